What follows belongs to an exercise in optimizing a design on an open flow for small area and a short achievable clock period; a production flow would make more cautious choices.
Where RTL was checked, it was by simulation tests only, not by an equivalence proof against the original.
Runs are listed by start time; runs that overlapped did not see each other's results, and the first one shown may already differ from the original design.
Not every run is shown, and edits may drop behaviour that the tests do not exercise.
For runs 1 and 2, only the layout was checked, not whether the RTL still works.
No activity file was given, so power comes from the tool's default toggle rates.

### design.v
module comparer2 #(
    parameter DATA_WIDTH = 8
)(clk,arstn,dinA,dinB,max,min);
input clk;
input arstn;
input [DATA_WIDTH-1:0]dinA;
input [DATA_WIDTH-1:0]dinB;
output [DATA_WIDTH-1:0]max;
output [DATA_WIDTH-1:0]min;
reg [DATA_WIDTH-1:0]max_reg;
reg [DATA_WIDTH-1:0]min_reg;
assign max = max_reg;
assign min = min_reg;
always@(posedge clk or negedge arstn)
    begin
        if(~arstn)
            begin
                max_reg <= 0;
                min_reg <= 0;
            end
        else
            begin
                if(dinA > dinB)
                    begin
                        max_reg <= dinA;
                        min_reg <= dinB;
                    end
                else
                    begin
                        max_reg <= dinB;
                        min_reg <= dinA;
                    end
            end
    end
endmodule
module comparer3 #(
    parameter DATA_WIDTH = 8
)(clk,arstn,dinA,dinB,dinC,max,mid,min);
input clk;
input arstn;
input [DATA_WIDTH-1:0]dinA;
input [DATA_WIDTH-1:0]dinB;
input [DATA_WIDTH-1:0]dinC;
output [DATA_WIDTH-1:0]max;
output [DATA_WIDTH-1:0]mid;
output [DATA_WIDTH-1:0]min;
reg [DATA_WIDTH-1:0]dinc_delay;
always@(posedge clk or negedge arstn)
    begin
        if(~arstn)
            dinc_delay <= 0;
        else
            dinc_delay <= dinC;
    end
wire [DATA_WIDTH-1:0]first_max;
wire [DATA_WIDTH-1:0]first_min;
reg [DATA_WIDTH-1:0]first_min_delay;
always@(posedge clk or negedge arstn)
    begin
        if(~arstn)
            first_min_delay <= 0;
        else
            first_min_delay <= first_min;
    end
comparer2 #(
    .DATA_WIDTH(DATA_WIDTH)
)Inst_compare2_first(
    .clk(clk),
    .arstn(arstn),
    .dinA(dinA),
    .dinB(dinB),
    .max(first_max),
    .min(first_min)
);
wire [DATA_WIDTH-1:0]second_max;
wire [DATA_WIDTH-1:0]second_min;
reg [DATA_WIDTH-1:0]max_reg;
always@(posedge clk or negedge arstn)
    begin
        if(~arstn)
            max_reg <= 0;
        else
            max_reg <= second_max;
    end
assign max = max_reg;
comparer2 #(
    .DATA_WIDTH(DATA_WIDTH)
)Inst_compare2_second(
    .clk(clk),
    .arstn(arstn),
    .dinA(dinc_delay),
    .dinB(first_max),
    .max(second_max),
    .min(second_min)
);
comparer2 #(
    .DATA_WIDTH(DATA_WIDTH)
)Inst_compare2_third(
    .clk(clk),
    .arstn(arstn),
    .dinA(second_min),
    .dinB(first_min_delay),
    .max(mid),
    .min(min)
);
endmodule
module MidSort3x3 #(
    parameter DATA_WIDTH = 8
)(clk,arstn,din00,din01,din02,din10,din11,din12,
    din20,din21,din22,din_valid,dout_data,dout_valid,out0,out1,out2,
    out3,out4,out5,out6,out7,out8);
input clk;
input arstn;
input din_valid;
input [DATA_WIDTH-1:0]din00;
input [DATA_WIDTH-1:0]din01;
input [DATA_WIDTH-1:0]din02;
input [DATA_WIDTH-1:0]din10;
input [DATA_WIDTH-1:0]din11;
input [DATA_WIDTH-1:0]din12;
input [DATA_WIDTH-1:0]din20;
input [DATA_WIDTH-1:0]din21;
input [DATA_WIDTH-1:0]din22;
output [DATA_WIDTH-1:0]dout_data;
output dout_valid;
output [DATA_WIDTH-1:0]out0;
output [DATA_WIDTH-1:0]out1;
output [DATA_WIDTH-1:0]out2;
output [DATA_WIDTH-1:0]out3;
output [DATA_WIDTH-1:0]out4;
output [DATA_WIDTH-1:0]out5;
output [DATA_WIDTH-1:0]out6;
output [DATA_WIDTH-1:0]out7;
output [DATA_WIDTH-1:0]out8;
localparam W = DATA_WIDTH;
function ge;
    input [W-1:0] a;
    input [W-1:0] b;
    integer n;
    reg c;
    begin
        c = 1'b1;
        for (n = 0; n < W; n = n + 1)
            c = (a[n] & ~b[n]) | ((a[n] | ~b[n]) & c);
        ge = c;
    end
endfunction
function [7:0] bsort;
    input [7:0] v;
    reg [7:0] t;
    reg h;
    begin
        t = v;
        begin h = t[0] | t[1]; t[1] = t[0] & t[1]; t[0] = h; end begin h = t[2] | t[3]; t[3] = t[2] & t[3]; t[2] = h; end begin h = t[4] | t[5]; t[5] = t[4] & t[5]; t[4] = h; end begin h = t[6] | t[7]; t[7] = t[6] & t[7]; t[6] = h; end
        begin h = t[0] | t[2]; t[2] = t[0] & t[2]; t[0] = h; end begin h = t[1] | t[3]; t[3] = t[1] & t[3]; t[1] = h; end begin h = t[4] | t[6]; t[6] = t[4] & t[6]; t[4] = h; end begin h = t[5] | t[7]; t[7] = t[5] & t[7]; t[5] = h; end
        begin h = t[1] | t[2]; t[2] = t[1] & t[2]; t[1] = h; end begin h = t[5] | t[6]; t[6] = t[5] & t[6]; t[5] = h; end
        begin h = t[0] | t[4]; t[4] = t[0] & t[4]; t[0] = h; end begin h = t[1] | t[5]; t[5] = t[1] & t[5]; t[1] = h; end begin h = t[2] | t[6]; t[6] = t[2] & t[6]; t[2] = h; end begin h = t[3] | t[7]; t[7] = t[3] & t[7]; t[3] = h; end
        begin h = t[2] | t[4]; t[4] = t[2] & t[4]; t[2] = h; end begin h = t[3] | t[5]; t[5] = t[3] & t[5]; t[3] = h; end
        begin h = t[1] | t[2]; t[2] = t[1] & t[2]; t[1] = h; end begin h = t[3] | t[4]; t[4] = t[3] & t[4]; t[3] = h; end begin h = t[5] | t[6]; t[6] = t[5] & t[6]; t[5] = h; end
        bsort = t;
    end
endfunction
function [8:0] count1h;
    input [7:0] x;
    reg [7:0] t;
    begin
        t = bsort(x);
        count1h = {t[7], t[6:0] & ~t[7:1], ~t[0]};
    end
endfunction
wire [W-1:0] d [0:8];
assign d[0] = din00; assign d[1] = din01; assign d[2] = din02;
assign d[3] = din10; assign d[4] = din11; assign d[5] = din12;
assign d[6] = din20; assign d[7] = din21; assign d[8] = din22;
reg valid1, valid2;
always @(posedge clk or negedge arstn)
    if (~arstn) begin
        valid1 <= 1'b0;
        valid2 <= 1'b0;
    end else begin
        valid1 <= din_valid;
        valid2 <= valid1;
    end
assign dout_valid = valid2;
reg [W-1:0] s1_d [0:8];
reg [8:0] s1_ge [0:8];
integer i, j, k;
always @(posedge clk) begin
    for (i = 0; i < 9; i = i + 1) begin
        s1_d[i] <= d[i];
        for (j = 0; j < 9; j = j + 1)
            if (i < j) s1_ge[i][j] <= ge(d[i], d[j]);
    end
end
reg [7:0] beat [0:8];
reg [8:0] pos [0:8];
reg [W-1:0] res [0:8];
always @(*) begin
    for (i = 0; i < 9; i = i + 1) begin
        beat[i] = 8'd0;
        for (j = 0; j < 9; j = j + 1) begin
            if (j < i) beat[i][j] = s1_ge[j][i];
            if (j > i) beat[i][j-1] = ~s1_ge[i][j];
        end
        pos[i] = count1h(beat[i]);
    end
    for (k = 0; k < 9; k = k + 1) begin
        res[k] = {W{1'b0}};
        for (i = 0; i < 9; i = i + 1)
            res[k] = res[k] | (s1_d[i] & {W{pos[i][k]}});
    end
end
reg [W-1:0] s2_out [0:8];
always @(posedge clk) begin
    for (k = 0; k < 9; k = k + 1)
        s2_out[k] <= res[k];
end
assign out0 = s2_out[0];
assign out1 = s2_out[1];
assign out2 = s2_out[2];
assign out3 = s2_out[3];
assign out4 = s2_out[4];
assign out5 = s2_out[5];
assign out6 = s2_out[6];
assign out7 = s2_out[7];
assign out8 = s2_out[8];
assign dout_data = s2_out[4];
endmodule
### constraint.sdc
create_clock -name core_clock -period 3.0 [get_ports {clk}]
set_input_delay 0.6000 -clock core_clock [delete_from_list [all_inputs] [get_ports {clk}]]
set_output_delay 0.6000 -clock core_clock [all_outputs]
set_load 0.01 [all_outputs]
### run.sh
#!/bin/bash
# synth_recipe.tcl (not shown) runs the flow's synth.tcl, then flattens the netlist and writes it again
# the make line also repeats each setting of config.mk as NAME=value (left out here)
make -C /OpenROAD-flow-scripts/flow DESIGN_CONFIG=/design/flow/config.mk WORK_HOME=/design/flow/orfs CLKGATE_MAP_FILE= SYNTH_SCRIPT=/design/flow/synth_recipe.tcl finish
### config.mk
export PLATFORM = sky130hd
export DESIGN_NAME = MidSort3x3
export DESIGN_NICKNAME = MidSort3x3
export VERILOG_FILES = /design/flow/design.v
export SDC_FILE = /design/flow/constraint.sdc
export NUM_CORES = 4
export LEC_CHECK = 0
export CAP_MARGIN = 20
export CORE_MARGIN = 2
export CORE_UTILIZATION = 40
export SETUP_SLACK_MARGIN = 1.2
export SLEW_MARGIN = 20
==> results of run 1 <==
[routing by layer]
layer / up-vias / GRT usage / wire [um]
met5: - / 0 / 0
met4: 0 / 0.186 / 3780
met3: 268 / 0.0643 / 6650
met2: 1228 / 0.542 / 30200
met1: 8011 / 0.463 / 26700
li1: 7320 / - / -
[cells by family (layout without fill, tap and decap cells)]
| group | count (synthesis) | in the layout |
|---|---|---|
| buf+inv | 359 | 589 |
| simple gates | 453 | 453 |
| other cells | 0 | 1 |
| compound gates | 675 | 675 |
| fa+ha+maj | 156 | 156 |
| flops | 182 | 182 |
[repair_timing]
| action | in CTS | in global routing |
|---|---|---|
| cloned | 2 | 0 |
| endpoints found under the setup margin | 189 | 107 |
| pin swaps | 210 | 161 |
| gates resized for setup | 662 | 164 |
| hold buffers | 0 | 0 |
| buffers inserted | 81 | 36 |
| hold endpoints to repair | 0 | 0 |
[area by class of cell]
| class | instances | area, um^2 |
|---|---|---|
| Clock buffer | 17 | 425 |
| Tap cell | 461 | 577 |
| Sequential cell | 182 | 3770 |
| Antenna cell | 1 | 2.50 |
| Multi-Input combinational cell | 1284 | 11500 |
| Fill cell | 3082 | 14300 |
| Inverter | 119 | 542 |
| Clock inverter | 15 | 204 |
| Timing Repair Buffer | 438 | 4070 |
[worst max path at each step]
stage,start,endpoint,slack (ps),depth (start not counted)
after floorplan,s1_ge[2][8],s2_out[5][6],250,15
after global placement,din10[0],s1_ge[3][4],-10,8
after detailed placement,din01[1],s1_ge[0][1],-40,7
after CTS,s1_ge[2][8],s2_out[5][6],350,11
after global routing,s1_ge[2][8],s2_out[3][0],150,11
final,s1_ge[2][8],s2_out[3][5],260,11
[through the flow]
step           instances  area, um^2
2_1_floorplan       1825       15800
3_3_place_gp        2365       17400
3_5_place_dp        2365       17400
4_1_cts             2480       20100
5_1_grt             2516       21100
6_report            2517       21100
[sequential cells by signal, indices dropped and copies added, names as in the netlist]
register,count
valid1,1
s2_out,72
s1_d,72
valid2,1
s1_ge,36
[cell usage in the layout, fill, tap and decap left out, types with 32 or more instances in the layout]
cell type                         n
sky130_fd_sc_hd__buf_4          204
sky130_fd_sc_hd__dfxtp_1        144
sky130_fd_sc_hd__nand2_1        124
sky130_fd_sc_hd__maj3_2          94
sky130_fd_sc_hd__dlygate4sd2_1   90
sky130_fd_sc_hd__inv_1           80
sky130_fd_sc_hd__a22oi_1         80
sky130_fd_sc_hd__a222oi_1        73
sky130_fd_sc_hd__a21oi_1         69
sky130_fd_sc_hd__nor2_1          68
sky130_fd_sc_hd__buf_6           68
sky130_fd_sc_hd__a22o_1          62
sky130_fd_sc_hd__nand3_1         61
sky130_fd_sc_hd__a221oi_2        46
sky130_fd_sc_hd__o21ai_0         39
sky130_fd_sc_hd__a221o_1         33
sky130_fd_sc_hd__o22ai_1         33
sky130_fd_sc_hd__a21oi_2         32
[power groups by stage]
stage	Clock (uW)	Sequential, uW	Combinational (uW)
after floorplan	0	3150	3180
after global placement	0	3310	4830
after detailed placement	0	3330	4850
final	2340	3290	5620
after global routing	2460	3320	5940
after CTS	2370	3270	5220
==> tab_implementation.tex, run 1 <==
\begin{tabular}{lr}
\hline
Metric & Value \\
\hline
\multicolumn{2}{l}{\textbf{STA}} \\
Least-Margin Pin Slew & 695 ps \\
Fin crit share & 0.914 \\
Headroom to the max-slew limit & 0.535 \\
Worst hold slack across all endpoints & 311 ps \\
Setup Skew & 13.9 ps \\
Fmax & 365 MHz \\
Setup-violating endpoint count in the final report & 0 \\
Final Hold Fails & 0 \\
Shortest period the worst path allows & 2740 ps \\
Least setup slack across all paths after layout & 257 ps \\
Total count of max-transition violations in the final report & 0 \\
Unrepaired setup endpoints after global routing & yes \\
Setup TNS & 0 ps \\
\multicolumn{2}{l}{\textbf{Yosys}} \\
Portion of the post-synthesis area used by sequential elements & 0.256 \\
Simple-Gate Fraction of Synth Area & 0.160 \\
Largest cells by area after synthesis & sky130\_fd\_sc\_hd\_\_dfxtp\_1 (25\%), sky130\_fd\_sc\_hd\_\_maj3\_1 (6.9\%), sky130\_fd\_sc\_hd\_\_a22oi\_1 (5.3\%), sky130\_fd\_sc\_hd\_\_a222oi\_1 (5.1\%), sky130\_fd\_sc\_hd\_\_ha\_1 (4.7\%) \\
Cell taking the most area after synthesis & sky130\_fd\_sc\_hd\_\_dfxtp\_1 \\
Ys flop type & sky130\_fd\_sc\_hd\_\_dfxtp\_1 \\
Dominant combinational cell family by area after synthesis & compound AO/OA/AOI/OAI gates \\
Share of the synthesized netlist area taken by xor and xnor gates & 0 \\
EDFF count, synth & 0 \\
Post-synthesis sequential element count & 182 \\
Compound-gate portion of the synthesized area & 0.353 \\
Synthesis Warnings & 7 \\
Syn nets & 1,954 \\
List of most frequent post-synthesis cells & sky130\_fd\_sc\_hd\_\_dfxtp\_1 (180), sky130\_fd\_sc\_hd\_\_nand2\_1 (149), sky130\_fd\_sc\_hd\_\_clkbuf\_1 (147) \\
Summed instance area of the synthesized netlist & 0.0143 mm\^{}2 \\
Fraction of synthesized area in multiplexers & 0 \\
Fraction of synthesized cell area taken by the top area cell type & 0.252 \\
Gate Count Post-Synth & 1,825 \\
Count leader, synth & sky130\_fd\_sc\_hd\_\_dfxtp\_1 \\
Async S/R FF share, synth & 0.0110 \\
Adder-Cell Fraction of Synth Area & 0.119 \\
Avg Inst Size Synth & 7.83 um\^{}2 \\
Synth unique cells & 79 \\
\multicolumn{2}{l}{\textbf{Placement}} \\
Last weighted congestion value of the routability-driven placer & 0.956 \\
\# port buffers & 155 \\
Detailed placer's ending HPWL & 49,800 um \\
Worst setup slack before clock tree synthesis & -35.5 ps \\
\multicolumn{2}{l}{\textbf{Floorplan}} \\
Die Span Y & 193 um \\
Die Outline Area & 0.0373 mm\^{}2 \\
Initial cell density of the core & 0.404 \\
Total I/O pin count & 156 \\
Placeable Area & 0.0354 mm\^{}2 \\
Die extent in x & 193 um \\
Number of placement rows & 69 \\
\multicolumn{2}{l}{\textbf{Global route}} \\
First-pass GRT wire length & 98,700 um \\
Number of global-route vias before repair & 15,900 \\
Antenna violations before repair & 2 \\
Global-route usage over all layers & 0.350 \\
Overflow left after global routing & 0 \\
Pin count of the biggest net entering global routing & 21 \\
\multicolumn{2}{l}{\textbf{CTS}} \\
Latest clock arrival within the worst-skew pair & 460 ps \\
Worst-path clk slew & 70 ps \\
Number of clock sinks seen by CTS & 182 \\
Clock root cell & sky130\_fd\_sc\_hd\_\_clkbuf\_16 \\
H-tree depth reported by CTS & 4 \\
TritonCTS clock tree & built \\
Buffer depth of the longest clock path & 2 \\
Total clock buffers created by CTS & 17 \\
\multicolumn{2}{l}{\textbf{Setup path}} \\
Reg2reg setup slack & 260 ps \\
Critical-path maximum fanout & 8 \\
CP Capture Type & flip-flop \\
CP cell instances & or2\_4 -> nand2\_2 -> nand2\_4 -> o22ai\_1 -> o21ai\_0 -> ha\_4 -> and2\_4 -> buf\_12 -> a222oi\_1 -> nand3\_1 -> a221o\_1 \\
Family of cells with the greatest summed delay on the critical path & compound AO/OA/AOI/OAI gates \\
Worst r2r dst & s2\_out[3][5] \\
Slowest Stage Delay on Critical Path & 360 ps \\
Type of origin of the critical path & flip-flop \\
Category of the most critical setup path & flip-flop to flip-flop \\
Library cell contributing the largest single delay on the critical path & sky130\_fd\_sc\_hd\_\_dfxtp\_4 \\
WP data required & 3330 ps \\
Crit path arrival time & 3080 ps \\
Buffers and inverters on the worst path & 1 \\
Register-to-Register Path Depth & 11 \\
Reg2Reg Launch Point & s1\_ge[2][8] \\
\multicolumn{2}{l}{\textbf{Power}} \\
Internal power component & 6630 uW \\
Logic pwr share & 0.499 \\
Clk network pwr share & 0.208 \\
Net switching fraction of the power & 0.411 \\
Part of the total power dissipated in sequential elements & 0.292 \\
Peak supply drop & 0.472 mV \\
Pwr Density & 533 mW/mm\^{}2 \\
Tot Pwr & 11,300 uW \\
LEAKAGE & 0.00859 uW \\
Net Switching & 4630 uW \\
\multicolumn{2}{l}{\textbf{Flow run}} \\
Max Cap Viol & 0 \\
\multicolumn{2}{l}{\textbf{Route}} \\
Via count & 16,800 \\
Post-detailed-route via-to-cell ratio & 6.69 \\
DRC violations left & 0 \\
Number of nets with antenna violations after detailed routing & 0 \\
DRT Pass-1 Iters & 12 \\
DRC violation total after the first TritonRoute iteration & 2,678 \\
Drt total wl & 67,300 um \\
Wire length per cell & 26.7 um \\
\multicolumn{2}{l}{\textbf{Final layout}} \\
Number of nets in the layout & 2,171 \\
End-of-flow core utilization & 0.596 \\
Growth of design area from synthesis to finish & 47.6\% \\
Share of cells above drive strength 1 & 0.444 \\
\multicolumn{2}{l}{\textbf{Outcome}} \\
Run status & finished clean \\
\multicolumn{2}{l}{\textbf{Hold path}} \\
Kind of path behind the tightest hold check & input port to asynchronous set/reset pin \\
\hline
\end{tabular}
==> run 2, diff against run 1 <==
==> flow/run.sh (new file) <==
#!/bin/bash
# Standard layout, with each tool's output in its own log.
bash standard.sh > standard.log 2>&1
==> standard.sh (new file) <==
#!/bin/bash
# synth_recipe.tcl (not shown) runs the flow's synth.tcl, then flattens the netlist and writes it again
# the make line also repeats each setting of config.mk as NAME=value (left out here)
make -C /OpenROAD-flow-scripts/flow DESIGN_CONFIG=/design/flow/config.mk WORK_HOME=/design/flow/orfs CLKGATE_MAP_FILE= SYNTH_SCRIPT=/design/flow/synth_recipe.tcl "${@:-finish}"
removed: run.sh
==> tab_implementation.tex, run 2 <==
\begin{tabular}{lr}
\hline
Metric & Value \\
\hline
\multicolumn{2}{l}{\textbf{Outcome}} \\
Run status & finished clean \\
\multicolumn{2}{l}{\textbf{CTS}} \\
Number of clock sinks seen by CTS & 182 (unchanged) \\
Total clock buffers created by CTS & 17 (unchanged) \\
Buffer depth of the longest clock path & 2 (unchanged) \\
Worst-path clk slew & 70 ps (about the same) \\
Latest clock arrival within the worst-skew pair & 460 ps (about the same) \\
Clock root cell & sky130\_fd\_sc\_hd\_\_clkbuf\_16 \\
H-tree depth reported by CTS & 4 (unchanged) \\
TritonCTS clock tree & built \\
Total of hold buffers inserted after clock tree synthesis & 0 (unchanged) \\
\multicolumn{2}{l}{\textbf{Setup path}} \\
WP data required & 3330 ps (about the same) \\
Category of the most critical setup path & flip-flop to flip-flop \\
CP Capture Type & flip-flop \\
Library cell contributing the largest single delay on the critical path & sky130\_fd\_sc\_hd\_\_dfxtp\_4 \\
Type of origin of the critical path & flip-flop \\
Slowest Stage Delay on Critical Path & 360 ps (about the same) \\
CP cell instances & or2\_4 -> nand2\_2 -> nand2\_4 -> o22ai\_1 -> o21ai\_0 -> ha\_4 -> and2\_4 -> buf\_12 -> a222oi\_1 -> nand3\_1 -> a221o\_1 \\
Crit path arrival time & 3080 ps (about the same) \\
Critical-path maximum fanout & 8 (unchanged) \\
\multicolumn{2}{l}{\textbf{Yosys}} \\
List of most frequent post-synthesis cells & sky130\_fd\_sc\_hd\_\_dfxtp\_1 (180), sky130\_fd\_sc\_hd\_\_nand2\_1 (149), sky130\_fd\_sc\_hd\_\_clkbuf\_1 (147) \\
Count leader, synth & sky130\_fd\_sc\_hd\_\_dfxtp\_1 \\
Gate Count Post-Synth & 1,825 (unchanged) \\
Post-synthesis sequential element count & 182 (unchanged) \\
Summed instance area of the synthesized netlist & 0.0143 mm\^{}2 (unchanged) \\
Cell taking the most area after synthesis & sky130\_fd\_sc\_hd\_\_dfxtp\_1 \\
Avg Inst Size Synth & 7.83 um\^{}2 (unchanged) \\
Syn nets & 1,954 (unchanged) \\
Fraction of synthesized cell area taken by the top area cell type & 0.252 (unchanged) \\
Synth unique cells & 79 (unchanged) \\
EDFF count, synth & 0 (unchanged) \\
Portion of the post-synthesis area used by sequential elements & 0.256 (unchanged) \\
Largest cells by area after synthesis & sky130\_fd\_sc\_hd\_\_dfxtp\_1 (25\%), sky130\_fd\_sc\_hd\_\_maj3\_1 (6.9\%), sky130\_fd\_sc\_hd\_\_a22oi\_1 (5.3\%), sky130\_fd\_sc\_hd\_\_a222oi\_1 (5.1\%), sky130\_fd\_sc\_hd\_\_ha\_1 (4.7\%) \\
Async S/R FF share, synth & 0.0110 (unchanged) \\
Ys flop type & sky130\_fd\_sc\_hd\_\_dfxtp\_1 \\
Synthesis Warnings & 7 (unchanged) \\
\multicolumn{2}{l}{\textbf{STA}} \\
Setup TNS & 0 ps (unchanged) \\
Total count of max-transition violations in the final report & 0 (unchanged) \\
Setup Skew & 13.9 ps (unchanged) \\
Setup-violating endpoint count in the final report & 0 (unchanged) \\
Fin crit share & 0.914 (unchanged) \\
Fmax & 365 MHz (unchanged) \\
Final Hold Fails & 0 (unchanged) \\
Headroom to the max-slew limit & 0.535 (unchanged) \\
Unrepaired setup endpoints after global routing & yes \\
Shortest period the worst path allows & 2740 ps (unchanged) \\
Least-Margin Pin Slew & 695 ps (unchanged) \\
Worst hold slack across all endpoints & 311 ps (unchanged) \\
\multicolumn{2}{l}{\textbf{Final layout}} \\
Share of cells above drive strength 1 & 0.444 (unchanged) \\
Filler cell count & 3,082 (unchanged) \\
Number of nets in the layout & 2,171 (unchanged) \\
Leading cell types in the layout, fill and taps excluded & sky130\_fd\_sc\_hd\_\_buf\_4 (204), sky130\_fd\_sc\_hd\_\_dfxtp\_1 (144), sky130\_fd\_sc\_hd\_\_nand2\_1 (124) \\
Non-filler cells, final & 2,517 (unchanged) \\
Growth of design area from synthesis to finish & 47.6\% (unchanged) \\
Commonest non-fill, non-tap cell in the layout & sky130\_fd\_sc\_hd\_\_buf\_4 \\
\multicolumn{2}{l}{\textbf{Route}} \\
Drt total wl & 67,300 um (unchanged) \\
Post-detailed-route via-to-cell ratio & 6.69 (unchanged) \\
Wire length per cell & 26.7 um (unchanged) \\
DRC violations left & 0 (unchanged) \\
DRT Pass-1 Iters & 12 (unchanged) \\
Via count & 16,800 (unchanged) \\
Number of nets with antenna violations after detailed routing & 0 (unchanged) \\
DRC violation total after the first TritonRoute iteration & 2,678 (unchanged) \\
\multicolumn{2}{l}{\textbf{Placement}} \\
\# port buffers & 155 (unchanged) \\
Last weighted congestion value of the routability-driven placer & 0.956 (unchanged) \\
Cell Count Post-Placement & 2,365 (unchanged) \\
Detailed placer's ending HPWL & 49,800 um (unchanged) \\
\multicolumn{2}{l}{\textbf{Global route}} \\
Pin count of the biggest net entering global routing & 21 (unchanged) \\
First-pass GRT wire length & 98,700 um (unchanged) \\
Global-route usage over all layers & 0.350 (unchanged) \\
Number of global-route vias before repair & 15,900 (unchanged) \\
Antenna violations before repair & 2 (unchanged) \\
Overflow left after global routing & 0 (unchanged) \\
\multicolumn{2}{l}{\textbf{Flow run}} \\
Max Cap Viol & 0 (unchanged) \\
\multicolumn{2}{l}{\textbf{Floorplan}} \\
Number of placement rows & 69 (unchanged) \\
Initial cell density of the core & 0.404 (unchanged) \\
Placeable Area & 0.0354 mm\^{}2 (unchanged) \\
Total I/O pin count & 156 (unchanged) \\
Die Outline Area & 0.0373 mm\^{}2 (unchanged) \\
Die extent in x & 193 um (unchanged) \\
Die Span Y & 193 um (unchanged) \\
\multicolumn{2}{l}{\textbf{Power}} \\
Peak supply drop & 0.472 mV (unchanged) \\
Pwr Density & 533 mW/mm\^{}2 (unchanged) \\
Tot Pwr & 11,300 uW (unchanged) \\
LEAKAGE & 0.00859 uW (unchanged) \\
\multicolumn{2}{l}{\textbf{Hold path}} \\
Kind of path behind the tightest hold check & input port to asynchronous set/reset pin \\
\hline
\end{tabular}
-- run 2: cell counts after synthesis --
No cell type changed its count.
-- run 2: cell families (layout without fill, tap and decap cells) --
group / Yosys count / count (layout) / synth area share
flip-flops: 182 / 182 / 0.256
other: 0 / 1 / 0
AO/OA/AOI/OAI: 675 / 675 / 0.353
buffers and inverters: 359 / 589 / 0.112
AND/OR/NAND/NOR: 453 / 453 / 0.160
adder cells (fa/ha/maj): 156 / 156 / 0.119
-- run 2: worst paths after layout --
path,start,endpoint,slack [ps],depth (start not counted)
hold / removal,arstn,valid1,310,1
max in group asynchronous,arstn,valid2,2560,1
min in group core_clock,din01[1],s1_d[1][1],310,1
hold reg to reg,valid1,valid2,350,0
setup / recovery,s1_ge[2][8],s2_out[3][5],260,11
setup reg to reg,s1_ge[2][8],s2_out[3][5],260,11
-- run 2: area by class of cell --
type,instances,area (um^2),area share
Antenna cell,1,2.50,0.000119
Clock buffer,17,425,0.0202
Clock inverter,15,204,0.00966
Inverter,119,542,0.0257
Multi-Input combinational cell,1284,11500,0.546
Sequential cell,182,3770,0.179
Tap cell,461,577,0.0273
Timing Repair Buffer,438,4070,0.193
-- run 2: routing by layer --
| metal | share of wire | track usage |
|---|---|---|
| met5 | 0 | 0 |
| met4 | 0.056 | 0.186 |
| met3 | 0.099 | 0.0643 |
| met2 | 0.45 | 0.542 |
| met1 | 0.40 | 0.463 |
-- run 2: worst max-delay path: cells and delay by family, from the launching register on --
family,cells,cell delay [ps]
and+or+nand+nor,5,680
DFF,1,360
buffers and inverters,1,140
adders and majority gates,1,230
AOI/OAI and AO/OA,4,1210
-- run 2: report_power, final --
group	switching (uW)	internal, uW	leakage, uW
Sequential	461	2830	0.00154
Clock	1130	1210	0.000301
Combinational	3030	2590	0.00675
Total	4630	6630	0.00859
-- run 2: metrics by stage --
| step | util | worst slack [ps] | cell area, um^2 |
|---|---|---|---|
| after global routing | 0.596 | 146 | 21100 |
| after detailed placement | 0.493 | -35.5 | 17400 |
| after CTS | 0.569 | 351 | 20100 |
| after floorplan | - | 249 | 15800 |
| final | 0.596 | 257 | 21100 |
| after global placement | 0.493 | -9.86 | 17400 |
-- run 2: timing repair --
action,4_1_cts,5_1_grt
pin swaps,210,161
endpoints found under the setup margin,189,107
gates cloned,2,0
buffers inserted,81,36
gates resized for setup,662,164
==> run 3, diff against run 2 <==
--- a/design.v
+++ b/design.v
@@ -135,35 +135,18 @@
 localparam W = DATA_WIDTH;
-function ge;
+function [3*W-1:0] sort3;
     input [W-1:0] a;
     input [W-1:0] b;
-    integer n;
-    reg c;
-    begin
-        c = 1'b1;
-        for (n = 0; n < W; n = n + 1)
-            c = (a[n] & ~b[n]) | ((a[n] | ~b[n]) & c);
-        ge = c;
-    end
-endfunction
-function [7:0] bsort;
-    input [7:0] v;
-    reg [7:0] t;
-    reg h;
-    begin
-        t = v;
-        begin h = t[0] | t[1]; t[1] = t[0] & t[1]; t[0] = h; end begin h = t[2] | t[3]; t[3] = t[2] & t[3]; t[2] = h; end begin h = t[4] | t[5]; t[5] = t[4] & t[5]; t[4] = h; end begin h = t[6] | t[7]; t[7] = t[6] & t[7]; t[6] = h; end
-        begin h = t[0] | t[2]; t[2] = t[0] & t[2]; t[0] = h; end begin h = t[1] | t[3]; t[3] = t[1] & t[3]; t[1] = h; end begin h = t[4] | t[6]; t[6] = t[4] & t[6]; t[4] = h; end begin h = t[5] | t[7]; t[7] = t[5] & t[7]; t[5] = h; end
-        begin h = t[1] | t[2]; t[2] = t[1] & t[2]; t[1] = h; end begin h = t[5] | t[6]; t[6] = t[5] & t[6]; t[5] = h; end
-        begin h = t[0] | t[4]; t[4] = t[0] & t[4]; t[0] = h; end begin h = t[1] | t[5]; t[5] = t[1] & t[5]; t[1] = h; end begin h = t[2] | t[6]; t[6] = t[2] & t[6]; t[2] = h; end begin h = t[3] | t[7]; t[7] = t[3] & t[7]; t[3] = h; end
-        begin h = t[2] | t[4]; t[4] = t[2] & t[4]; t[2] = h; end begin h = t[3] | t[5]; t[5] = t[3] & t[5]; t[3] = h; end
-        begin h = t[1] | t[2]; t[2] = t[1] & t[2]; t[1] = h; end begin h = t[3] | t[4]; t[4] = t[3] & t[4]; t[3] = h; end begin h = t[5] | t[6]; t[6] = t[5] & t[6]; t[5] = h; end
-        bsort = t;
-    end
-endfunction
-function [8:0] count1h;
-    input [7:0] x;
-    reg [7:0] t;
-    begin
-        t = bsort(x);
-        count1h = {t[7], t[6:0] & ~t[7:1], ~t[0]};
+    input [W-1:0] c;
+    reg ab, ac, bc;
+    reg [2:0] ra, rb, rc;   
+    begin
+        ab = a >= b;
+        ac = a >= c;
+        bc = b >= c;
+        ra = {~ab & ~ac, ab ^ ac, ab & ac};
+        rb = {ab & ~bc, ~(ab ^ bc), ~ab & bc};
+        rc = {ac & bc, ac ^ bc, ~ac & ~bc};
+        sort3 = {(a & {W{ra[0]}}) | (b & {W{rb[0]}}) | (c & {W{rc[0]}}),
+                 (a & {W{ra[1]}}) | (b & {W{rb[1]}}) | (c & {W{rc[1]}}),
+                 (a & {W{ra[2]}}) | (b & {W{rb[2]}}) | (c & {W{rc[2]}})};
     end
@@ -174,3 +157,3 @@
 assign d[6] = din20; assign d[7] = din21; assign d[8] = din22;
-reg valid1, valid2;
+reg valid1, valid2, valid3;
 always @(posedge clk or negedge arstn)
@@ -179,2 +162,3 @@
         valid2 <= 1'b0;
+        valid3 <= 1'b0;
     end else begin
@@ -182,25 +166,23 @@
         valid2 <= valid1;
-    end
-assign dout_valid = valid2;
-reg [W-1:0] s1_d [0:8];
-reg [8:0] s1_ge [0:8];
-integer i, j, k;
-always @(posedge clk) begin
-    for (i = 0; i < 9; i = i + 1) begin
-        s1_d[i] <= d[i];
-        for (j = 0; j < 9; j = j + 1)
-            if (i < j) s1_ge[i][j] <= ge(d[i], d[j]);
-    end
-end
-reg [7:0] beat [0:8];
-reg [8:0] pos [0:8];
+        valid3 <= valid2;
+    end
+assign dout_valid = valid3;
+integer r, c, u, v, k;
+reg [W-1:0] s1 [0:8];    
+always @(posedge clk)
+    for (r = 0; r < 3; r = r + 1)
+        {s1[3*r], s1[3*r+1], s1[3*r+2]} <= sort3(d[3*r], d[3*r+1], d[3*r+2]);
+reg [W-1:0] s2 [0:8];    
+always @(posedge clk)
+    for (c = 0; c < 3; c = c + 1)
+        {s2[c], s2[3+c], s2[6+c]} <= sort3(s1[c], s1[3+c], s1[6+c]);
+reg [8:0] pos [0:8];     
 reg [W-1:0] res [0:8];
 always @(*) begin
-    for (i = 0; i < 9; i = i + 1) begin
-        beat[i] = 8'd0;
-        for (j = 0; j < 9; j = j + 1) begin
-            if (j < i) beat[i][j] = s1_ge[j][i];
-            if (j > i) beat[i][j-1] = ~s1_ge[i][j];
-        end
-        pos[i] = count1h(beat[i]);
+    for (u = 0; u < 9; u = u + 1) begin
+        pos[u] = 9'b1 << ((u/3 + 1) * (u%3 + 1) - 1);
+        for (v = 0; v < 9; v = v + 1)
+            if ((u/3 < v/3 && u%3 > v%3) || (u/3 > v/3 && u%3 < v%3))
+                if (v < u ? (s2[v] >= s2[u]) : (s2[v] > s2[u]))
+                    pos[u] = {pos[u][7:0], 1'b0};
     end
@@ -208,21 +190,20 @@
         res[k] = {W{1'b0}};
-        for (i = 0; i < 9; i = i + 1)
-            res[k] = res[k] | (s1_d[i] & {W{pos[i][k]}});
+        for (u = 0; u < 9; u = u + 1)
+            res[k] = res[k] | (s2[u] & {W{pos[u][k]}});
     end
 end
-reg [W-1:0] s2_out [0:8];
-always @(posedge clk) begin
+reg [W-1:0] s3 [0:8];
+always @(posedge clk)
     for (k = 0; k < 9; k = k + 1)
-        s2_out[k] <= res[k];
-end
-assign out0 = s2_out[0];
-assign out1 = s2_out[1];
-assign out2 = s2_out[2];
-assign out3 = s2_out[3];
-assign out4 = s2_out[4];
-assign out5 = s2_out[5];
-assign out6 = s2_out[6];
-assign out7 = s2_out[7];
-assign out8 = s2_out[8];
-assign dout_data = s2_out[4];
+        s3[k] <= res[k];
+assign out0 = s3[0];
+assign out1 = s3[1];
+assign out2 = s3[2];
+assign out3 = s3[3];
+assign out4 = s3[4];
+assign out5 = s3[5];
+assign out6 = s3[6];
+assign out7 = s3[7];
+assign out8 = s3[8];
+assign dout_data = s3[4];
 endmodule
==> flow/run.sh (replaced) <==
#!/bin/bash
# Layout: the standard flow (standard.sh) with our own synthesis script
# (flow/my_synth.tcl) and buf_2 cells as the port buffers.
set -euo pipefail
HERE=$(pwd)
export MY_NO_FA=1
export MY_ABC='log_cmd abc {*}$lib_args {*}$lib_dont_use_args'
export BUFFER_PORTS_ARGS="-buffer_cell sky130_fd_sc_hd__buf_2"
bash standard.sh SYNTH_SCRIPT=$HERE/flow/my_synth.tcl finish > standard.log 2>&1
==> flow/my_synth.tcl (new file) <==
# The standard synthesis (synth_recipe.tcl) with two changes to ORFS's synth.tcl:
# the combinational logic is mapped by Yosys's default ABC script (better area
# than ORFS's) and, if MY_NO_FA is 1, no half/full adder cells are extracted.
# Registers, their names and cell types are as in the standard synthesis.
proc synth {args} { yosys synth -nofsm -noshare {*}$args }
set here [file dirname [file normalize [info script]]]
set f [open $::env(SCRIPTS_DIR)/synth.tcl r]; set src [read $f]; close $f
if {[info exists ::env(MY_NO_FA)] && $::env(MY_NO_FA)} {
  set src [string map {"extract_fa \{*\}\[dont_use_extract_fa_args\]" "# no extract_fa"} $src]
}
set src [string map [list {log_cmd abc {*}$abc_args} $::env(MY_ABC)] $src]
set f [open $here/synth_patched.tcl w]; puts $f $src; close $f
source $here/synth_patched.tcl
# left out here: clear keep_hierarchy, flatten, clean up, hide names made inside functions, write 1_2_yosys.v
--- a/config.mk
+++ b/config.mk
@@ -10,3 +10,3 @@
 export CORE_UTILIZATION = 40
-export SETUP_SLACK_MARGIN = 1.2
+export SETUP_SLACK_MARGIN = 1.0
 export SLEW_MARGIN = 20
==> tab_implementation.tex, run 3 <==
\begin{tabular}{lr}
\hline
Metric & Value \\
\hline
\multicolumn{2}{l}{\textbf{Outcome}} \\
Run status & finished clean \\
\multicolumn{2}{l}{\textbf{Global route}} \\
Global-route usage over all layers & 0.278 (-0.0722) \\
Number of global-route vias before repair & 11,300 (-29\%) \\
Overflow left after global routing & 0 (unchanged) \\
Pin count of the biggest net entering global routing & 16 (-24\%) \\
Antenna violations before repair & 0 (-2) \\
First-pass GRT wire length & 62,800 um (-36\%) \\
\multicolumn{2}{l}{\textbf{Yosys}} \\
Async S/R FF share, synth & 0.0137 (+0.00271) \\
Avg Inst Size Synth & 8.74 um\^{}2 (+12\%) \\
Summed instance area of the synthesized netlist & 0.0108 mm\^{}2 (-25\%) \\
Portion of the post-synthesis area used by sequential elements & 0.408 (+0.152) \\
Synth unique cells & 45 (-43\%) \\
Gate Count Post-Synth & 1,235 (-32\%) \\
List of most frequent post-synthesis cells & sky130\_fd\_sc\_hd\_\_dfxtp\_1 (216), sky130\_fd\_sc\_hd\_\_clkinv\_1 (195), sky130\_fd\_sc\_hd\_\_nand2\_1 (107) \\
Ys flop type & sky130\_fd\_sc\_hd\_\_dfxtp\_1 \\
Fraction of synthesized cell area taken by the top area cell type & 0.401 (+0.149) \\
Count leader, synth & sky130\_fd\_sc\_hd\_\_dfxtp\_1 \\
Syn nets & 1,310 (-33\%) \\
Largest cells by area after synthesis & sky130\_fd\_sc\_hd\_\_dfxtp\_1 (40\%), sky130\_fd\_sc\_hd\_\_a222oi\_1 (9.4\%), sky130\_fd\_sc\_hd\_\_clkinv\_1 (6.8\%), sky130\_fd\_sc\_hd\_\_a221o\_1 (5.6\%), sky130\_fd\_sc\_hd\_\_o22ai\_1 (4.3\%) \\
EDFF count, synth & 0 (unchanged) \\
Synthesis Warnings & 6 (-1) \\
Post-synthesis sequential element count & 219 (+20\%) \\
Cell taking the most area after synthesis & sky130\_fd\_sc\_hd\_\_dfxtp\_1 \\
\multicolumn{2}{l}{\textbf{Power}} \\
Logic pwr share & 0.592 (+0.093) \\
Clk network pwr share & 0.136 (-0.072) \\
Pwr Density & 1250 mW/mm\^{}2 (+130\%) \\
Net switching fraction of the power & 0.440 (+0.0289) \\
Part of the total power dissipated in sequential elements & 0.271 (-0.021) \\
LEAKAGE & 0.00636 uW (-26\%) \\
Peak supply drop & 0.542 mV (+15\%) \\
Internal power component & 11,200 uW (+69\%) \\
Net Switching & 8790 uW (+90\%) \\
\multicolumn{2}{l}{\textbf{Setup path}} \\
WP data required & 3410 ps (+80 ps) \\
CP Capture Type & flip-flop \\
Critical-path maximum fanout & 6 (-2) \\
Type of origin of the critical path & flip-flop \\
Category of the most critical setup path & flip-flop to flip-flop \\
Crit path arrival time & 3100 ps (+20 ps) \\
\multicolumn{2}{l}{\textbf{CTS}} \\
Number of clock sinks seen by CTS & 219 (+20\%) \\
Latest clock arrival within the worst-skew pair & 520 ps (+60 ps) \\
TritonCTS clock tree & built \\
Worst-path clk slew & 60 ps (about the same) \\
H-tree depth reported by CTS & 1 (-3) \\
Buffer depth of the longest clock path & 3 (+1) \\
Clock root cell & sky130\_fd\_sc\_hd\_\_clkbuf\_16 \\
Total clock buffers created by CTS & 23 (+6) \\
\multicolumn{2}{l}{\textbf{Floorplan}} \\
Number of placement rows & 60 (-13\%) \\
Die Span Y & 168 um (-13\%) \\
Placeable Area & 0.0267 mm\^{}2 (-24\%) \\
Die Outline Area & 0.0283 mm\^{}2 (-24\%) \\
Die extent in x & 168 um (-13\%) \\
Initial cell density of the core & 0.404 (about the same) \\
Total I/O pin count & 156 (unchanged) \\
\multicolumn{2}{l}{\textbf{STA}} \\
Least-Margin Pin Slew & 628 ps (-66.9 ps) \\
Setup-violating endpoint count in the final report & 0 (unchanged) \\
Headroom to the max-slew limit & 0.580 (+0.0452) \\
Total count of max-transition violations in the final report & 0 (unchanged) \\
Final Hold Fails & 0 (unchanged) \\
Shortest period the worst path allows & 2690 ps (-50.9 ps) \\
Fmax & 371 MHz (+1.9\%) \\
Setup TNS & 0 ps (unchanged) \\
Setup Skew & 19.6 ps (+5.74 ps) \\
Unrepaired setup endpoints after global routing & yes \\
Fin crit share & 0.897 (-0.0170) \\
\multicolumn{2}{l}{\textbf{Final layout}} \\
End-of-flow core utilization & 0.599 (+0.00224) \\
Share of cells above drive strength 1 & 0.429 (-0.0153) \\
Commonest non-fill, non-tap cell in the layout & sky130\_fd\_sc\_hd\_\_clkinv\_1 \\
Leading cell types in the layout, fill and taps excluded & sky130\_fd\_sc\_hd\_\_clkinv\_1 (171), sky130\_fd\_sc\_hd\_\_dfxtp\_1 (167), sky130\_fd\_sc\_hd\_\_buf\_2 (146) \\
Number of nets in the layout & 1,673 (-23\%) \\
Antenna diode count & 0 (-1) \\
Growth of design area from synthesis to finish & 48.2\% \\
\multicolumn{2}{l}{\textbf{Route}} \\
DRC violation total after the first TritonRoute iteration & 1,464 (-45\%) \\
Post-detailed-route via-to-cell ratio & 6.17 (-7.7\%) \\
Drt total wl & 41,200 um (-39\%) \\
DRC violations left & 0 (unchanged) \\
DRT Pass-1 Iters & 10 (-2) \\
Number of nets with antenna violations after detailed routing & 0 (unchanged) \\
Via count & 12,100 (-28\%) \\
Wire length per cell & 21.1 um (-21\%) \\
\multicolumn{2}{l}{\textbf{Placement}} \\
Detailed placer's ending HPWL & 29,200 um (-41\%) \\
\# port buffers & 155 (unchanged) \\
Last weighted congestion value of the routability-driven placer & 0.974 (+1.8\%) \\
\multicolumn{2}{l}{\textbf{Flow run}} \\
Max Cap Viol & 0 (unchanged) \\
\multicolumn{2}{l}{\textbf{Hold path}} \\
Kind of path behind the tightest hold check & input port to flip-flop \\
\hline
\end{tabular}
## run 3: changes by cell type in the layout (fill, tap and decap cells not counted), moves of 60 or more
| cell | previous run | this run |
|---|---|---|
| sky130_fd_sc_hd__buf_4 | 204 | 144 |
| sky130_fd_sc_hd__nand3_1 | 61 | 1 |
| sky130_fd_sc_hd__buf_2 | 6 | 146 |
| sky130_fd_sc_hd__a21oi_1 | 69 | 6 |
| sky130_fd_sc_hd__clkinv_1 | 1 | 171 |
| sky130_fd_sc_hd__maj3_2 | 94 | 17 |
| sky130_fd_sc_hd__dlygate4sd2_1 | 90 | 0 |
| sky130_fd_sc_hd__inv_1 | 80 | 0 |
| sky130_fd_sc_hd__a22oi_1 | 80 | 14 |
## run 3: worst paths after layout
check                           from        to  slack [ps]  cells past startpoint
setup / recovery            s1[1][0]  s2[7][2]         310                     10
max in group asynchronous      arstn    valid1        2480                      2
setup reg to reg            s1[1][0]  s2[7][2]         310                     10
hold reg to reg             s2[0][6]  s3[0][6]         330                      0
min in group asynchronous      arstn    valid3         420                      2
hold / removal             din_valid    valid1         200                      1
## run 3: kinds of logic after synthesis
kind of cell / count (synthesis) / synth area share
buffers and inverters: 203 / 0.0734
DFF: 219 / 0.408
adders and majority gates: 21 / 0.0195
AOI/OAI and AO/OA: 444 / 0.339
xor gates and xnor gates: 7 / 0.00568
and+or+nand+nor: 341 / 0.155
## run 3: area by class of cell
| type | count | area, um^2 |
|---|---|---|
| fill | 2296 | 10700 |
| multi-input combinational | 823 | 7160 |
| sequential | 219 | 4520 |
| timing repair buffer | 336 | 2370 |
| inverter | 195 | 783 |
| clock buffer | 30 | 633 |
| tap | 341 | 427 |
| clock inverter | 10 | 97.6 |
## run 3: worst max-delay path: stages, from the launching register on
cell	delay (ps)
sky130_fd_sc_hd__dfxtp_4	350
sky130_fd_sc_hd__nand2b_4	130
sky130_fd_sc_hd__maj3_2	300
sky130_fd_sc_hd__maj3_2	310
sky130_fd_sc_hd__a221oi_2	260
sky130_fd_sc_hd__o221ai_2	150
sky130_fd_sc_hd__a22oi_2	210
sky130_fd_sc_hd__nor2_4	100
sky130_fd_sc_hd__a222oi_1	540
sky130_fd_sc_hd__buf_4	210
sky130_fd_sc_hd__clkinv_2	40
## run 3: power by group through the flow
stage                     logic (uW)  registers, uW  clock network (uW)
after floorplan                 6140           5190                   0
after global placement          8970           5420                   0
after detailed placement        8960           5450                   0
after CTS                      10400           5370                2770
after global routing           12600           5510                2910
final                          11800           5420                2720
## run 3: through the flow
stage / setup WS, ps / hold slack, ps / cells / power, uW / cell area, um^2
floorplan: 214 / 304 / 1235 / 11300 / 11600
global placement: 65.8 / 313 / 1771 / 14400 / 13100
detailed placement: 27.6 / 313 / 1771 / 14400 / 13100
CTS: 319 / 185 / 1901 / 18500 / 15100
global route: 228 / 183 / 1954 / 21000 / 16000
finish: 308 / 203 / 1954 / 20000 / 16000
## run 3: repair_timing
action	in CTS	in global routing
gates resized for setup	158	122
endpoints found under the setup margin	200	200
cloned	10	0
endpoints found under the hold margin	3	0
hold buffers	1	0
pin swaps	133	112
setup buffers	79	53
## run 3: metal layers
layer,track usage,wire length [um],vias to the layer above
li1,-,-,5570
met1,0.348,16300,5624
met2,0.468,19300,720
met3,0.0329,3270,140
met4,0.150,2340,0
met5,0,0,-
==> run 4, diff against run 3 <==
--- a/design.v
+++ b/design.v
@@ -173,3 +173,3 @@
     for (r = 0; r < 3; r = r + 1)
-        {s1[3*r], s1[3*r+1], s1[3*r+2]} <= sort3(d[3*r], d[3*r+1], d[3*r+2]);
+        {s1[3*r], s1[3*r+1], s1[3*r+2]} <= ~sort3(d[3*r], d[3*r+1], d[3*r+2]);
 reg [W-1:0] s2 [0:8];    
@@ -177,3 +177,3 @@
     for (c = 0; c < 3; c = c + 1)
-        {s2[c], s2[3+c], s2[6+c]} <= sort3(s1[c], s1[3+c], s1[6+c]);
+        {s2[c], s2[3+c], s2[6+c]} <= sort3(~s1[c], ~s1[3+c], ~s1[6+c]);
 reg [8:0] pos [0:8];     
==> flow/run.sh (replaced) <==
#!/bin/bash
# Layout: the standard flow (standard.sh) with our own synthesis script
# (flow/my_synth.tcl: Yosys's default ABC mapping, no adder extraction) and
# buf_1 cells as the port buffers. Each ORFS step logs to orfs/logs/; the
# make output goes to standard.log.
set -euo pipefail
HERE=$(pwd)
export MY_NO_FA=1
export MY_ABC='log_cmd abc {*}$lib_args {*}$lib_dont_use_args'
export BUFFER_PORTS_ARGS="-buffer_cell sky130_fd_sc_hd__buf_1"
bash standard.sh SYNTH_SCRIPT=$HERE/flow/my_synth.tcl finish > standard.log 2>&1
--- a/config.mk
+++ b/config.mk
@@ -9,4 +9,5 @@
 export CORE_MARGIN = 2
-export CORE_UTILIZATION = 40
-export SETUP_SLACK_MARGIN = 1.0
+export CORE_UTILIZATION = 60
+export GPL_TIMING_DRIVEN = 0
+export SETUP_SLACK_MARGIN = 0.1
 export SLEW_MARGIN = 20
==> tab_implementation.tex, run 4 <==
\begin{tabular}{lr}
\hline
Metric & Value \\
\hline
\multicolumn{2}{l}{\textbf{Final layout}} \\
Number of nets in the layout & 1,429 (-15\%) \\
Post-Layout Inst Area & 0.0127 mm\^{}2 (-21\%) \\
Commonest non-fill, non-tap cell in the layout & sky130\_fd\_sc\_hd\_\_dfxtp\_1 \\
Antenna diode count & 0 (unchanged) \\
Leading cell types in the layout, fill and taps excluded & sky130\_fd\_sc\_hd\_\_dfxtp\_1 (200), sky130\_fd\_sc\_hd\_\_buf\_1 (155), sky130\_fd\_sc\_hd\_\_clkinv\_1 (111) \\
Filler cell count & 1,315 (-43\%) \\
Share of cells above drive strength 1 & 0.110 (-0.319) \\
Growth of design area from synthesis to finish & 20.9\% \\
\multicolumn{2}{l}{\textbf{STA}} \\
Setup TNS & 0 ps (unchanged) \\
Total count of max-transition violations in the final report & 0 (unchanged) \\
Fin crit share & 0.938 (+0.0405) \\
Shortest period the worst path allows & 2810 ps (+122 ps) \\
Final Hold Fails & 0 (unchanged) \\
Headroom to the max-slew limit & 0.520 (-0.0607) \\
Least-Margin Pin Slew & 721 ps (+92.3 ps) \\
Setup-violating endpoint count in the final report & 0 (unchanged) \\
Setup Skew & 12.1 ps (-7.47 ps) \\
Fmax & 355 MHz (-4.3\%) \\
Unrepaired setup endpoints after global routing & yes \\
\multicolumn{2}{l}{\textbf{Route}} \\
Post-detailed-route via-to-cell ratio & 7.04 (+14\%) \\
DRT Pass-1 Iters & 17 (+7) \\
Via count & 11,200 (-6.8\%) \\
DRC violation total after the first TritonRoute iteration & 2,102 (+44\%) \\
Number of nets with antenna violations after detailed routing & 0 (unchanged) \\
DRC violations left & 0 (unchanged) \\
Wire length per cell & 21.8 um (+3.6\%) \\
Drt total wl & 34,800 um (-15\%) \\
\multicolumn{2}{l}{\textbf{Yosys}} \\
Gate Count Post-Synth & 1,157 (-6.3\%) \\
Cell taking the most area after synthesis & sky130\_fd\_sc\_hd\_\_dfxtp\_1 \\
Fraction of synthesized cell area taken by the top area cell type & 0.412 (+0.0117) \\
Portion of the post-synthesis area used by sequential elements & 0.420 (+0.0119) \\
Ys flop type & sky130\_fd\_sc\_hd\_\_dfxtp\_1 \\
Count leader, synth & sky130\_fd\_sc\_hd\_\_dfxtp\_1 \\
Avg Inst Size Synth & 9.06 um\^{}2 (+3.7\%) \\
List of most frequent post-synthesis cells & sky130\_fd\_sc\_hd\_\_dfxtp\_1 (216), sky130\_fd\_sc\_hd\_\_clkinv\_1 (118), sky130\_fd\_sc\_hd\_\_a222oi\_1 (96) \\
Syn nets & 1,232 (-6.0\%) \\
Async S/R FF share, synth & 0.0137 (unchanged) \\
EDFF count, synth & 0 (unchanged) \\
Synth unique cells & 48 (+6.7\%) \\
Largest cells by area after synthesis & sky130\_fd\_sc\_hd\_\_dfxtp\_1 (41\%), sky130\_fd\_sc\_hd\_\_a222oi\_1 (9.2\%), sky130\_fd\_sc\_hd\_\_o221ai\_1 (5.9\%), sky130\_fd\_sc\_hd\_\_o22ai\_1 (4.7\%), sky130\_fd\_sc\_hd\_\_clkinv\_1 (4.2\%) \\
Post-synthesis sequential element count & 219 (unchanged) \\
Summed instance area of the synthesized netlist & 0.0105 mm\^{}2 (-2.8\%) \\
Synthesis Warnings & 6 (unchanged) \\
\multicolumn{2}{l}{\textbf{CTS}} \\
Clock root cell & sky130\_fd\_sc\_hd\_\_clkbuf\_16 \\
H-tree depth reported by CTS & 1 (unchanged) \\
Buffer depth of the longest clock path & 3 (unchanged) \\
TritonCTS clock tree & built \\
Number of clock sinks seen by CTS & 219 (unchanged) \\
Total clock buffers created by CTS & 22 (-4.3\%) \\
Worst-path clk slew & 60 ps (about the same) \\
Latest clock arrival within the worst-skew pair & 510 ps (about the same) \\
\multicolumn{2}{l}{\textbf{Setup path}} \\
Critical-path maximum fanout & 10 (+4) \\
Library cell contributing the largest single delay on the critical path & sky130\_fd\_sc\_hd\_\_dfxtp\_2 \\
Register-to-Register Path Depth & 9 (-1) \\
Reg2Reg Launch Point & s2[2][2] \\
Category of the most critical setup path & flip-flop to flip-flop \\
CP Capture Type & flip-flop \\
Type of origin of the critical path & flip-flop \\
Slowest Stage Delay on Critical Path & 500 ps (-40 ps) \\
Buffers and inverters on the worst path & 1 (-1) \\
WP data required & 3380 ps (-30 ps) \\
Family of cells with the greatest summed delay on the critical path & simple AND/OR/NAND/NOR gates \\
Crit path arrival time & 3190 ps (+90 ps) \\
Reg2reg setup slack & 190 ps (-120 ps) \\
Worst r2r dst & s3[3][4] \\
CP cell instances & clkinv\_1 -> o221ai\_1 -> a21oi\_1 -> o22ai\_1 -> a21oi\_2 -> nor4\_4 -> and3\_2 -> nor4\_1 -> or3b\_1 \\
\multicolumn{2}{l}{\textbf{Power}} \\
Pwr Density & 1310 mW/mm\^{}2 (+5.2\%) \\
Peak supply drop & 0.879 mV (+62\%) \\
Tot Pwr & 16,600 uW (-17\%) \\
LEAKAGE & 0.00453 uW (-29\%) \\
\multicolumn{2}{l}{\textbf{Global route}} \\
Antenna violations before repair & 0 (unchanged) \\
Pin count of the biggest net entering global routing & 16 (unchanged) \\
Global-route usage over all layers & 0.360 (+0.0826) \\
First-pass GRT wire length & 52,800 um (-16\%) \\
Overflow left after global routing & 0 (unchanged) \\
Number of global-route vias before repair & 9,868 (-13\%) \\
\multicolumn{2}{l}{\textbf{Flow run}} \\
Max Cap Viol & 0 (unchanged) \\
\multicolumn{2}{l}{\textbf{Hold path}} \\
Kind of path behind the tightest hold check & input port to flip-flop \\
Cell depth of the worst hold path & 1 (unchanged) \\
HP Start & din\_valid \\
WHS Endpoint & valid1 \\
\multicolumn{2}{l}{\textbf{Floorplan}} \\
Number of placement rows & 48 (-20\%) \\
Total I/O pin count & 156 (unchanged) \\
Initial cell density of the core & 0.610 (+0.207) \\
Die Outline Area & 0.0185 mm\^{}2 (-34\%) \\
Die extent in x & 136 um (-19\%) \\
Placeable Area & 0.0172 mm\^{}2 (-36\%) \\
Die Span Y & 136 um (-19\%) \\
\multicolumn{2}{l}{\textbf{Placement}} \\
Last weighted congestion value of the routability-driven placer & 1.00 (+3.0\%) \\
Post-Place Cell Area & 0.0114 mm\^{}2 (-13\%) \\
\# port buffers & 155 (unchanged) \\
Detailed placer's ending HPWL & 24,200 um (-17\%) \\
\multicolumn{2}{l}{\textbf{Outcome}} \\
Run status & finished clean \\
\hline
\end{tabular}
-- run 4: timing repair --
item                                    4_1_cts  5_1_grt
buffers inserted                              7       10
pin swaps                                     3        8
hold buffers                                  1        0
gates resized for setup                      43       77
hold endpoints to repair                      3        0
gates cloned                                  0        0
endpoints found under the setup margin       65       93
-- run 4: metal layers --
layer	up-vias	GRT usage	share of wire	wire, um
met5	-	0	0	0
met1	5130	0.477	0.38	13400
li1	5079	-	-	-
met4	0	0.189	0.061	2140
met2	836	0.561	0.44	15200
met3	189	0.0656	0.12	4090
-- run 4: per-stage QoR --
stage           util  std cells  setup slack, ps  hold slack [ps]
2_1_floorplan      -       1157              157              304
3_3_place_gp   0.661       1537             -582              310
3_5_place_dp   0.661       1537             -632              314
4_1_cts        0.719       1585             79.2              185
5_1_grt        0.738       1595             72.4              205
6_report       0.738       1595              186              197
-- run 4: power by group --
group / switching, uW / internal, uW / total [uW]
Combinational: 4840 / 3300 / 8140
Sequential: 1510 / 4130 / 5640
Clock: 1110 / 1760 / 2870
Total: 7460 / 9190 / 16600
-- run 4: final cells by class --
type / instances / area (um^2) / share of cell area
plain buffers: 8 / 60.1 / 0.00474
clock buffers: 29 / 638 / 0.0503
clock inverters: 11 / 143 / 0.0113
inverters: 118 / 463 / 0.0365
multi-input cells: 812 / 5940 / 0.469
flip-flops and latches: 219 / 4430 / 0.350
well taps: 225 / 282 / 0.0222
repair buffers: 173 / 719 / 0.0568
-- run 4: how the worst max path moves through the flow --
stage / start / to / cells past startpoint
6_report: s2[2][2] / s3[3][4] / 9
3_5_place_dp: s2[6][3] / s3[3][0] / 9
3_3_place_gp: s2[6][3] / s3[4][0] / 9
5_1_grt: s2[2][2] / s3[3][4] / 9
4_1_cts: s2[6][3] / s3[4][4] / 9
2_1_floorplan: s2[6][3] / s3[3][6] / 9
-- run 4: kinds of logic (layout without fill, tap and decap cells) --
kind of cell / Yosys count / after routing / share of synthesized area
AOI/OAI and AO/OA: 473 / 473 / 0.361
xor gates and xnor gates: 4 / 4 / 0.00334
adders and majority gates: 18 / 18 / 0.0172
buffers and inverters: 126 / 339 / 0.0480
DFF: 219 / 219 / 0.420
and+or+nand+nor: 317 / 317 / 0.151
==> run 5, diff against run 4 <==
==> flow/run.sh (replaced) <==
#!/bin/bash
# Layout: the standard flow (standard.sh) with our own synthesis script
# (flow/my_synth.tcl: ABC maps with flow/abc_fast.script, a delay-oriented
# mapping with gate sizing (the {D} in it is left empty: no delay target),
# and no adder extraction) and buf_1 cells as the
# port buffers. Each ORFS step logs to orfs/logs/; make's output goes to
# standard.log.
set -euo pipefail
HERE=$(pwd)
export MY_NO_FA=1
export MY_ABC="log_cmd abc -script $HERE/flow/abc_fast.script {*}\$lib_args {*}\$lib_dont_use_args"
export BUFFER_PORTS_ARGS="-buffer_cell sky130_fd_sc_hd__buf_1"
bash standard.sh SYNTH_SCRIPT=$HERE/flow/my_synth.tcl finish > standard.log 2>&1
==> flow/abc_fast.script (new file) <==
strash; dch -f; map {D}; topo; buffer -p; upsize {D}; dnsize {D}; stime -p
--- a/flow/my_synth.tcl
+++ b/flow/my_synth.tcl
@@ -1,4 +1,4 @@
 # The standard synthesis (synth_recipe.tcl) with two changes to ORFS's synth.tcl:
-# the combinational logic is mapped by Yosys's default ABC script (better area
-# than ORFS's) and, if MY_NO_FA is 1, no half/full adder cells are extracted.
+# the combinational logic is mapped by the ABC command in MY_ABC (see run.sh)
+# and, if MY_NO_FA is 1, no half/full adder cells are extracted.
 # Registers, their names and cell types are as in the standard synthesis.
--- a/config.mk
+++ b/config.mk
@@ -10,4 +10,5 @@
 export CORE_UTILIZATION = 60
+export CTS_BUF_LIST = sky130_fd_sc_hd__clkbuf_8
 export GPL_TIMING_DRIVEN = 0
-export SETUP_SLACK_MARGIN = 0.1
+export SETUP_SLACK_MARGIN = 0.8
 export SLEW_MARGIN = 20
==> tab_implementation.tex, run 5 <==
\begin{tabular}{lr}
\hline
Metric & Value \\
\hline
\multicolumn{2}{l}{\textbf{Setup path}} \\
CP Capture Type & flip-flop \\
Register-to-Register Path Depth & 7 (-2) \\
Category of the most critical setup path & flip-flop to flip-flop \\
Reg2reg setup slack & 790 ps (+610 ps) \\
Critical-path maximum fanout & 10 (unchanged) \\
Reg2Reg Launch Point & s1[7][7] \\
Worst r2r dst & s2[7][4] \\
Crit path arrival time & 2610 ps (-580 ps) \\
WP data required & 3410 ps (+30 ps) \\
Type of origin of the critical path & flip-flop \\
\multicolumn{2}{l}{\textbf{Global route}} \\
Number of global-route vias before repair & 13,200 (+33\%) \\
Antenna violations before repair & 2 (+2) \\
Overflow left after global routing & 0 (unchanged) \\
First-pass GRT wire length & 69,300 um (+31\%) \\
Routing usage on met3 & 0.0870 (+0.0214) \\
Met1 Usage GRT & 0.484 (+0.00663) \\
Pin count of the biggest net entering global routing & 14 (-2) \\
Global-route usage over all layers & 0.386 (+0.0256) \\
GR Util met2 & 0.626 (+0.0654) \\
Most used routing layer in global routing & met2 \\
\multicolumn{2}{l}{\textbf{CTS}} \\
Buffer depth of the longest clock path & 3 (unchanged) \\
Latest clock arrival within the worst-skew pair & 530 ps (+20 ps) \\
Total clock buffers created by CTS & 36 (+64\%) \\
H-tree depth reported by CTS & 2 (+1) \\
Worst-path clk slew & 60 ps (about the same) \\
Clock root cell & sky130\_fd\_sc\_hd\_\_clkbuf\_8 \\
Number of clock sinks seen by CTS & 219 (unchanged) \\
TritonCTS clock tree & built \\
\multicolumn{2}{l}{\textbf{STA}} \\
Total count of max-transition violations in the final report & 0 (unchanged) \\
Final Hold Fails & 0 (unchanged) \\
Fmax & 453 MHz (+28\%) \\
Headroom to the max-slew limit & 0.521 (+0.00109) \\
Shortest period the worst path allows & 2210 ps (-607 ps) \\
Setup Skew & 22.2 ps (+10.0 ps) \\
Unrepaired setup endpoints after global routing & yes \\
Setup TNS & 0 ps (unchanged) \\
Least setup slack across all paths after layout & 794 ps (+607 ps) \\
Least-Margin Pin Slew & 714 ps (-6.42 ps) \\
Fin crit share & 0.735 (-0.202) \\
Setup-violating endpoint count in the final report & 0 (unchanged) \\
\multicolumn{2}{l}{\textbf{Final layout}} \\
Growth of design area from synthesis to finish & 17.8\% \\
Number of nets in the layout & 2,059 (+44\%) \\
Leading cell types in the layout, fill and taps excluded & sky130\_fd\_sc\_hd\_\_nand2\_1 (289), sky130\_fd\_sc\_hd\_\_nand3\_1 (220), sky130\_fd\_sc\_hd\_\_nor2\_1 (174) \\
Commonest non-fill, non-tap cell in the layout & sky130\_fd\_sc\_hd\_\_nand2\_1 \\
Filler cell count & 1,738 (+32\%) \\
Share of cells above drive strength 1 & 0.190 (+0.0802) \\
\multicolumn{2}{l}{\textbf{Yosys}} \\
Cell taking the most area after synthesis & sky130\_fd\_sc\_hd\_\_dfxtp\_1 \\
Post-synthesis sequential element count & 219 (unchanged) \\
Count leader, synth & sky130\_fd\_sc\_hd\_\_nand2\_1 \\
Ys flop type & sky130\_fd\_sc\_hd\_\_dfxtp\_1 \\
Async S/R FF share, synth & 0.0137 (unchanged) \\
Avg Inst Size Synth & 7.39 um\^{}2 (-18\%) \\
Synthesis Warnings & 6 (unchanged) \\
Synth unique cells & 84 (+75\%) \\
List of most frequent post-synthesis cells & sky130\_fd\_sc\_hd\_\_nand2\_1 (307), sky130\_fd\_sc\_hd\_\_nand3\_1 (223), sky130\_fd\_sc\_hd\_\_dfxtp\_1 (216) \\
Summed instance area of the synthesized netlist & 0.0130 mm\^{}2 (+24\%) \\
Syn nets & 1,839 (+49\%) \\
EDFF count, synth & 0 (unchanged) \\
Gate Count Post-Synth & 1,764 (+52\%) \\
Portion of the post-synthesis area used by sequential elements & 0.337 (-0.0821) \\
Largest cells by area after synthesis & sky130\_fd\_sc\_hd\_\_dfxtp\_1 (33\%), sky130\_fd\_sc\_hd\_\_nand2\_1 (8.8\%), sky130\_fd\_sc\_hd\_\_nand3\_1 (8.6\%), sky130\_fd\_sc\_hd\_\_nor2\_1 (5.2\%), sky130\_fd\_sc\_hd\_\_inv\_1 (4.3\%) \\
Fraction of synthesized cell area taken by the top area cell type & 0.332 (-0.0807) \\
\multicolumn{2}{l}{\textbf{Floorplan}} \\
Number of placement rows & 53 (+10\%) \\
Die Span Y & 151 um (+11\%) \\
Total I/O pin count & 156 (unchanged) \\
Placeable Area & 0.0212 mm\^{}2 (+23\%) \\
Die extent in x & 151 um (+11\%) \\
Die Outline Area & 0.0229 mm\^{}2 (+24\%) \\
Initial cell density of the core & 0.616 (+0.00588) \\
\multicolumn{2}{l}{\textbf{Hold path}} \\
WHS Endpoint & valid1 \\
Cell depth of the worst hold path & 1 (unchanged) \\
HP Start & din\_valid \\
Kind of path behind the tightest hold check & input port to flip-flop \\
\multicolumn{2}{l}{\textbf{Power}} \\
Pwr Density & 1330 mW/mm\^{}2 (+1.3\%) \\
LEAKAGE & 0.00669 uW (+48\%) \\
Peak supply drop & 0.691 mV (-21\%) \\
\multicolumn{2}{l}{\textbf{Placement}} \\
\# port buffers & 155 (unchanged) \\
Worst setup slack before clock tree synthesis & 336 ps (+968 ps) \\
Detailed placer's ending HPWL & 34,100 um (+41\%) \\
Last weighted congestion value of the routability-driven placer & 1.05 (+4.8\%) \\
\multicolumn{2}{l}{\textbf{Route}} \\
DRC violation total after the first TritonRoute iteration & 2,103 (+0.048\%) \\
DRC violations left & 0 (unchanged) \\
Number of nets with antenna violations after detailed routing & 0 (unchanged) \\
Post-detailed-route via-to-cell ratio & 6.47 (-8.1\%) \\
Drt total wl & 45,300 um (+30\%) \\
Wire length per cell & 19.8 um (-9.2\%) \\
DRT Pass-1 Iters & 7 (-10) \\
Via count & 14,800 (+31\%) \\
\multicolumn{2}{l}{\textbf{Flow run}} \\
Max Cap Viol & 0 (unchanged) \\
\multicolumn{2}{l}{\textbf{Outcome}} \\
Run status & finished clean \\
\hline
\end{tabular}
## run 5: cell count changes after synthesis, sizes merged, moves of 22 or more
| cell | change |
|---|---|
| inv | +197 |
| o211a | +24 |
| clkinv | -112 |
| a222oi | -96 |
| nand3 | +208 |
| nor2 | +136 |
| nand4 | +80 |
| nor2b | -48 |
| a22o | -22 |
| nand2b | -53 |
| nand2 | +242 |
| buf | +29 |
| a21oi | +27 |
## run 5: cell type report
type                    instances  area (um^2)  share of cell area
plain buffers                  37          258              0.0168
multi-input cells            1305         7860               0.512
inverters                     203          800              0.0520
flip-flops and latches        219         4500               0.293
diodes                          1         2.50            0.000163
well taps                     275          344              0.0224
repair buffers                182          818              0.0533
clock inverters                18          196              0.0128
clock buffers                  42          578              0.0376
## run 5: where the power goes
part	switching, uW	total (uW)	internal [uW]
combinational	7660	11800	4160
clock	1130	2760	1630
sequential	1540	5850	4310
total	10300	20400	10100
## run 5: timing repair
action,in CTS,in global routing
gates resized for setup,27,117
pin swaps,0,10
endpoints found under the setup margin,53,134
hold buffers,1,0
buffers inserted,0,26
endpoints found under the hold margin,3,0
gates cloned,0,0
## run 5: worst max-delay path by stage
| stage | to | start |
|---|---|---|
| 3_3_place_gp | s1[8][6] | din20[2] |
| 4_1_cts | s2[2][2] | s1[2][1] |
| 5_1_grt | s2[7][5] | s1[1][1] |
| 2_1_floorplan | s1[4][2] | din11[6] |
| 3_5_place_dp | s1[7][7] | din20[7] |
| 6_report | s2[7][4] | s1[7][7] |
## run 5: worst max-delay path, cell delays in order (launching register included)
cell                       delay (ps)
sky130_fd_sc_hd__dfxtp_1          450
sky130_fd_sc_hd__xor2_1           220
sky130_fd_sc_hd__nor2_1            80
sky130_fd_sc_hd__a221oi_1         320
sky130_fd_sc_hd__and2_1           250
sky130_fd_sc_hd__nand2_1          200
sky130_fd_sc_hd__buf_2            260
sky130_fd_sc_hd__o221ai_1         290
## run 5: stage by stage
stage	utilization	total power (uW)	area (um^2)	hold slack (ps)	instances
after floorplan	-	12800	13000	304	1764
after global placement	0.660	15900	14000	310	2194
after detailed placement	0.660	16000	14000	312	2194
after CTS	0.700	18900	14800	179	2255
after global routing	0.726	21700	15400	205	2281
final	0.726	20400	15400	191	2282
## run 5: logic make-up after synthesis
kind of cell             after synthesis  synth area share
buffers and inverters                240            0.0794
flip-flops                           219             0.337
AO/OA/AOI/OAI                        407             0.245
XOR/XNOR                              25            0.0179
adder cells (fa/ha/maj)                6           0.00489
AND/OR/NAND/NOR                      867             0.315
## run 5: metal layers
layer	wire, um	up-vias
li1	-	6808
met1	17000	6670
met2	20400	1062
met3	5430	222
met4	2480	2
met5	13	-
==> run 6, diff against run 5 <==
--- a/design.v
+++ b/design.v
@@ -135,2 +135,18 @@
 localparam W = DATA_WIDTH;
+function ge;
+    input [W-1:0] a;
+    input [W-1:0] b;
+    reg [W-1:0] gt, eq;
+    integer n, step;
+    begin
+        gt = a & ~b;
+        eq = ~(a ^ b);
+        for (step = 1; step < W; step = step * 2)
+            for (n = 0; n + step < W; n = n + 2 * step) begin
+                gt[n] = gt[n + step] | (eq[n + step] & gt[n]);
+                eq[n] = eq[n + step] & eq[n];
+            end
+        ge = gt[0] | eq[0];
+    end
+endfunction
 function [3*W-1:0] sort3;
@@ -142,5 +158,5 @@
     begin
-        ab = a >= b;
-        ac = a >= c;
-        bc = b >= c;
+        ab = ge(a, b);
+        ac = ge(a, c);
+        bc = ge(b, c);
         ra = {~ab & ~ac, ab ^ ac, ab & ac};
@@ -185,3 +201,3 @@
             if ((u/3 < v/3 && u%3 > v%3) || (u/3 > v/3 && u%3 < v%3))
-                if (v < u ? (s2[v] >= s2[u]) : (s2[v] > s2[u]))
+                if (v < u ? ge(s2[v], s2[u]) : ~ge(s2[u], s2[v]))
                     pos[u] = {pos[u][7:0], 1'b0};
--- a/flow/run.sh
+++ b/flow/run.sh
@@ -2,5 +2,4 @@
 # Layout: the standard flow (standard.sh) with our own synthesis script
-# (flow/my_synth.tcl: ABC maps with flow/abc_fast.script, a delay-oriented
-# mapping with gate sizing (the {D} in it is left empty: no delay target),
-# and no adder extraction) and buf_1 cells as the
+# (flow/my_synth.tcl: ABC maps with flow/abc_fast.script, a mapping for a
+# 1.2 ns delay target with gate sizing, and no adder extraction) and buf_1 cells as the
 # port buffers. Each ORFS step logs to orfs/logs/; make's output goes to
==> flow/abc_fast.script (replaced) <==
strash; dch -f; map -D 1200; topo; buffer -p; upsize -D 1200; dnsize -D 1200; stime -p
--- a/config.mk
+++ b/config.mk
@@ -12,3 +12,3 @@
 export GPL_TIMING_DRIVEN = 0
-export SETUP_SLACK_MARGIN = 0.8
+export SETUP_SLACK_MARGIN = 0.6
 export SLEW_MARGIN = 20
==> tab_implementation.tex, run 6 <==
\begin{tabular}{lr}
\hline
Metric & Value \\
\hline
\multicolumn{2}{l}{\textbf{Outcome}} \\
Run status & finished clean \\
\multicolumn{2}{l}{\textbf{Yosys}} \\
Synth unique cells & 59 (-30\%) \\
Synthesis Warnings & 6 (unchanged) \\
Cell taking the most area after synthesis & sky130\_fd\_sc\_hd\_\_dfxtp\_1 \\
Ys flop type & sky130\_fd\_sc\_hd\_\_dfxtp\_1 \\
Summed instance area of the synthesized netlist & 0.0113 mm\^{}2 (-13\%) \\
Portion of the post-synthesis area used by sequential elements & 0.390 (+0.0521) \\
Avg Inst Size Synth & 7.47 um\^{}2 (+1.1\%) \\
Async S/R FF share, synth & 0.0137 (unchanged) \\
Gate Count Post-Synth & 1,511 (-14\%) \\
List of most frequent post-synthesis cells & sky130\_fd\_sc\_hd\_\_nand2\_1 (245), sky130\_fd\_sc\_hd\_\_dfxtp\_1 (216), sky130\_fd\_sc\_hd\_\_inv\_1 (173) \\
Count leader, synth & sky130\_fd\_sc\_hd\_\_nand2\_1 \\
Post-synthesis sequential element count & 219 (unchanged) \\
Syn nets & 1,586 (-14\%) \\
Fraction of synthesized cell area taken by the top area cell type & 0.383 (+0.0512) \\
Largest cells by area after synthesis & sky130\_fd\_sc\_hd\_\_dfxtp\_1 (38\%), sky130\_fd\_sc\_hd\_\_nand2\_1 (8.1\%), sky130\_fd\_sc\_hd\_\_nand3\_1 (6.1\%), sky130\_fd\_sc\_hd\_\_o221ai\_1 (6.0\%), sky130\_fd\_sc\_hd\_\_inv\_1 (5.8\%) \\
EDFF count, synth & 0 (unchanged) \\
\multicolumn{2}{l}{\textbf{Global route}} \\
Antenna violations before repair & 0 (-2) \\
Overflow left after global routing & 0 (unchanged) \\
Number of global-route vias before repair & 11,100 (-15\%) \\
Global-route usage over all layers & 0.374 (-0.0116) \\
Pin count of the biggest net entering global routing & 12 (-2) \\
First-pass GRT wire length & 59,200 um (-15\%) \\
\multicolumn{2}{l}{\textbf{STA}} \\
Fin crit share & 0.782 (+0.0467) \\
Setup TNS & 0 ps (unchanged) \\
Setup-violating endpoint count in the final report & 0 (unchanged) \\
Shortest period the worst path allows & 2350 ps (+140 ps) \\
Fmax & 426 MHz (-6.0\%) \\
Least-Margin Pin Slew & 574 ps (-141 ps) \\
Headroom to the max-slew limit & 0.616 (+0.0956) \\
Final Hold Fails & 0 (unchanged) \\
Total count of max-transition violations in the final report & 0 (unchanged) \\
Unrepaired setup endpoints after global routing & yes \\
Setup Skew & 26.5 ps (+4.30 ps) \\
\multicolumn{2}{l}{\textbf{Route}} \\
DRC violation total after the first TritonRoute iteration & 1,802 (-14\%) \\
DRC violations left & 0 (unchanged) \\
Number of nets with antenna violations after detailed routing & 0 (unchanged) \\
Via count & 12,900 (-12\%) \\
Post-detailed-route via-to-cell ratio & 6.53 (+0.97\%) \\
Uppermost routed layer & met4 \\
Wire length per cell & 19.8 um (-0.41\%) \\
Drt total wl & 39,100 um (-14\%) \\
DRT Pass-1 Iters & 8 (+1) \\
Met3 wire length & 4200 um (-23\%) \\
M1 wire length & 15,000 um (-11\%) \\
Amount of wire on met2 after detailed routing & 17,900 um (-12\%) \\
\multicolumn{2}{l}{\textbf{Floorplan}} \\
Total I/O pin count & 156 (unchanged) \\
Number of placement rows & 50 (-5.7\%) \\
Placeable Area & 0.0186 mm\^{}2 (-12\%) \\
Die extent in x & 141 um (-6.7\%) \\
Die Span Y & 141 um (-6.7\%) \\
Die Outline Area & 0.0199 mm\^{}2 (-13\%) \\
Initial cell density of the core & 0.608 (-0.00850) \\
\multicolumn{2}{l}{\textbf{Power}} \\
Pwr Density & 1320 mW/mm\^{}2 (-0.98\%) \\
LEAKAGE & 0.00587 uW (-12\%) \\
Tot Pwr & 17,900 uW (-12\%) \\
Peak supply drop & 0.655 mV (-5.3\%) \\
\multicolumn{2}{l}{\textbf{Setup path}} \\
Critical-path maximum fanout & 10 (unchanged) \\
Reg2reg setup slack & 650 ps (-140 ps) \\
Category of the most critical setup path & flip-flop to flip-flop \\
WP data required & 3420 ps (about the same) \\
Crit path arrival time & 2770 ps (+160 ps) \\
Type of origin of the critical path & flip-flop \\
CP Capture Type & flip-flop \\
Register-to-Register Path Depth & 11 (+4) \\
\multicolumn{2}{l}{\textbf{CTS}} \\
H-tree depth reported by CTS & 2 (unchanged) \\
Clock root cell & sky130\_fd\_sc\_hd\_\_clkbuf\_8 \\
Latest clock arrival within the worst-skew pair & 530 ps (about the same) \\
Worst-path clk slew & 70 ps (about the same) \\
Total clock buffers created by CTS & 36 (unchanged) \\
Number of clock sinks seen by CTS & 219 (unchanged) \\
TritonCTS clock tree & built \\
Buffer depth of the longest clock path & 3 (unchanged) \\
\multicolumn{2}{l}{\textbf{Final layout}} \\
Growth of design area from synthesis to finish & 20.4\% \\
Share of cells above drive strength 1 & 0.165 (-0.0250) \\
Commonest non-fill, non-tap cell in the layout & sky130\_fd\_sc\_hd\_\_nand2\_1 \\
Antenna diode count & 0 (-1) \\
Sequential cell area & 0.00448 mm\^{}2 (-0.42\%) \\
Area used by multi-input combinational logic & 0.00634 mm\^{}2 (-19\%) \\
Post-Layout Inst Area & 0.0136 mm\^{}2 (-11\%) \\
Leading cell types in the layout, fill and taps excluded & sky130\_fd\_sc\_hd\_\_nand2\_1 (222), sky130\_fd\_sc\_hd\_\_dfxtp\_1 (181), sky130\_fd\_sc\_hd\_\_inv\_1 (176) \\
Number of nets in the layout & 1,797 (-13\%) \\
Filler cell count & 1,544 (-11\%) \\
\multicolumn{2}{l}{\textbf{Flow run}} \\
Max Cap Viol & 0 (unchanged) \\
\multicolumn{2}{l}{\textbf{Placement}} \\
Detailed placer's ending HPWL & 29,000 um (-15\%) \\
Post-Place Cell Area & 0.0122 mm\^{}2 (-13\%) \\
Last weighted congestion value of the routability-driven placer & 1.03 (-1.8\%) \\
\# port buffers & 155 (unchanged) \\
\multicolumn{2}{l}{\textbf{Hold path}} \\
Kind of path behind the tightest hold check & input port to flip-flop \\
Cell depth of the worst hold path & 1 (unchanged) \\
\hline
\end{tabular}
## run 6: changes by cell type after synthesis, moves of 19 or more
cell                       delta
sky130_fd_sc_hd__a31oi_1     -20
sky130_fd_sc_hd__nand3_1     -86
sky130_fd_sc_hd__nand2_1     -62
sky130_fd_sc_hd__nand2_2     -19
sky130_fd_sc_hd__a22oi_1     +64
sky130_fd_sc_hd__a21oi_1     +35
sky130_fd_sc_hd__o21ai_0     +26
sky130_fd_sc_hd__nand4_1     -51
sky130_fd_sc_hd__o22ai_1     +27
sky130_fd_sc_hd__o221ai_1    +19
sky130_fd_sc_hd__inv_1       +24
sky130_fd_sc_hd__nor2_1      -58
## run 6: critical path, stage by stage, from the launching register on
cell and delay (ps):
sky130_fd_sc_hd__dfxtp_4 410, sky130_fd_sc_hd__inv_2 140, sky130_fd_sc_hd__nor2_1 70, sky130_fd_sc_hd__nor3_1 240, sky130_fd_sc_hd__nand4_1 180, sky130_fd_sc_hd__a21oi_2 180
sky130_fd_sc_hd__or2_4 170, sky130_fd_sc_hd__nand3_1 120, sky130_fd_sc_hd__nor2_2 170, sky130_fd_sc_hd__inv_2 90, sky130_fd_sc_hd__buf_2 210, sky130_fd_sc_hd__o221ai_1 240
## run 6: logic make-up (layout without fill, tap and decap cells)
group / after synthesis / after routing / synth area share
AO/OA/AOI/OAI: 492 / 492 / 0.309
flip-flops: 219 / 219 / 0.390
AND/OR/NAND/NOR: 556 / 556 / 0.211
XOR/XNOR: 9 / 9 / 0.00698
buffers and inverters: 235 / 471 / 0.0836
## run 6: cell type report
type | instances | area share
clock buffer | 45 | 0.0455
clock inverter | 18 | 0.0113
buffer | 23 | 0.0113
sequential | 219 | 0.330
timing repair buffer | 173 | 0.0547
tap | 234 | 0.0215
multi-input combinational | 1057 | 0.466
inverter | 212 | 0.0596
## run 6: through the flow
stage	instances	hold slack (ps)	setup slack (ps)	util
floorplan	1511	304	875	-
global route	1981	156	537	0.732
finish	1981	169	653	0.732
global placement	1900	310	-121	0.655
detailed placement	1900	312	-168	0.655
CTS	1966	147	592	0.704
## run 6: path summary, 6_finish.rpt
kind / startpoint / endpoint
setup / recovery: s2[2][6] / s3[2][6]
hold / removal: din_valid / valid1
setup reg to reg: s2[2][6] / s3[2][6]
hold reg to reg: s2[0][5] / s3[0][5]
max in group asynchronous: arstn / valid2
min in group asynchronous: arstn / valid3
## run 6: layer usage
metal,track usage,vias to the layer above
met5,0,-
li1,-,5949
met4,0.169,0
met1,0.484,5853
met2,0.603,952
met3,0.0812,187
## run 6: where the power goes
part	internal [uW]	total [uW]	switching, uW	leakage (uW)
clock	1540	2740	1190	0.000415
combinational	3460	9610	6150	0.00360
sequential	4210	5560	1340	0.00185
## run 6: timing repair
item	CTS	global route
buffers inserted	2	15
endpoints found under the setup margin	72	143
endpoints found under the hold margin	3	0
resized for setup	45	118
hold buffers	1	0
pin swaps	0	9
==> run 7, diff against run 6 <==
--- a/flow/run.sh
+++ b/flow/run.sh
@@ -3,3 +3,3 @@
 # (flow/my_synth.tcl: ABC maps with flow/abc_fast.script, a mapping for a
-# 1.2 ns delay target with gate sizing, and no adder extraction) and buf_1 cells as the
+# 1.3 ns delay target with gate sizing, and no adder extraction) and buf_1 cells as the
 # port buffers. Each ORFS step logs to orfs/logs/; make's output goes to
==> flow/abc_fast.script (replaced) <==
strash; dch -f; map -D 1300; topo; buffer -p; upsize -D 1300; dnsize -D 1300; stime -p
==> tab_implementation.tex, run 7 <==
\begin{tabular}{lr}
\hline
Metric & Value \\
\hline
\multicolumn{2}{l}{\textbf{Outcome}} \\
Run status & finished clean \\
\multicolumn{2}{l}{\textbf{Setup path}} \\
Worst r2r dst & s3[2][7] \\
Family of cells with the greatest summed delay on the critical path & compound AO/OA/AOI/OAI gates \\
Reg2reg setup slack & 640 ps (-20 ps) \\
Reg2Reg Launch Point & s2[6][2] \\
Category of the most critical setup path & flip-flop to flip-flop \\
Cell type with the highest occurrence count on the critical path & sky130\_fd\_sc\_hd\_\_o221ai\_1 \\
Register-to-Register Path Depth & 11 (unchanged) \\
WP data required & 3430 ps (about the same) \\
Slowest Stage Delay on Critical Path & 440 ps (+30 ps) \\
CP Capture Type & flip-flop \\
Type of origin of the critical path & flip-flop \\
Library cell contributing the largest single delay on the critical path & sky130\_fd\_sc\_hd\_\_dfxtp\_4 \\
Critical-path maximum fanout & 10 (unchanged) \\
Buffers and inverters on the worst path & 2 (-1) \\
Crit path arrival time & 2790 ps (+20 ps) \\
CP cell instances & inv\_4 -> a22oi\_1 -> nand2\_1 -> o221ai\_1 -> o21ai\_1 -> a21boi\_2 -> nand3\_2 -> nor2\_4 -> nand2\_2 -> buf\_2 -> o221ai\_1 \\
\multicolumn{2}{l}{\textbf{Floorplan}} \\
Placeable Area & 0.0181 mm\^{}2 (-2.3\%) \\
Number of placement rows & 49 (-2.0\%) \\
Die extent in x & 141 um (-0.43\%) \\
Die Outline Area & 0.0198 mm\^{}2 (-0.86\%) \\
Total I/O pin count & 156 (unchanged) \\
Initial cell density of the core & 0.617 (+0.00905) \\
Die Span Y & 141 um (-0.43\%) \\
\multicolumn{2}{l}{\textbf{STA}} \\
Worst hold slack across all endpoints & 182 ps (+12.3 ps) \\
Setup-violating endpoint count in the final report & 0 (unchanged) \\
Headroom to the max-slew limit & 0.529 (-0.0869) \\
Final Hold Fails & 0 (unchanged) \\
Fin crit share & 0.787 (+0.00502) \\
Least-Margin Pin Slew & 706 ps (+132 ps) \\
Total count of max-transition violations in the final report & 0 (unchanged) \\
Fmax & 423 MHz (-0.64\%) \\
Shortest period the worst path allows & 2360 ps (+15.1 ps) \\
Setup Skew & 47.2 ps (+20.7 ps) \\
Unrepaired setup endpoints after global routing & yes \\
\multicolumn{2}{l}{\textbf{Yosys}} \\
Synth unique cells & 64 (+8.5\%) \\
Portion of the post-synthesis area used by sequential elements & 0.393 (+0.00344) \\
Ys flop type & sky130\_fd\_sc\_hd\_\_dfxtp\_1 \\
Count leader, synth & sky130\_fd\_sc\_hd\_\_dfxtp\_1 \\
Synthesis Warnings & 6 (unchanged) \\
Cell taking the most area after synthesis & sky130\_fd\_sc\_hd\_\_dfxtp\_1 \\
Syn nets & 1,496 (-5.7\%) \\
Summed instance area of the synthesized netlist & 0.0112 mm\^{}2 (-0.88\%) \\
Async S/R FF share, synth & 0.0137 (unchanged) \\
Post-synthesis sequential element count & 219 (unchanged) \\
Gate Count Post-Synth & 1,421 (-6.0\%) \\
EDFF count, synth & 0 (unchanged) \\
List of most frequent post-synthesis cells & sky130\_fd\_sc\_hd\_\_dfxtp\_1 (216), sky130\_fd\_sc\_hd\_\_nand2\_1 (204), sky130\_fd\_sc\_hd\_\_nor2\_1 (136) \\
Avg Inst Size Synth & 7.88 um\^{}2 (+5.4\%) \\
Fraction of synthesized cell area taken by the top area cell type & 0.386 (+0.00338) \\
Largest cells by area after synthesis & sky130\_fd\_sc\_hd\_\_dfxtp\_1 (39\%), sky130\_fd\_sc\_hd\_\_nand2\_1 (6.8\%), sky130\_fd\_sc\_hd\_\_o221ai\_1 (6.4\%), sky130\_fd\_sc\_hd\_\_a22oi\_1 (5.7\%), sky130\_fd\_sc\_hd\_\_o22ai\_1 (5.1\%) \\
\multicolumn{2}{l}{\textbf{Global route}} \\
Global-route usage over all layers & 0.356 (-0.0185) \\
Antenna violations before repair & 0 (unchanged) \\
Pin count of the biggest net entering global routing & 14 (+2) \\
Overflow left after global routing & 0 (unchanged) \\
Number of global-route vias before repair & 10,600 (-4.7\%) \\
First-pass GRT wire length & 56,800 um (-4.0\%) \\
\multicolumn{2}{l}{\textbf{Final layout}} \\
Growth of design area from synthesis to finish & 20.3\% \\
Filler cell count & 1,444 (-6.5\%) \\
Share of cells above drive strength 1 & 0.203 (+0.0376) \\
Antenna diode count & 0 (unchanged) \\
Commonest non-fill, non-tap cell in the layout & sky130\_fd\_sc\_hd\_\_nand2\_1 \\
Number of nets in the layout & 1,712 (-4.7\%) \\
Non-filler cells, final & 1,889 (-4.6\%) \\
Leading cell types in the layout, fill and taps excluded & sky130\_fd\_sc\_hd\_\_nand2\_1 (194), sky130\_fd\_sc\_hd\_\_dfxtp\_1 (192), sky130\_fd\_sc\_hd\_\_buf\_1 (136) \\
\multicolumn{2}{l}{\textbf{CTS}} \\
TritonCTS clock tree & built \\
Latest clock arrival within the worst-skew pair & 550 ps (+20 ps) \\
Total clock buffers created by CTS & 36 (unchanged) \\
Worst-path clk slew & 60 ps (about the same) \\
Number of clock sinks seen by CTS & 219 (unchanged) \\
Buffer depth of the longest clock path & 3 (unchanged) \\
Clock root cell & sky130\_fd\_sc\_hd\_\_clkbuf\_8 \\
H-tree depth reported by CTS & 2 (unchanged) \\
\multicolumn{2}{l}{\textbf{Hold path}} \\
WHS Endpoint & valid1 \\
HP Start & din\_valid \\
Cell depth of the worst hold path & 1 (unchanged) \\
Kind of path behind the tightest hold check & input port to flip-flop \\
\multicolumn{2}{l}{\textbf{Placement}} \\
Last weighted congestion value of the routability-driven placer & 1.01 (-2.1\%) \\
\# port buffers & 155 (unchanged) \\
Detailed placer's ending HPWL & 27,500 um (-5.3\%) \\
Cell Count Post-Placement & 1,805 (-5.0\%) \\
\multicolumn{2}{l}{\textbf{Power}} \\
Pwr Density & 1320 mW/mm\^{}2 (+0.62\%) \\
LEAKAGE & 0.00570 uW (-2.9\%) \\
Peak supply drop & 0.750 mV (+15\%) \\
\multicolumn{2}{l}{\textbf{Route}} \\
Number of nets with antenna violations after detailed routing & 0 (unchanged) \\
DRT Pass-1 Iters & 9 (+1) \\
Drt total wl & 36,800 um (-5.9\%) \\
Post-detailed-route via-to-cell ratio & 6.50 (-0.57\%) \\
DRC violations left & 0 (unchanged) \\
Wire length per cell & 19.5 um (-1.3\%) \\
Via count & 12,300 (-5.2\%) \\
DRC violation total after the first TritonRoute iteration & 1,525 (-15\%) \\
\multicolumn{2}{l}{\textbf{Flow run}} \\
Max Cap Viol & 0 (unchanged) \\
\hline
\end{tabular}
[run 7: cell count changes in the layout (fill, tap and decap cells not counted), sizes merged, moves of 21 or more]
| cell | previous run | this run |
|---|---|---|
| a21oi | 78 | 54 |
| a221oi | 19 | 58 |
| nand2 | 246 | 214 |
| nand3 | 137 | 71 |
| nor2 | 132 | 153 |
| o21ai | 64 | 42 |
[run 7: worst max path at each step]
stage / startpoint / endpoint / cells after the start
final: s2[6][2] / s3[2][7] / 11
after detailed placement: din02[3] / s1[1][7] / 13
after global routing: s1[3][1] / s2[6][5] / 11
after floorplan: s2[6][7] / s3[2][1] / 9
after global placement: din02[3] / s1[1][7] / 13
after CTS: din01[1] / s1[2][7] / 11
[run 7: cells by family (layout without fill, tap and decap cells)]
family / count (synthesis) / count (layout) / synth area share
AO/OA/AOI/OAI: 484 / 484 / 0.325
flip-flops: 219 / 219 / 0.393
buffers and inverters: 234 / 473 / 0.0880
AND/OR/NAND/NOR: 470 / 470 / 0.183
XOR/XNOR: 14 / 14 / 0.0116
[run 7: final cells by class]
| cell class | instances | area (um^2) | share of cell area |
|---|---|---|---|
| well taps | 229 | 287 | 0.0213 |
| inverters | 210 | 838 | 0.0623 |
| clock inverters | 18 | 179 | 0.0133 |
| repair buffers | 178 | 782 | 0.0581 |
| multi-input cells | 968 | 6170 | 0.458 |
| plain buffers | 24 | 155 | 0.0115 |
| clock buffers | 43 | 592 | 0.0440 |
| flip-flops and latches | 219 | 4460 | 0.332 |
[run 7: what timing repair did]
action                                  4_1_cts  5_1_grt
hold endpoints to repair                      3        0
hold buffers                                  1        0
buffers inserted                              0       22
resized for setup                            23      108
pin swaps                                     0        7
endpoints found under the setup margin       42      103
[run 7: where the power goes]
group | switching, uW | internal [uW] | total (uW) | leakage [uW]
registers | 1280 | 4200 | 5480 | 0.00185
clock network | 1170 | 1570 | 2740 | 0.000410
logic | 6100 | 3520 | 9620 | 0.00343
total | 8540 | 9300 | 17800 | 0.00570
[run 7: per-stage QoR]
stage / worst slack, ps / util / setup TNS [ps] / area, um^2 / power (uW)
after floorplan: 861 / - / 0 / 11200 / 11300
after global placement: -31.0 / 0.665 / -31.0 / 12100 / 13800
after detailed placement: -116 / 0.665 / -116 / 12100 / 13900
after CTS: 610 / 0.710 / 0 / 12900 / 16700
after global routing: 554 / 0.742 / 0 / 13500 / 18900
final: 638 / 0.742 / 0 / 13500 / 17800
[run 7: metal layers]
metal / GRT usage / part of all wire / vias up
li1: - / - / 5674
met1: 0.478 / 0.39 / 5525
met2: 0.575 / 0.46 / 919
met3: 0.0625 / 0.11 / 152
met4: 0.141 / 0.045 / 0
met5: 0 / 0 / -
[run 7: worst register-to-register path: stages (launching register included)]
cell and delay [ps]:
sky130_fd_sc_hd__dfxtp_4 440, sky130_fd_sc_hd__inv_4 100, sky130_fd_sc_hd__a22oi_1 200, sky130_fd_sc_hd__nand2_1 80, sky130_fd_sc_hd__o221ai_1 70, sky130_fd_sc_hd__o21ai_1 100
sky130_fd_sc_hd__a21boi_2 260, sky130_fd_sc_hd__nand3_2 200, sky130_fd_sc_hd__nor2_4 170, sky130_fd_sc_hd__nand2_2 130, sky130_fd_sc_hd__buf_2 230, sky130_fd_sc_hd__o221ai_1 260
==> run 8, diff against run 7 <==
--- a/design.v
+++ b/design.v
@@ -138,13 +138,13 @@
     input [W-1:0] b;
-    reg [W-1:0] gt, eq;
+    reg [W-1:0] g, p;
     integer n, step;
     begin
-        gt = a & ~b;
-        eq = ~(a ^ b);
+        g = a & ~b;
+        p = a | ~b;
         for (step = 1; step < W; step = step * 2)
             for (n = 0; n + step < W; n = n + 2 * step) begin
-                gt[n] = gt[n + step] | (eq[n + step] & gt[n]);
-                eq[n] = eq[n + step] & eq[n];
+                g[n] = g[n + step] | (p[n + step] & g[n]);
+                p[n] = p[n + step] & p[n];
             end
-        ge = gt[0] | eq[0];
+        ge = g[0] | p[0];
     end
==> tab_implementation.tex, run 8 <==
\begin{tabular}{lr}
\hline
Metric & Value \\
\hline
\multicolumn{2}{l}{\textbf{Outcome}} \\
Run status & finished clean \\
\multicolumn{2}{l}{\textbf{Setup path}} \\
Slowest Stage Delay on Critical Path & 440 ps (about the same) \\
Register-to-Register Path Depth & 13 (+2) \\
Depth of the critical timing path with buffers and inverters included & 13 (+2) \\
CP Capture Type & flip-flop \\
Critical-path maximum fanout & 10 (unchanged) \\
Crit path arrival time & 2790 ps (about the same) \\
WP data required & 3400 ps (-30 ps) \\
Type of origin of the critical path & flip-flop \\
CP cell instances & inv\_8 -> nor2\_2 -> a21oi\_2 -> nand2\_1 -> a21oi\_1 -> nand3\_1 -> o221ai\_4 -> nor2\_4 -> nand2\_2 -> inv\_2 -> nand2\_2 -> clkbuf\_4 -> o221ai\_1 \\
Cell type with the highest occurrence count on the critical path & sky130\_fd\_sc\_hd\_\_nand2\_2 \\
Library cell contributing the largest single delay on the critical path & sky130\_fd\_sc\_hd\_\_dfxtp\_4 \\
Buffers and inverters on the worst path & 3 (+1) \\
Family of cells with the greatest summed delay on the critical path & simple AND/OR/NAND/NOR gates \\
Category of the most critical setup path & flip-flop to flip-flop \\
\multicolumn{2}{l}{\textbf{CTS}} \\
Number of clock sinks seen by CTS & 219 (unchanged) \\
Total clock buffers created by CTS & 34 (-5.6\%) \\
TritonCTS clock tree & built \\
H-tree depth reported by CTS & 2 (unchanged) \\
Buffer depth of the longest clock path & 3 (unchanged) \\
Clock root cell & sky130\_fd\_sc\_hd\_\_clkbuf\_8 \\
Worst-path clk slew & 60 ps (about the same) \\
Latest clock arrival within the worst-skew pair & 520 ps (-30 ps) \\
\multicolumn{2}{l}{\textbf{STA}} \\
Setup-violating endpoint count in the final report & 0 (unchanged) \\
Setup Skew & 20.0 ps (-27.1 ps) \\
Setup TNS & 0 ps (unchanged) \\
Unrepaired setup endpoints after global routing & yes \\
Total count of max-transition violations in the final report & 0 (unchanged) \\
Fmax & 418 MHz (-1.2\%) \\
Least-Margin Pin Slew & 681 ps (-24.7 ps) \\
Headroom to the max-slew limit & 0.544 (+0.0148) \\
Final Hold Fails & 0 (unchanged) \\
Shortest period the worst path allows & 2390 ps (+29.2 ps) \\
Fin crit share & 0.797 (+0.00972) \\
\multicolumn{2}{l}{\textbf{Yosys}} \\
Largest cells by area after synthesis & sky130\_fd\_sc\_hd\_\_dfxtp\_1 (39\%), sky130\_fd\_sc\_hd\_\_o22ai\_1 (7.9\%), sky130\_fd\_sc\_hd\_\_o221ai\_1 (7.8\%), sky130\_fd\_sc\_hd\_\_nand2\_1 (7.5\%), sky130\_fd\_sc\_hd\_\_inv\_1 (5.7\%) \\
Count leader, synth & sky130\_fd\_sc\_hd\_\_nand2\_1 \\
Synth unique cells & 58 (-9.4\%) \\
Ys flop type & sky130\_fd\_sc\_hd\_\_dfxtp\_1 \\
Portion of the post-synthesis area used by sequential elements & 0.400 (+0.00734) \\
Async S/R FF share, synth & 0.0137 (unchanged) \\
Syn nets & 1,477 (-1.3\%) \\
Fraction of synthesized cell area taken by the top area cell type & 0.393 (+0.00721) \\
Gate Count Post-Synth & 1,402 (-1.3\%) \\
Post-synthesis sequential element count & 219 (unchanged) \\
Synthesis Warnings & 6 (unchanged) \\
EDFF count, synth & 0 (unchanged) \\
Summed instance area of the synthesized netlist & 0.0110 mm\^{}2 (-1.8\%) \\
Cell taking the most area after synthesis & sky130\_fd\_sc\_hd\_\_dfxtp\_1 \\
List of most frequent post-synthesis cells & sky130\_fd\_sc\_hd\_\_nand2\_1 (221), sky130\_fd\_sc\_hd\_\_dfxtp\_1 (216), sky130\_fd\_sc\_hd\_\_inv\_1 (167) \\
Avg Inst Size Synth & 7.84 um\^{}2 (-0.50\%) \\
\multicolumn{2}{l}{\textbf{Final layout}} \\
Growth of design area from synthesis to finish & 18.2\% \\
Commonest non-fill, non-tap cell in the layout & sky130\_fd\_sc\_hd\_\_nand2\_1 \\
Share of cells above drive strength 1 & 0.151 (-0.0523) \\
Leading cell types in the layout, fill and taps excluded & sky130\_fd\_sc\_hd\_\_nand2\_1 (209), sky130\_fd\_sc\_hd\_\_dfxtp\_1 (190), sky130\_fd\_sc\_hd\_\_inv\_1 (172) \\
Antenna diode count & 0 (unchanged) \\
Number of nets in the layout & 1,677 (-2.0\%) \\
End-of-flow core utilization & 0.723 (-0.0190) \\
\multicolumn{2}{l}{\textbf{Hold path}} \\
Kind of path behind the tightest hold check & input port to flip-flop \\
Cell depth of the worst hold path & 1 (unchanged) \\
\multicolumn{2}{l}{\textbf{Global route}} \\
Overflow left after global routing & 0 (unchanged) \\
Pin count of the biggest net entering global routing & 12 (-2) \\
First-pass GRT wire length & 54,700 um (-3.7\%) \\
Antenna violations before repair & 1 (+1) \\
Global-route usage over all layers & 0.345 (-0.0107) \\
Number of global-route vias before repair & 10,700 (+0.87\%) \\
\multicolumn{2}{l}{\textbf{Route}} \\
Drt total wl & 35,300 um (-4.2\%) \\
Wire length per cell & 19.0 um (-2.5\%) \\
DRC violation total after the first TritonRoute iteration & 1,306 (-14\%) \\
DRC violations left & 0 (unchanged) \\
DRT Pass-1 Iters & 6 (-3) \\
Post-detailed-route via-to-cell ratio & 6.46 (-0.47\%) \\
Number of nets with antenna violations after detailed routing & 0 (unchanged) \\
Via count & 12,000 (-2.3\%) \\
\multicolumn{2}{l}{\textbf{Floorplan}} \\
Initial cell density of the core & 0.612 (-0.00511) \\
Die Span Y & 139 um (-0.89\%) \\
Total I/O pin count & 156 (unchanged) \\
Number of placement rows & 49 (unchanged) \\
Placeable Area & 0.0180 mm\^{}2 (-1.0\%) \\
Die extent in x & 139 um (-0.89\%) \\
Die Outline Area & 0.0194 mm\^{}2 (-1.8\%) \\
\multicolumn{2}{l}{\textbf{Power}} \\
Net Switching & 8470 uW (-0.84\%) \\
Part of the total power dissipated in sequential elements & 0.319 (+0.012) \\
Peak supply drop & 1.25 mV (+67\%) \\
Internal power component & 9140 uW (-1.8\%) \\
Pwr Density & 1360 mW/mm\^{}2 (+2.3\%) \\
LEAKAGE & 0.00546 uW (-4.1\%) \\
Logic pwr share & 0.528 (-0.011) \\
Clk network pwr share & 0.154 (about the same) \\
Net switching fraction of the power & 0.481 (+0.00230) \\
\multicolumn{2}{l}{\textbf{Flow run}} \\
Max Cap Viol & 0 (unchanged) \\
\multicolumn{2}{l}{\textbf{Placement}} \\
Last weighted congestion value of the routability-driven placer & 1.02 (+1.0\%) \\
\# port buffers & 155 (unchanged) \\
Detailed placer's ending HPWL & 26,400 um (-3.9\%) \\
\hline
\end{tabular}
[run 8: routing by layer]
layer,track usage,share of wire,vias up
li1,-,-,5568
met1,0.431,0.38,5474
met2,0.568,0.46,795
met3,0.0616,0.097,155
met4,0.188,0.058,0
met5,0,0,-
[run 8: repair_timing]
action	in CTS	in global routing
buffers inserted	0	8
endpoints found under the setup margin	40	84
resized for setup	22	67
hold endpoints to repair	3	0
hold buffers	1	0
pin swaps	0	5
cloned	0	0
[run 8: final timing paths]
check | start | endpoint | slack, ps
worst min-delay path | din_valid | valid1 | 180
worst max-delay path | s2[6][7] | s3[2][0] | 610
min in group asynchronous | arstn | valid2 | 410
worst max register to register | s2[6][7] | s3[2][0] | 610
worst min register to register | s2[8][3] | s3[8][3] | 310
max in group asynchronous | arstn | valid1 | 2440
[run 8: final cells by class]
class,count,area (um^2)
Timing Repair Buffer,164,652
Buffer,22,153
Tap cell,229,287
Multi-Input combinational cell,953,5880
Clock inverter,15,141
Clock buffer,45,619
Fill cell,1542,4980
Inverter,208,808
Sequential cell,219,4450
[run 8: logic make-up (layout without fill, tap and decap cells)]
family | after synthesis | count (layout) | synth area share
DFF | 219 | 219 | 0.400
AOI/OAI and AO/OA | 531 | 531 | 0.343
and+or+nand+nor | 409 | 409 | 0.158
xor gates and xnor gates | 13 | 13 | 0.0124
buffers and inverters | 230 | 454 | 0.0865
[run 8: power by group through the flow]
stage	clock network, uW	logic, uW	registers, uW
after floorplan	0	6140	5210
after global placement	0	8380	5480
after detailed placement	0	8480	5520
after CTS	2740	8560	5480
after global routing	2880	10100	5660
final	2710	9290	5610
[run 8: metrics by stage]
stage / power [uW] / hold slack, ps / cells / instance area, um^2 / worst slack (ps)
final: 17600 / 184 / 1855 / 13000 / 609
after global routing: 18600 / 166 / 1855 / 13000 / 473
after CTS: 16800 / 175 / 1847 / 12700 / 600
after detailed placement: 14000 / 312 / 1786 / 11900 / 166
after global placement: 13900 / 311 / 1786 / 11900 / 182
after floorplan: 11400 / 304 / 1402 / 11000 / 973
==> run 9, diff against run 8 <==
--- a/config.mk
+++ b/config.mk
@@ -11,4 +11,4 @@
 export CTS_BUF_LIST = sky130_fd_sc_hd__clkbuf_8
-export GPL_TIMING_DRIVEN = 0
-export SETUP_SLACK_MARGIN = 0.6
+export GPL_TIMING_DRIVEN = 1
+export SETUP_SLACK_MARGIN = 0.7
 export SLEW_MARGIN = 20
==> tab_implementation.tex, run 9 <==
\begin{tabular}{lr}
\hline
Metric & Value \\
\hline
\multicolumn{2}{l}{\textbf{Final layout}} \\
Antenna diode count & 0 (unchanged) \\
Commonest non-fill, non-tap cell in the layout & sky130\_fd\_sc\_hd\_\_nand2\_1 \\
Post-Layout Inst Area & 0.0130 mm\^{}2 (+0.17\%) \\
Non-filler cells, final & 1,855 (unchanged) \\
Share of cells above drive strength 1 & 0.156 (+0.00492) \\
Number of nets in the layout & 1,677 (unchanged) \\
Leading cell types in the layout, fill and taps excluded & sky130\_fd\_sc\_hd\_\_nand2\_1 (210), sky130\_fd\_sc\_hd\_\_dfxtp\_1 (194), sky130\_fd\_sc\_hd\_\_inv\_1 (177) \\
Growth of design area from synthesis to finish & 18.4\% \\
Filler cell count & 1,511 (-2.0\%) \\
\multicolumn{2}{l}{\textbf{Yosys}} \\
EDFF count, synth & 0 (unchanged) \\
Post-synthesis sequential element count & 219 (unchanged) \\
Synthesis Warnings & 6 (unchanged) \\
Gate Count Post-Synth & 1,402 (unchanged) \\
Portion of the post-synthesis area used by sequential elements & 0.400 (unchanged) \\
Fraction of synthesized cell area taken by the top area cell type & 0.393 (unchanged) \\
Syn nets & 1,477 (unchanged) \\
List of most frequent post-synthesis cells & sky130\_fd\_sc\_hd\_\_nand2\_1 (221), sky130\_fd\_sc\_hd\_\_dfxtp\_1 (216), sky130\_fd\_sc\_hd\_\_inv\_1 (167) \\
Avg Inst Size Synth & 7.84 um\^{}2 (unchanged) \\
Async S/R FF share, synth & 0.0137 (unchanged) \\
Count leader, synth & sky130\_fd\_sc\_hd\_\_nand2\_1 \\
Synth unique cells & 58 (unchanged) \\
Cell taking the most area after synthesis & sky130\_fd\_sc\_hd\_\_dfxtp\_1 \\
Largest cells by area after synthesis & sky130\_fd\_sc\_hd\_\_dfxtp\_1 (39\%), sky130\_fd\_sc\_hd\_\_o22ai\_1 (7.9\%), sky130\_fd\_sc\_hd\_\_o221ai\_1 (7.8\%), sky130\_fd\_sc\_hd\_\_nand2\_1 (7.5\%), sky130\_fd\_sc\_hd\_\_inv\_1 (5.7\%) \\
Ys flop type & sky130\_fd\_sc\_hd\_\_dfxtp\_1 \\
Summed instance area of the synthesized netlist & 0.0110 mm\^{}2 (unchanged) \\
\multicolumn{2}{l}{\textbf{Setup path}} \\
Library cell contributing the largest single delay on the critical path & sky130\_fd\_sc\_hd\_\_dfxtp\_2 \\
Slowest Stage Delay on Critical Path & 490 ps (+50 ps) \\
Critical-path maximum fanout & 9 (-1) \\
CP Capture Type & flip-flop \\
Crit path arrival time & 2640 ps (-150 ps) \\
Type of origin of the critical path & flip-flop \\
CP cell instances & inv\_2 -> o22ai\_1 -> nand2\_1 -> a311oi\_2 -> o21ai\_2 -> nor2\_1 -> inv\_2 -> and2\_2 -> nand2\_1 -> o211ai\_1 \\
Category of the most critical setup path & flip-flop to flip-flop \\
WP data required & 3380 ps (-20 ps) \\
\multicolumn{2}{l}{\textbf{STA}} \\
Fin crit share & 0.753 (-0.0444) \\
Unrepaired setup endpoints after global routing & yes \\
Headroom to the max-slew limit & 0.532 (-0.0120) \\
Fmax & 443 MHz (+5.9\%) \\
Setup TNS & 0 ps (unchanged) \\
Setup-violating endpoint count in the final report & 0 (unchanged) \\
Worst hold slack across all endpoints & 174 ps (-9.98 ps) \\
Final Hold Fails & 0 (unchanged) \\
Least-Margin Pin Slew & 701 ps (+19.7 ps) \\
Shortest period the worst path allows & 2260 ps (-133 ps) \\
Setup Skew & 28.5 ps (+8.51 ps) \\
Total count of max-transition violations in the final report & 0 (unchanged) \\
\multicolumn{2}{l}{\textbf{Route}} \\
Drt total wl & 36,100 um (+2.4\%) \\
Number of nets with antenna violations after detailed routing & 0 (unchanged) \\
DRC violation total after the first TritonRoute iteration & 1,408 (+7.8\%) \\
DRT Pass-1 Iters & 6 (unchanged) \\
Post-detailed-route via-to-cell ratio & 6.45 (-0.15\%) \\
DRC violations left & 0 (unchanged) \\
Wire length per cell & 19.5 um (+2.4\%) \\
Via count & 12,000 (-0.15\%) \\
\multicolumn{2}{l}{\textbf{Flow run}} \\
Max Cap Viol & 0 (unchanged) \\
\multicolumn{2}{l}{\textbf{Power}} \\
LEAKAGE & 0.00548 uW (+0.35\%) \\
Peak supply drop & 1.10 mV (-12\%) \\
Pwr Density & 1350 mW/mm\^{}2 (-0.49\%) \\
\multicolumn{2}{l}{\textbf{CTS}} \\
Total clock buffers created by CTS & 34 (unchanged) \\
Latest clock arrival within the worst-skew pair & 530 ps (about the same) \\
Clock root cell & sky130\_fd\_sc\_hd\_\_clkbuf\_8 \\
Buffer depth of the longest clock path & 3 (unchanged) \\
Worst-path clk slew & 60 ps (about the same) \\
TritonCTS clock tree & built \\
H-tree depth reported by CTS & 2 (unchanged) \\
Number of clock sinks seen by CTS & 219 (unchanged) \\
\multicolumn{2}{l}{\textbf{Global route}} \\
Antenna violations before repair & 0 (-1) \\
Overflow left after global routing & 0 (unchanged) \\
Number of global-route vias before repair & 10,500 (-1.6\%) \\
Pin count of the biggest net entering global routing & 17 (+5) \\
First-pass GRT wire length & 54,600 um (-0.19\%) \\
Global-route usage over all layers & 0.349 (+0.00326) \\
\multicolumn{2}{l}{\textbf{Outcome}} \\
Run status & finished clean \\
\multicolumn{2}{l}{\textbf{Floorplan}} \\
Number of placement rows & 49 (unchanged) \\
Die extent in x & 139 um (unchanged) \\
Die Span Y & 139 um (unchanged) \\
Placeable Area & 0.0180 mm\^{}2 (unchanged) \\
Total I/O pin count & 156 (unchanged) \\
Die Outline Area & 0.0194 mm\^{}2 (unchanged) \\
Initial cell density of the core & 0.612 (unchanged) \\
\multicolumn{2}{l}{\textbf{Placement}} \\
Cell Count Post-Placement & 1,784 (-0.11\%) \\
\# port buffers & 155 (unchanged) \\
Detailed placer's ending HPWL & 26,700 um (+1.2\%) \\
Post-Place Cell Area & 0.0119 mm\^{}2 (about the same) \\
Last weighted congestion value of the routability-driven placer & 1.01 (-1.0\%) \\
\multicolumn{2}{l}{\textbf{Hold path}} \\
Kind of path behind the tightest hold check & input port to flip-flop \\
\hline
\end{tabular}
## run 9: cell counts after synthesis
No cell type changed its count.
## run 9: per-layer routing
layer | vias up | share of wire | global-route usage | routed length, um
met5 | - | 0 | 0 | 0
li1 | 5576 | - | - | -
met3 | 151 | 0.097 | 0.0606 | 3500
met1 | 5421 | 0.38 | 0.442 | 13800
met2 | 826 | 0.47 | 0.564 | 16900
met4 | 0 | 0.055 | 0.195 | 1970
## run 9: report_power, final
part | internal, uW | switching (uW)
Sequential | 4200 | 1270
Clock | 1370 | 1100
Combinational | 3440 | 6180
Total | 9000 | 8540
## run 9: cells by family after synthesis
| group | share of synthesized area |
|---|---|
| flops | 0.400 |
| compound gates | 0.343 |
| simple gates | 0.158 |
| xor+xnor | 0.0124 |
| buf+inv | 0.0865 |
## run 9: metrics by stage
| step | total power [uW] | util | worst slack [ps] |
|---|---|---|---|
| floorplan | 11400 | - | 973 |
| global placement | 13900 | 0.661 | 347 |
| detailed placement | 14000 | 0.661 | 300 |
| CTS | 16500 | 0.700 | 702 |
| global route | 18500 | 0.724 | 569 |
| finish | 17500 | 0.724 | 742 |
## run 9: layout make-up
type | instances | area [um^2] | share of cell area
repair buffers | 186 | 817 | 0.0628
multi-input cells | 953 | 5970 | 0.459
well taps | 229 | 287 | 0.0220
clock inverters | 17 | 95.1 | 0.00731
clock buffers | 43 | 592 | 0.0455
inverters | 208 | 812 | 0.0624
flip-flops and latches | 219 | 4440 | 0.341
## run 9: worst max-delay path, delay by kind of cell (launching register included)
family	cells	cell delay, ps
buffers and inverters	2	230
AO/OA/AOI/OAI	4	820
AND/OR/NAND/NOR	4	570
flip-flops	1	490
## run 9: timing repair
action,in CTS,in global routing
setup endpoints to repair,52,114
setup buffers,0,10
endpoints found under the hold margin,3,0
resized for setup,14,88
pin swaps,0,6
hold buffers,1,0
## run 9: final timing paths
path	start	to	slack [ps]	cells past startpoint
max reg2reg	s2[6][3]	s3[6][1]	740	10
min reg2reg	s2[0][0]	s3[0][0]	320	0
min	din_valid	valid1	170	1
max	s2[6][3]	s3[6][1]	740	10
max in group asynchronous	arstn	valid3	2450	2
min in group asynchronous	arstn	valid2	400	2
==> run 10, diff against run 9 <==
--- a/config.mk
+++ b/config.mk
@@ -12,3 +12,3 @@
 export GPL_TIMING_DRIVEN = 1
-export SETUP_SLACK_MARGIN = 0.7
+export SETUP_SLACK_MARGIN = 0.6
 export SLEW_MARGIN = 20
==> tab_implementation.tex, run 10 <==
\begin{tabular}{lr}
\hline
Metric & Value \\
\hline
\multicolumn{2}{l}{\textbf{Final layout}} \\
Share of cells above drive strength 1 & 0.132 (-0.0240) \\
Leading cell types in the layout, fill and taps excluded & sky130\_fd\_sc\_hd\_\_nand2\_1 (213), sky130\_fd\_sc\_hd\_\_dfxtp\_1 (201), sky130\_fd\_sc\_hd\_\_inv\_1 (178) \\
Number of nets in the layout & 1,670 (-0.42\%) \\
End-of-flow core utilization & 0.712 (-0.0127) \\
Growth of design area from synthesis to finish & 16.3\% \\
Area used by multi-input combinational logic & 0.00582 mm\^{}2 (-2.6\%) \\
Commonest non-fill, non-tap cell in the layout & sky130\_fd\_sc\_hd\_\_nand2\_1 \\
Filler cell count & 1,543 (+2.1\%) \\
Antenna diode count & 0 (unchanged) \\
Non-filler cells, final & 1,848 (-0.38\%) \\
Sequential cell area & 0.00442 mm\^{}2 (-0.42\%) \\
\multicolumn{2}{l}{\textbf{CTS}} \\
Total clock buffers created by CTS & 34 (unchanged) \\
Number of clock sinks seen by CTS & 219 (unchanged) \\
Worst-path clk slew & 60 ps (about the same) \\
Latest clock arrival within the worst-skew pair & 530 ps (about the same) \\
Buffer depth of the longest clock path & 3 (unchanged) \\
TritonCTS clock tree & built \\
Clock root cell & sky130\_fd\_sc\_hd\_\_clkbuf\_8 \\
H-tree depth reported by CTS & 2 (unchanged) \\
\multicolumn{2}{l}{\textbf{Yosys}} \\
Portion of the post-synthesis area used by sequential elements & 0.400 (unchanged) \\
Avg Inst Size Synth & 7.84 um\^{}2 (unchanged) \\
Synthesis Warnings & 6 (unchanged) \\
Async S/R FF share, synth & 0.0137 (unchanged) \\
Summed instance area of the synthesized netlist & 0.0110 mm\^{}2 (unchanged) \\
EDFF count, synth & 0 (unchanged) \\
Largest cells by area after synthesis & sky130\_fd\_sc\_hd\_\_dfxtp\_1 (39\%), sky130\_fd\_sc\_hd\_\_o22ai\_1 (7.9\%), sky130\_fd\_sc\_hd\_\_o221ai\_1 (7.8\%), sky130\_fd\_sc\_hd\_\_nand2\_1 (7.5\%), sky130\_fd\_sc\_hd\_\_inv\_1 (5.7\%) \\
Count leader, synth & sky130\_fd\_sc\_hd\_\_nand2\_1 \\
Post-synthesis sequential element count & 219 (unchanged) \\
Syn nets & 1,477 (unchanged) \\
Synth unique cells & 58 (unchanged) \\
Cell taking the most area after synthesis & sky130\_fd\_sc\_hd\_\_dfxtp\_1 \\
Ys flop type & sky130\_fd\_sc\_hd\_\_dfxtp\_1 \\
Fraction of synthesized cell area taken by the top area cell type & 0.393 (unchanged) \\
List of most frequent post-synthesis cells & sky130\_fd\_sc\_hd\_\_nand2\_1 (221), sky130\_fd\_sc\_hd\_\_dfxtp\_1 (216), sky130\_fd\_sc\_hd\_\_inv\_1 (167) \\
Gate Count Post-Synth & 1,402 (unchanged) \\
\multicolumn{2}{l}{\textbf{STA}} \\
Unrepaired setup endpoints after global routing & yes \\
Fin crit share & 0.784 (+0.0319) \\
Setup TNS & 0 ps (unchanged) \\
Shortest period the worst path allows & 2350 ps (+95.6 ps) \\
Headroom to the max-slew limit & 0.531 (-0.00102) \\
Setup-violating endpoint count in the final report & 0 (unchanged) \\
Worst hold slack across all endpoints & 173 ps (-0.362 ps) \\
Fmax & 425 MHz (-4.1\%) \\
Setup Skew & 27.3 ps (-1.28 ps) \\
Final Hold Fails & 0 (unchanged) \\
Least-Margin Pin Slew & 703 ps (+1.53 ps) \\
Total count of max-transition violations in the final report & 0 (unchanged) \\
\multicolumn{2}{l}{\textbf{Global route}} \\
Number of global-route vias before repair & 10,500 (-0.24\%) \\
Pin count of the biggest net entering global routing & 17 (unchanged) \\
Overflow left after global routing & 0 (unchanged) \\
First-pass GRT wire length & 54,700 um (+0.14\%) \\
Global-route usage over all layers & 0.349 (about the same) \\
Antenna violations before repair & 0 (unchanged) \\
\multicolumn{2}{l}{\textbf{Route}} \\
Post-detailed-route via-to-cell ratio & 6.45 (about the same) \\
Number of nets with antenna violations after detailed routing & 0 (unchanged) \\
Drt total wl & 35,700 um (-1.1\%) \\
Via count & 11,900 (-0.47\%) \\
DRT Pass-1 Iters & 6 (unchanged) \\
DRC violations left & 0 (unchanged) \\
DRC violation total after the first TritonRoute iteration & 1,413 (+0.36\%) \\
Wire length per cell & 19.3 um (-0.73\%) \\
\multicolumn{2}{l}{\textbf{Placement}} \\
Last weighted congestion value of the routability-driven placer & 1.01 (unchanged) \\
Cell Count Post-Placement & 1,784 (unchanged) \\
Detailed placer's ending HPWL & 26,700 um (unchanged) \\
\# port buffers & 155 (unchanged) \\
\multicolumn{2}{l}{\textbf{Setup path}} \\
WP data required & 3420 ps (+40 ps) \\
Worst r2r dst & s3[2][1] \\
Crit path arrival time & 2770 ps (+130 ps) \\
Category of the most critical setup path & flip-flop to flip-flop \\
CP Capture Type & flip-flop \\
Reg2Reg Launch Point & s2[6][7] \\
Reg2reg setup slack & 650 ps (-100 ps) \\
Register-to-Register Path Depth & 12 (+2) \\
Type of origin of the critical path & flip-flop \\
Critical-path maximum fanout & 16 (+7) \\
\multicolumn{2}{l}{\textbf{Hold path}} \\
Kind of path behind the tightest hold check & input port to flip-flop \\
WHS Endpoint & valid1 \\
Cell depth of the worst hold path & 1 (unchanged) \\
HP Start & din\_valid \\
\multicolumn{2}{l}{\textbf{Floorplan}} \\
Die Outline Area & 0.0194 mm\^{}2 (unchanged) \\
Die Span Y & 139 um (unchanged) \\
Initial cell density of the core & 0.612 (unchanged) \\
Total I/O pin count & 156 (unchanged) \\
Number of placement rows & 49 (unchanged) \\
Die extent in x & 139 um (unchanged) \\
Placeable Area & 0.0180 mm\^{}2 (unchanged) \\
\multicolumn{2}{l}{\textbf{Outcome}} \\
Run status & finished clean \\
\multicolumn{2}{l}{\textbf{Power}} \\
Peak supply drop & 1.16 mV (+5.2\%) \\
LEAKAGE & 0.00541 uW (-1.3\%) \\
Logic pwr share & 0.541 (-0.007) \\
Net switching fraction of the power & 0.486 (-0.000574) \\
Pwr Density & 1340 mW/mm\^{}2 (-0.63\%) \\
Part of the total power dissipated in sequential elements & 0.316 (+0.005) \\
Net Switching & 8330 uW (-2.5\%) \\
Clk network pwr share & 0.143 (+0.002) \\
Internal power component & 8800 uW (-2.3\%) \\
Tot Pwr & 17,100 uW (-2.4\%) \\
\multicolumn{2}{l}{\textbf{Flow run}} \\
Max Cap Viol & 0 (unchanged) \\
\hline
\end{tabular}
run 10: per-layer routing:
layer  up-vias  track usage  wire [um]  share of wire
li1       5543            -          -              -
met1      5374        0.443      13600           0.38
met2       845        0.566      16600           0.46
met3       156       0.0602       3570           0.10
met4         0        0.191       1940          0.054
met5         -            0          0              0
run 10: area by class of cell:
type	instances	area share
clock buffer	43	0.0463
clock inverter	17	0.00744
inverter	208	0.0632
multi-input combinational	953	0.455
sequential	219	0.346
tap	229	0.0224
timing repair buffer	179	0.0598
run 10: repair_timing:
| item | 4_1_cts | 5_1_grt |
|---|---|---|
| hold endpoints to repair | 3 | 0 |
| buffers inserted | 0 | 3 |
| setup endpoints to repair | 41 | 76 |
| hold buffers | 1 | 0 |
| resized for setup | 5 | 53 |
run 10: how the worst max path moves through the flow:
stage / start / end / slack (ps) / cells past startpoint
after CTS: s2[2][4] / s3[5][5] / 600 / 11
after global placement: din12[1] / s1[4][6] / 350 / 11
after global routing: s2[6][7] / s3[3][5] / 570 / 13
after detailed placement: din12[1] / s1[4][7] / 300 / 11
after floorplan: din01[1] / s1[1][5] / 970 / 10
final: s2[6][7] / s3[2][1] / 650 / 12
run 10: cells by family after synthesis:
group                     Yosys count  share of synthesized area
buffers and inverters             230                     0.0865
AOI/OAI and AO/OA                 531                      0.343
xor gates and xnor gates           13                     0.0124
DFF                               219                      0.400
and+or+nand+nor                   409                      0.158
run 10: stage by stage:
stage | cell area [um^2] | setup slack [ps]
after floorplan | 11000 | 973
after global placement | 11900 | 347
after detailed placement | 11900 | 300
after CTS | 12600 | 601
after global routing | 12800 | 572
final | 12800 | 647
run 10: power by group through the flow:
| stage | Sequential (uW) | Combinational (uW) | Clock, uW |
|---|---|---|---|
| 3_5_place_dp | 5370 | 8590 | 0 |
| 3_3_place_gp | 5340 | 8520 | 0 |
| 2_1_floorplan | 5210 | 6140 | 0 |
| 6_report | 5410 | 9260 | 2460 |
| 4_1_cts | 5320 | 8630 | 2500 |
| 5_1_grt | 5480 | 10000 | 2610 |
run 10: worst max-delay path: stages (launching register included):
cell and delay [ps]:
sky130_fd_sc_hd__dfxtp_4 440, sky130_fd_sc_hd__inv_8 70, sky130_fd_sc_hd__nor2_2 170, sky130_fd_sc_hd__a21oi_2 40, sky130_fd_sc_hd__nand2_1 140, sky130_fd_sc_hd__a21oi_1 70, sky130_fd_sc_hd__nand3_1 160, sky130_fd_sc_hd__o221ai_4 220
sky130_fd_sc_hd__nor2_4 190, sky130_fd_sc_hd__nand2_2 110, sky130_fd_sc_hd__inv_2 90, sky130_fd_sc_hd__nand2_2 210, sky130_fd_sc_hd__o221ai_1 330

afterwards: timing with drivers on the ports:
In the flow no input, the clock included, has a driving cell. The finished layouts below were timed again as built, in two steps.
Step 1, drivers: a clkbuf_16 drives clk and a buf_2 each remaining input, both assumed.
Step 2 also shifts input and output timing later by t, the mid clock arrival at the registers, as if the neighbouring blocks saw the same clock.
Slacks: ideal ports / drivers / drivers and shift; pairs: ideal ports / drivers.
run	shift t [ns]	setup WS [ns]	hold WS [ns]	clock arrival spread, ns	slew at the worst register clock pin (ns)
run 1	0.501	0.257 / 0.257 / 0.257	0.311 / 0.290 / 0.351	0.014 / 0.014	0.08 / 0.08
run 2	0.501	0.257 / 0.257 / 0.257	0.311 / 0.290 / 0.351	0.014 / 0.014	0.08 / 0.08
run 3	0.556	0.308 / 0.308 / 0.110	0.203 / 0.174 / 0.326	0.020 / 0.020	0.06 / 0.06
run 4	0.549	0.186 / 0.186 / -0.252	0.197 / 0.172 / 0.326	0.014 / 0.014	0.07 / 0.07
run 5	0.566	0.794 / 0.794 / 0.304	0.191 / 0.164 / 0.323	0.023 / 0.022	0.06 / 0.06
run 6	0.561	0.653 / 0.653 / 0.191	0.169 / 0.148 / 0.325	0.032 / 0.031	0.07 / 0.07
run 7	0.571	0.638 / 0.638 / 0.146	0.182 / 0.158 / 0.288	0.047 / 0.047	0.07 / 0.07
run 8	0.555	0.609 / 0.609 / 0.153	0.184 / 0.159 / 0.312	0.020 / 0.021	0.06 / 0.06
run 9	0.561	0.742 / 0.742 / 0.272	0.174 / 0.152 / 0.323	0.029 / 0.029	0.07 / 0.07
run 10	0.559	0.647 / 0.647 / 0.257	0.173 / 0.153 / 0.313	0.028 / 0.027	0.07 / 0.07
Met with ideal ports but missed after step 2: setup timing in run 4. For run 7, which loses most, drivers alone change the setup slack by 0.000 ns; drivers and shift together by -0.492 ns.
